This is an optimization exercise on Yosys and OpenROAD, whose aim is a short achievable clock period and few clock cycles, not a production implementation.
Function was checked by simulation only, so behaviour that the tests miss may differ from the original.
The runs stand in the order in which they began. Some may have run side by side, so a run need not build on the results above it, and the first need not be the original design.
Some runs may be left out. An edit can pass the tests and still lose a function that they never use.
No activity file was given, so power comes from the tool's default toggle rates.

--- config.mk ---
export PLATFORM = sky130hd
export DESIGN_NAME = PipelineCPU_top
export DESIGN_NICKNAME = PipelineCPU_top
export VERILOG_FILES = /design/flow/design.v
export SDC_FILE = /design/flow/constraint.sdc
export NUM_CORES = 4
export LEC_CHECK = 0
export CAP_MARGIN = 20
export CORE_MARGIN = 2
export CORE_UTILIZATION = 40
export SLEW_MARGIN = 20
--- constraint.sdc ---
create_clock -name core_clock -period 9.0 [get_ports {Clk_CPU}]
set_input_delay 1.8000 -clock core_clock [delete_from_list [all_inputs] [get_ports {Clk_CPU}]]
set_output_delay 1.8000 -clock core_clock [all_outputs]
set_load 0.01 [all_outputs]
--- design.v ---
module adder32(
    input [31:0] in0, in1,
    output [31:0] out
);
assign out = in0 + in1;
endmodule
module mux2(
    input sel,
    input [31:0] in0, in1,
    output [31:0] out
);
    function [31:0] select;
        input [31:0] in0,in1;
        input sel;
        case (sel) 
            1'b0: select = in0;
            1'b1: select = in1;
            default: select = in0;
        endcase
    endfunction
    assign out = select(in0, in1, sel);
endmodule
module mux3(
    input [1:0] sel,
    input [31:0] in0, in1, in2, 
    output [31:0] out
);
    function [31:0] select;
        input [31:0] in0,in1,in2;
        input [1:0] sel;
        case (sel) 
            2'b00: select = in0;
            2'b01: select = in1;
            2'b10: select = in2;
            2'b11: select = in1;
            default: select = in0;
        endcase
    endfunction
    assign out = select(in0, in1, in2, sel);
endmodule
module mux4(
    input [2:0] sel,
    input [31:0] in0, in1, in2, in3, 
    output [31:0] out
);
    function [31:0] select;
        input [31:0] in0,in1,in2,in3;
        input [2:0] sel;
        case (sel) 
            3'b000: select = in0;
            3'b001: select = in1;
            3'b010: select = in2;
            3'b100: select = in3;
            default: select = in0;
        endcase
    endfunction
    assign out = select(in0, in1, in2, in3, sel);
endmodule
module AND(
    input [2:0] NPCOp_in,
    input Zero,
    output [2:0] NPCOp_new
);
assign NPCOp_new = {NPCOp_in[2:1], NPCOp_in[0]&Zero};
endmodule
module shift(
    input [31:0] ImmGen_in,
    output [31:0] ImmGen_out
);
assign ImmGen_out = ImmGen_in << 1;
endmodule
module PC_reg_NEW(
    input clk,
    input we,
    input clr,
    input [31:0] NPC,
    output reg [31:0] PC
);
always @(posedge clk)
begin
    if(clr)
        begin
            PC <= 32'b0;
        end
    else
        if(we)
        begin
            PC <= NPC;
        end
end
endmodule
module IF_stage(
    input [31:0] PC, PC_b, PC_jal, PC_jalr,
    input [2:0] NPCOp,
    output [31:0] NPC, PCPLUS4
);
adder32 U_PCPLUS4(
    .in0(PC),
    .in1(32'b0000_0000_0000_0000_0000_0000_0000_0100),
    .out(PCPLUS4)
);
mux4 U_NPC(
    .sel(NPCOp),
    .in0(PCPLUS4),
    .in1(PC_b),
    .in2(PC_jal),
    .in3(PC_jalr),
    .out(NPC)
);
endmodule
module IF_ID_NEW(
    input clk,
    input [31:0] instr_in,
    input [31:0] PCPLUS4_in,
    input [31:0] PC_in,
    input we,
    input clr,
    output reg [31:0] instr_out,
    output reg [31:0] PCPLUS4_out,
    output reg [31:0] PC_out
);
always @(posedge clk)
begin
    if(clr)
        begin
            instr_out <= 32'b0;
            PCPLUS4_out <= 32'b0;
            PC_out <= 32'b0;
        end
    else
        if(we)
        begin
            instr_out <= instr_in;
            PCPLUS4_out <= PCPLUS4_in;
            PC_out <= PC_in;
        end
end
endmodule
module ctrl(
   input [31:0] instr_in,
   output       RegWrite,  
   output [5:0] EXTOp,     
   output [4:0] ALUOp,     
   output [2:0] NPCOp,     
   output ALUSrc,          
	output mem_w,
   output [3:0] wea,
   output [1:0] WDSel      
);
   wire [6:0]  Op;           
   wire [6:0]  Funct7;       
   wire [2:0]  Funct3;       
   assign Op = instr_in[6:0];   
   assign Funct7 = instr_in[31:25];  
   assign Funct3 = instr_in[14:12];  
   wire rtype  = ~Op[6]&Op[5]&Op[4]&~Op[3]&~Op[2]&Op[1]&Op[0];  
   wire i_add  = rtype& ~Funct7[6]&~Funct7[5]&~Funct7[4]&~Funct7[3]&~Funct7[2]&~Funct7[1]&~Funct7[0]&~Funct3[2]&~Funct3[1]&~Funct3[0];  
   wire i_sub  = rtype& ~Funct7[6]& Funct7[5]&~Funct7[4]&~Funct7[3]&~Funct7[2]&~Funct7[1]&~Funct7[0]&~Funct3[2]&~Funct3[1]&~Funct3[0];  
   wire i_or   = rtype& ~Funct7[6]&~Funct7[5]&~Funct7[4]&~Funct7[3]&~Funct7[2]&~Funct7[1]&~Funct7[0]& Funct3[2]& Funct3[1]&~Funct3[0];  
	wire i_xor	= rtype& ~Funct7[6]&~Funct7[5]&~Funct7[4]&~Funct7[3]&~Funct7[2]&~Funct7[1]&~Funct7[0]& Funct3[2]&~Funct3[1]&~Funct3[0];  
   wire i_and  = rtype& ~Funct7[6]&~Funct7[5]&~Funct7[4]&~Funct7[3]&~Funct7[2]&~Funct7[1]&~Funct7[0]& Funct3[2]& Funct3[1]& Funct3[0];  
	wire i_sll	= rtype& ~Funct7[6]&~Funct7[5]&~Funct7[4]&~Funct7[3]&~Funct7[2]&~Funct7[1]&~Funct7[0]&~Funct3[2]&~Funct3[1]& Funct3[0];  
	wire i_sra	= rtype& ~Funct7[6]& Funct7[5]&~Funct7[4]&~Funct7[3]&~Funct7[2]&~Funct7[1]&~Funct7[0]& Funct3[2]&~Funct3[1]& Funct3[0];  
	wire i_srl	= rtype& ~Funct7[6]&~Funct7[5]&~Funct7[4]&~Funct7[3]&~Funct7[2]&~Funct7[1]&~Funct7[0]& Funct3[2]&~Funct3[1]& Funct3[0];  
	wire i_slt	= rtype& ~Funct7[6]&~Funct7[5]&~Funct7[4]&~Funct7[3]&~Funct7[2]&~Funct7[1]&~Funct7[0]&~Funct3[2]& Funct3[1]&~Funct3[0];  
	wire i_sltu	= rtype& ~Funct7[6]&~Funct7[5]&~Funct7[4]&~Funct7[3]&~Funct7[2]&~Funct7[1]&~Funct7[0]&~Funct3[2]& Funct3[1]& Funct3[0];  
   wire itype_l= ~Op[6]&~Op[5]&~Op[4]&~Op[3]&~Op[2]&Op[1]&Op[0];  
	wire i_lw	= itype_l&~Funct3[2]& Funct3[1]&~Funct3[0];  
	wire i_lh	= itype_l&~Funct3[2]&~Funct3[1]& Funct3[0];  
	wire i_lhu	= itype_l& Funct3[2]&~Funct3[1]& Funct3[0];  
	wire i_lb	= itype_l&~Funct3[2]&~Funct3[1]&~Funct3[0];  
	wire i_lbu	= itype_l& Funct3[2]&~Funct3[1]&~Funct3[0];  
	wire itype_r= ~Op[6]&~Op[5]&Op[4]&~Op[3]&~Op[2]&Op[1]&Op[0];  
	wire i_addi	= itype_r&~Funct3[2]&~Funct3[1]&~Funct3[0];  
	wire i_ori	= itype_r& Funct3[2]& Funct3[1]&~Funct3[0];  
	wire i_xori	= itype_r& Funct3[2]&~Funct3[1]&~Funct3[0];  
	wire i_andi	= itype_r& Funct3[2]& Funct3[1]& Funct3[0];  
	wire i_srai	= itype_r& Funct3[2]&~Funct3[1]& Funct3[0]&~Funct7[6]& Funct7[5]&~Funct7[4]&~Funct7[3]&~Funct7[2]&~Funct7[1]&~Funct7[0];  
	wire i_slti	= itype_r&~Funct3[2]& Funct3[1]&~Funct3[0];  
	wire i_sltiu= itype_r&~Funct3[2]& Funct3[1]& Funct3[0];  
	wire i_slli	= itype_r&~Funct3[2]&~Funct3[1]& Funct3[0]&~Funct7[6]&~Funct7[5]&~Funct7[4]&~Funct7[3]&~Funct7[2]&~Funct7[1]&~Funct7[0];  
	wire i_srli	= itype_r& Funct3[2]&~Funct3[1]& Funct3[0]&~Funct7[6]&~Funct7[5]&~Funct7[4]&~Funct7[3]&~Funct7[2]&~Funct7[1]&~Funct7[0];  
	wire i_jalr = Op[6]&Op[5]&~Op[4]&~Op[3]&Op[2]&Op[1]&Op[0]; 
   wire stype  = ~Op[6]&Op[5]&~Op[4]&~Op[3]&~Op[2]&Op[1]&Op[0]; 
   wire i_sw   = stype&~Funct3[2]& Funct3[1]&~Funct3[0];  
	wire i_sh 	= stype&~Funct3[2]&~Funct3[1]& Funct3[0];  
	wire i_sb	= stype&~Funct3[2]&~Funct3[1]&~Funct3[0];  
   wire sbtype = Op[6]&Op[5]&~Op[4]&~Op[3]&~Op[2]&Op[1]&Op[0]; 
   wire i_beq  = sbtype&~Funct3[2]&~Funct3[1]&~Funct3[0];  
	wire i_bne 	= sbtype&~Funct3[2]&~Funct3[1]& Funct3[0];  
	wire i_blt	= sbtype& Funct3[2]&~Funct3[1]&~Funct3[0];  
	wire i_bge	= sbtype& Funct3[2]&~Funct3[1]& Funct3[0];  
	wire i_bltu	= sbtype& Funct3[2]& Funct3[1]&~Funct3[0];  
	wire i_bgeu	= sbtype& Funct3[2]& Funct3[1]& Funct3[0];  
	wire i_lui	= ~Op[6]&Op[5]&Op[4]&~Op[3]&Op[2]&Op[1]&Op[0];  
	wire i_auipc= ~Op[6]&~Op[5]&Op[4]&~Op[3]&Op[2]&Op[1]&Op[0];  
   wire i_jal  = Op[6]&Op[5]&~Op[4]&Op[3]&Op[2]&Op[1]&Op[0]; 
	assign RegWrite   = rtype | itype_r | | itype_l | i_jalr | i_jal | i_lui | i_auipc;  
	assign ALUSrc     = itype_r | itype_l | stype | i_jal | i_jalr | i_lui | i_auipc;    
  assign EXTOp[5] = i_srai | i_slli | i_srli;
  assign EXTOp[4] = i_ori | i_andi | i_jalr | i_addi | i_xori | i_slti | i_sltiu | itype_l;  
  assign EXTOp[3] = stype; 
  assign EXTOp[2] = sbtype; 
  assign EXTOp[1] = i_lui | i_auipc;   
  assign EXTOp[0] = i_jal;         
  assign wea[3] = i_sw;
  assign wea[2] = i_sw;
  assign wea[1] = i_sw | i_sh;
  assign wea[0] = i_sw | i_sh | i_sb;
  assign mem_w = i_sw | i_sh | i_sb;
  assign WDSel[0] = itype_l;
  assign WDSel[1] = i_jal | i_jalr;
  assign NPCOp[0] = sbtype;
  assign NPCOp[1] = i_jal;
  assign NPCOp[2] = i_jalr;
	assign ALUOp[0] = i_add|i_or|i_sll|i_sra|i_sltu|i_addi|i_ori|i_srai|i_sltiu|i_slli|i_jalr|itype_l||stype|i_bne|i_bge|i_bgeu|i_lui|i_jal;
	assign ALUOp[1] = i_add|i_and|i_sll|i_slt|i_sltu|i_addi|i_andi|i_slti|i_sltiu|i_slli|i_jalr|itype_l|stype|i_blt|i_bge|i_auipc|i_jal;
	assign ALUOp[2] = i_sub|i_or|i_xor|i_and|i_sll|i_ori|i_xori|i_andi|i_slli|i_beq|i_bne|i_blt|i_bge;
	assign ALUOp[3] = i_or|i_xor|i_and|i_sll|i_slt|i_sltu|i_ori|i_xori|i_andi|i_slti|i_sltiu|i_slli|i_bltu|i_bgeu;
	assign ALUOp[4] = i_sra|i_srl|i_srai|i_srli;
endmodule
module RF(   
    input clk, 
    input rst,
    input RFWr, 
    input [31:0] instr_in,
    input [4:0] wregnum, 
    input [31:0] WD, 
    output [31:0] RD1, RD2
);
  wire [4:0]  rs1;
  wire [4:0]  rs2;
  assign rs1 = instr_in[19:15];
  assign rs2 = instr_in[24:20];
  reg [31:0] rf[31:0];
  integer i;
  always @(negedge clk)
    if (rst)     
      for (i=1; i<32; i=i+1)
        rf[i] <= 0;
    else 
      if (RFWr)
      begin
        rf[wregnum] <= WD;
      end
  assign RD1 = (rs1 != 0) ? rf[rs1] : 0;
  assign RD2 = (rs2 != 0) ? rf[rs2] : 0; 
endmodule 
module EXT( 
	input [31:0] instr_in,
	input [5:0] EXTOp,
	output reg [31:0] immout
	);
	wire [4:0] iimm_shamt;
	wire [11:0] iimm,simm,bimm;
	wire [19:0] uimm,jimm;
	assign iimm_shamt=instr_in[24:20];
	assign iimm=instr_in[31:20];
	assign simm={instr_in[31:25],instr_in[11:7]};
	assign bimm={instr_in[31],instr_in[7],instr_in[30:25],instr_in[11:8]};
	assign uimm=instr_in[31:12];
	assign jimm={instr_in[31],instr_in[19:12],instr_in[20],instr_in[30:21]};
	always  @(*)
	 case (EXTOp)
		6'b100000:   immout<={27'b0,iimm_shamt[4:0]};
		6'b010000:	immout <= {{20{iimm[11]}}, iimm[11:0]};
		6'b001000:	immout <= {{20{simm[11]}}, simm[11:0]};
		6'b000100:  immout <= {{20{bimm[11]}}, bimm[11:0]};
		6'b000010:	immout <= {uimm[19:0], 12'b0}; 
		6'b000001:	immout <= {{12{jimm[19]}}, jimm[19:0]};
		default:	        immout <= 32'b0;
	 endcase
endmodule
module ID_stage(
    input clk,
    input rst,
    input [31:0] instr_in, 
    input RegWrite_in,
    input [4:0] wregnum,
    input [31:0] WD,
    output RegWrite_out,
    output [4:0] ALUOp_out,
    output [2:0] NPCOp_out,
    output ALUSrc_out,
    output mem_w_out,
    output [3:0] wea_out,
    output [1:0] WDSel_out,
    output [31:0] rs1_out,
    output [31:0] rs2_out,
    output [4:0] wregnum_out,
    output [31:0] ImmGen_out
);
assign wregnum_out = instr_in[11:7];
wire [5:0] EXTOp;
ctrl U_ctrl(
    .instr_in(instr_in),
    .RegWrite(RegWrite_out),
    .EXTOp(EXTOp),
    .ALUOp(ALUOp_out),
    .NPCOp(NPCOp_out),
    .ALUSrc(ALUSrc_out),
    .mem_w(mem_w_out),
    .wea(wea_out),
    .WDSel(WDSel_out)
);
RF U_RF(
    .clk(clk),
    .rst(rst),
    .RFWr(RegWrite_in),
    .instr_in(instr_in),
    .wregnum(wregnum),
    .WD(WD),
    .RD1(rs1_out),
    .RD2(rs2_out)
);
EXT U_EXT(
    .instr_in(instr_in),
    .EXTOp(EXTOp),
    .immout(ImmGen_out)
);
endmodule
module ID_EXE_NEW(
    input clk,
    input we,
    input clr,
    input RegWrite_in,
    input [4:0] ALUOp_in,
    input [2:0] NPCOp_in,
    input ALUSrc_in,
    input mem_w_in,
    input [3:0] wea_in,
    input [1:0] WDSel_in,
    input [31:0] rs1_in,
    input [31:0] rs2_in,
    input [4:0] wregnum_in,
    input [31:0] ImmGen_in,
    input [31:0] PCPLUS4_in,
    input [31:0] PC_in,
    input [1:0] rs1_fwd_sel_in,
    input [1:0] rs2_fwd_sel_in,
    output reg RegWrite_out,
    output reg [4:0] ALUOp_out,
    output reg [2:0] NPCOp_out,
    output reg ALUSrc_out,
    output reg mem_w_out,
    output reg [3:0] wea_out,
    output reg [1:0] WDSel_out,
    output reg [31:0] rs1_out,
    output reg [31:0] rs2_out,
    output reg [4:0] wregnum_out,
    output reg [31:0] ImmGen_out,
    output reg [31:0] PCPLUS4_out,
    output reg [31:0] PC_out,
    output reg [1:0] rs1_fwd_sel_out,
    output reg [1:0] rs2_fwd_sel_out
);
always @(posedge clk)
begin
    if(clr)
        begin
            RegWrite_out <= 1'b0;
            ALUOp_out <= 5'b0;
            NPCOp_out <= 3'b0;
            ALUSrc_out <= 1'b0;
            mem_w_out <= 1'b0;
            wea_out <= 4'b0;
            WDSel_out <= 2'b0;
            rs1_out <= 32'b0;
            rs2_out <= 32'b0;
            wregnum_out <= 5'b0;
            ImmGen_out <= 32'b0;
            PCPLUS4_out <= 32'b0;
            PC_out <= 32'b0;
            rs1_fwd_sel_out <= 2'b0;
            rs2_fwd_sel_out <= 2'b0;
        end
    else
        if(we)
            begin
            RegWrite_out <= RegWrite_in;
            ALUOp_out <= ALUOp_in;
            NPCOp_out <= NPCOp_in;
            ALUSrc_out <= ALUSrc_in;
            mem_w_out <= mem_w_in;
            wea_out <= wea_in;
            WDSel_out <= WDSel_in;
            rs1_out <= rs1_in;
            rs2_out <= rs2_in;
            wregnum_out <= wregnum_in;
            ImmGen_out <= ImmGen_in;
            PCPLUS4_out <= PCPLUS4_in;
            PC_out <= PC_in;
            rs1_fwd_sel_out <= rs1_fwd_sel_in;
            rs2_fwd_sel_out <= rs2_fwd_sel_in;
            end
end
endmodule
module alu(A, B, ALUOp, C, Zero,PC);
   input  signed [31:0] A, B;
   input         [4:0]  ALUOp;
   input  [31:0] PC;
   output signed [31:0] C;
   output Zero;
   reg signed [31:0] C;
   integer    i;
   always @* 
	begin
      case ( ALUOp )
			5'b00000:C=A;
			5'b00001:C=B;
			5'b00010:C=PC+B;
			5'b00011:C=A+B;
			5'b00100:C=A-B;
			5'b00101:C={31'b0,(A==B)};
			5'b00110:C={31'b0,(A>=B)};
			5'b00111:C={31'b0,(A<B)};
			5'b01000:C={31'b0,($unsigned(A)>=$unsigned(B))};
			5'b01001:C={31'b0,($unsigned(A)<$unsigned(B))};
			5'b01010:C={31'b0,(A<B)};
			5'b01011:C={31'b0,($unsigned(A)<$unsigned(B))};
			5'b01100:C=A^B;
			5'b01101:C=A|B;
			5'b01110:C=A&B;
			5'b01111:C=A<<B;
			5'b10000:C=A>>B;
			5'b10001:C=($signed(A))>>>B;
			default:C=32'b0;
      endcase
   end  
   assign Zero = (C == 32'b0);
endmodule
module EXE_stage(
    input [4:0] ALUOp_in,
    input [2:0] NPCOp_in,
    input ALUSrc_in,
    input [31:0] rs1_in,
    input [31:0] rs2_in,
    input [31:0] ImmGen,
    input [31:0] PC,
    input [31:0] WriteBackData_Fwd,
    input [31:0] ALU_result_Fwd,
    input [1:0] rs1_fwd_sel,
    input [1:0] rs2_fwd_sel,
    output [31:0] ALU_B,
    output [2:0] NPCOp_new,
    output [31:0] ALU_result,
    output [31:0] BranchAddr
);
wire [31:0] ALU_A;
mux3 rs1_fwd_mux(
    .sel(rs1_fwd_sel),
    .in0(rs1_in),
    .in1(ALU_result_Fwd),
    .in2(WriteBackData_Fwd),
    .out(ALU_A)
);
mux3 rs2_fwd_mux(
    .sel(rs2_fwd_sel),
    .in0(rs2_in),
    .in1(ALU_result_Fwd),
    .in2(WriteBackData_Fwd),
    .out(ALU_B)
);
wire [31:0] ALUSrc2;
mux2 U_ALUSrc(
    .sel(ALUSrc_in),
    .in0(ALU_B),
    .in1(ImmGen),
    .out(ALUSrc2)
);
wire Zero;
alu U_ALU(
    .A(ALU_A),
    .B(ALUSrc2),
    .ALUOp(ALUOp_in),
    .PC(PC),
    .C(ALU_result),
    .Zero(Zero)
);
AND U_AND(
    .NPCOp_in(NPCOp_in),
    .Zero(Zero),
    .NPCOp_new(NPCOp_new)
);
wire [31:0] ImmGen_out;
shift U_shift(
    .ImmGen_in(ImmGen),
    .ImmGen_out(ImmGen_out)
);
adder32 adder_branch(
    .in0(ImmGen_out),
    .in1(PC),
    .out(BranchAddr)
);
endmodule
module EXE_MEM_NEW(
    input clk,
    input we,
    input clr,
    input RegWrite_in,
    input mem_w_in,
    input [3:0] wea_in,
    input [1:0] WDSel_in,
    input [31:0] ALU_result_in,
    input [31:0] ALU_B_in,
    input [4:0] wregnum_in,
    input [31:0] PCPLUS4_in,
    output reg RegWrite_out,
    output reg mem_w_out,
    output reg [3:0] wea_out,
    output reg [1:0] WDSel_out,
    output reg [31:0] ALU_result_out,
    output reg [31:0] ALU_B_out,
    output reg [4:0] wregnum_out,
    output reg [31:0] PCPLUS4_out
);
always @(posedge clk)
begin
    if(clr)
        begin
            RegWrite_out <= 1'b0;
            mem_w_out <= 1'b0;
            wea_out <= 4'b0;
            WDSel_out <= 2'b0;
            ALU_result_out <= 32'b0;
            ALU_B_out <= 32'b0;
            wregnum_out <= 5'b0;
            PCPLUS4_out <= 32'b0;
        end
    else
        if(we)
        begin
            RegWrite_out <= RegWrite_in;
            mem_w_out <= mem_w_in;
            wea_out <= wea_in;
            WDSel_out <= WDSel_in;
            ALU_result_out <= ALU_result_in;
            ALU_B_out <= ALU_B_in;
            wregnum_out <= wregnum_in;
            PCPLUS4_out <= PCPLUS4_in;
        end
end
endmodule
module MEM_WB_NEW(
   input clk,
    input we,
    input clr,
    input RegWrite_in,
    input [1:0] WDSel_in,
    input [31:0] ALU_result_in,
    input [31:0] dout_in,
    input [4:0] wregnum_in,
    input  [31:0] PCPLUS4_in, 
    output reg RegWrite_out,
    output reg [1:0] WDSel_out,
    output reg [31:0] ALU_result_out,
    output reg [31:0] dout_out,
    output reg [4:0] wregnum_out,
    output reg [31:0] PCPLUS4_out
);
always @(posedge clk)
begin
    if(clr)
        begin
            RegWrite_out <= 1'b0;
            WDSel_out <= 2'b0;
            ALU_result_out <= 32'b0;
            dout_out <= 32'b0;
            wregnum_out <= 5'b0;
            PCPLUS4_out <= 32'b0;
        end
    else
        if(we)
        begin
            RegWrite_out <= RegWrite_in;
            WDSel_out <= WDSel_in;
            ALU_result_out <= ALU_result_in;
            dout_out <= dout_in;
            wregnum_out <= wregnum_in;
            PCPLUS4_out <= PCPLUS4_in;
        end
end
endmodule
module WB_stage(
    input [31:0] ALU_result,
    input [31:0] DM_data,
    input [1:0] WDSel,
    input [31:0] PCPLUS4,
    output [31:0] WriteBackData
);
mux3 U_WB(
    .sel(WDSel),
    .in0(ALU_result),
    .in1(DM_data),
    .in2(PCPLUS4),
    .out(WriteBackData)
);
endmodule
module HazardCtrl(
    input [31:0] instr,
    input RegWrite_EXE,
    input [4:0] wregnum_EXE,  
    input [2:0]  NPCOp_new_EXE,  
    input [1:0] WDSel_EXE,  
    input RegWrite_MEM,  
    input [4:0] wregnum_MEM,  
    output reg stall,
    output [1:0] rs1_fwd_sel,
    output [1:0] rs2_fwd_sel,
    output Flush_IF_ID,
    output Flush_ID_EXE
);
wire [6:0] Op;
wire [4:0] rs1;
wire [4:0] rs2;
assign Op = instr[6:0];
assign rs1 = instr[19:15];
assign rs2 = instr[24:20];
wire jtype = Op[6]&Op[5]&~Op[4]&~Op[3]&Op[2]&Op[1]&Op[0];  
wire btype = Op[6]&Op[5]&~Op[4]&~Op[3]&~Op[2]&Op[1]&Op[0];  
wire itype_load = ~Op[6]&~Op[5]&~Op[4]&~Op[3]&~Op[2]&Op[1]&Op[0];  
wire stype = ~Op[6]&Op[5]&~Op[4]&~Op[3]&~Op[2]&Op[1]&Op[0];  
wire itype_register = ~Op[6]&~Op[5]&Op[4]&~Op[3]&~Op[2]&Op[1]&Op[0];  
wire rtype = ~Op[6]&Op[5]&Op[4]&~Op[3]&~Op[2]&Op[1]&Op[0];  
wire rs1_used = jtype | btype | itype_load | stype | itype_register | rtype;
wire rs2_used = btype | stype | rtype;
assign rs1_fwd_sel[0] = RegWrite_EXE & (rs1 == wregnum_EXE) & (wregnum_EXE != 5'b00000);
assign rs1_fwd_sel[1] = RegWrite_MEM & (rs1 == wregnum_MEM) & (wregnum_MEM != 5'b00000);
assign rs2_fwd_sel[0] = RegWrite_EXE & (rs2 == wregnum_EXE) & (wregnum_EXE != 5'b00000); 
assign rs2_fwd_sel[1] = RegWrite_MEM & (rs2 == wregnum_MEM) & (wregnum_MEM != 5'b00000);
wire load_use;
assign load_use = (rs1_used & (rs1 != 5'b00000) & WDSel_EXE[0] & (rs1 == wregnum_EXE)) | 
                (rs2_used & (rs2 != 5'b00000) & WDSel_EXE[0] & (rs2 == wregnum_EXE)); 
assign Flush_IF_ID = NPCOp_new_EXE[0] + NPCOp_new_EXE[1] + NPCOp_new_EXE[2]; 
assign Flush_ID_EXE = NPCOp_new_EXE[0] + NPCOp_new_EXE[1] + NPCOp_new_EXE[2] + load_use;
always @*
begin 
    if(load_use == 1)
        stall = load_use;
    else
        stall = 0;
end
endmodule
module PipelineCPU_top(
    input Clk_CPU,
    input rst,
    input [31:0] inst_in,
    input [31:0] Data_in,
    output mem_w,
    output [31:0] PC_out,
    output [31:0] Addr_out,
    output [31:0] Data_out,
    output [3:0] wea
);
wire we, clr;
assign we = 1'b1;
assign clr = rst;
wire [31:0] NPC_out;
wire [31:0] PC_IF;
wire [31:0] BranchAddr;
wire [31:0] ALU_result_EXE;
wire [2:0] NPCOp_new;
wire [31:0] PCPLUS4_IF;
wire [31:0] PCPLUS4_ID;
wire [31:0] instr_IF;
wire [31:0] instr_ID;
wire [31:0] PC_ID;
wire stall;
PC_reg_NEW PC(
    .clk(Clk_CPU),
    .we(~stall),
    .clr(clr),
    .NPC(NPC_out),
    .PC(PC_IF)
);
assign PC_out = PC_IF;
IF_stage IF(
    .PC(PC_IF),
    .PC_b(BranchAddr),
    .PC_jal(BranchAddr),
    .PC_jalr(ALU_result_EXE),
    .NPCOp(NPCOp_new),
    .NPC(NPC_out),
    .PCPLUS4(PCPLUS4_IF)
);
assign instr_IF = inst_in;
wire Flush_IF_ID;
IF_ID_NEW IF_ID(
    .clk(Clk_CPU),
    .instr_in(instr_IF),
    .PCPLUS4_in(PCPLUS4_IF),
    .PC_in(PC_IF),
    .we(~stall),
    .clr(Flush_IF_ID | rst),
    .instr_out(instr_ID),
    .PCPLUS4_out(PCPLUS4_ID),
    .PC_out(PC_ID)
);
wire RegWrite_from_WB;
wire RegWrite_from_ID;
wire [31:0] WriteBackData;
wire [4:0] ALUOp_ID;  
wire [2:0] NPCOp_ID;
wire ALUSrc_ID;
wire mem_w_ID;
wire [3:0] wea_ID;
wire [1:0] WDSel_ID;
wire [31:0] rs1_ID;
wire [31:0] rs2_ID;
wire [4:0] wregnum_ID;
wire [4:0] wregnum_from_WB;
wire [31:0] ImmGen_ID;
ID_stage ID(
    .clk(Clk_CPU),
    .rst(rst),
    .instr_in(instr_ID),
    .RegWrite_in(RegWrite_from_WB),
    .wregnum(wregnum_from_WB),
    .WD(WriteBackData),
    .RegWrite_out(RegWrite_from_ID),
    .ALUOp_out(ALUOp_ID),
    .NPCOp_out(NPCOp_ID),
    .ALUSrc_out(ALUSrc_ID),
    .mem_w_out(mem_w_ID),
    .wea_out(wea_ID),
    .WDSel_out(WDSel_ID),
    .rs1_out(rs1_ID),
    .rs2_out(rs2_ID),
    .wregnum_out(wregnum_ID),
    .ImmGen_out(ImmGen_ID)
);
wire RegWrite_EXE;
wire [4:0] ALUOp_EXE;
wire [2:0] NPCOp_EXE;
wire ALUSrc_EXE;
wire mem_w_EXE;
wire [3:0] wea_EXE;
wire [1:0] WDSel_EXE;
wire [31:0] rs1_EXE;
wire [31:0] rs2_EXE;
wire [4:0] wregnum_EXE;
wire [31:0] ImmGen_EXE;
wire [31:0] PCPLUS4_EXE;
wire [31:0] PC_EXE;
wire [1:0] rs1_fwd_sel_ID;
wire [1:0] rs2_fwd_sel_ID;
wire [1:0] rs1_fwd_sel_EXE;
wire [1:0] rs2_fwd_sel_EXE;
wire Flush_ID_EXE;
ID_EXE_NEW ID_EXE(
    .clk(Clk_CPU),
    .we(we),
    .clr(Flush_ID_EXE | rst),
    .RegWrite_in(RegWrite_from_ID),
    .ALUOp_in(ALUOp_ID),
    .NPCOp_in(NPCOp_ID),
    .ALUSrc_in(ALUSrc_ID),
    .mem_w_in(mem_w_ID),
    .wea_in(wea_ID),
    .WDSel_in(WDSel_ID),
    .rs1_in(rs1_ID),
    .rs2_in(rs2_ID),
    .wregnum_in(wregnum_ID),
    .ImmGen_in(ImmGen_ID),
    .PCPLUS4_in(PCPLUS4_ID),
    .PC_in(PC_ID),
    .rs1_fwd_sel_in(rs1_fwd_sel_ID),
    .rs2_fwd_sel_in(rs2_fwd_sel_ID),
    .RegWrite_out(RegWrite_EXE),
    .ALUOp_out(ALUOp_EXE),
    .NPCOp_out(NPCOp_EXE),
    .ALUSrc_out(ALUSrc_EXE),
    .mem_w_out(mem_w_EXE),
    .wea_out(wea_EXE),
    .WDSel_out(WDSel_EXE),
    .rs1_out(rs1_EXE),
    .rs2_out(rs2_EXE),
    .wregnum_out(wregnum_EXE),
    .ImmGen_out(ImmGen_EXE),
    .PCPLUS4_out(PCPLUS4_EXE),
    .PC_out(PC_EXE),
    .rs1_fwd_sel_out(rs1_fwd_sel_EXE),
    .rs2_fwd_sel_out(rs2_fwd_sel_EXE)
);
wire [31:0] ALU_result_MEM;
wire [31:0] ALU_B_EXE;
EXE_stage EXE(
    .ALUOp_in(ALUOp_EXE),
    .NPCOp_in(NPCOp_EXE),
    .ALUSrc_in(ALUSrc_EXE),
    .rs1_in(rs1_EXE),
    .rs2_in(rs2_EXE),
    .ImmGen(ImmGen_EXE),
    .PC(PC_EXE),
    .WriteBackData_Fwd(WriteBackData),
    .ALU_result_Fwd(ALU_result_MEM),
    .rs1_fwd_sel(rs1_fwd_sel_EXE),
    .rs2_fwd_sel(rs2_fwd_sel_EXE),
    .ALU_B(ALU_B_EXE),
    .NPCOp_new(NPCOp_new),
    .ALU_result(ALU_result_EXE),
    .BranchAddr(BranchAddr)
);
wire RegWrite_MEM;
wire [1:0] WDSel_MEM;
wire mem_w_MEM;
wire [3:0] wea_MEM;
wire [31:0] rs2_MEM;
wire [4:0] wregnum_MEM;
wire [31:0] PCPLUS4_MEM;
EXE_MEM_NEW EXE_MEM(
    .clk(Clk_CPU),
    .we(we),
    .clr(clr),
    .RegWrite_in(RegWrite_EXE),
    .mem_w_in(mem_w_EXE),
    .wea_in(wea_EXE),
    .WDSel_in(WDSel_EXE),
    .ALU_result_in(ALU_result_EXE),
    .ALU_B_in(ALU_B_EXE),
    .wregnum_in(wregnum_EXE),
    .PCPLUS4_in(PCPLUS4_EXE),
    .RegWrite_out(RegWrite_MEM),
    .mem_w_out(mem_w_MEM),
    .wea_out(wea_MEM),
    .WDSel_out(WDSel_MEM),
    .ALU_result_out(ALU_result_MEM),
    .ALU_B_out(rs2_MEM),
    .wregnum_out(wregnum_MEM),
    .PCPLUS4_out(PCPLUS4_MEM)
);
wire [31:0] ReadData_MEM;
assign mem_w = mem_w_MEM;
assign wea = wea_MEM;
assign Addr_out = ALU_result_MEM;
assign Data_out = rs2_MEM;
assign ReadData_MEM = Data_in;
wire [1:0] WDSel_WB;
wire [31:0] ALU_result_WB;
wire [31:0] dout_WB;
wire [31:0] PCPLUS4_WB;
MEM_WB_NEW MEM_WB(
    .clk(Clk_CPU),
    .we(we),
    .clr(clr),
    .RegWrite_in(RegWrite_MEM),
    .WDSel_in(WDSel_MEM),
    .ALU_result_in(ALU_result_MEM),
    .dout_in(ReadData_MEM),
    .wregnum_in(wregnum_MEM),
    .PCPLUS4_in(PCPLUS4_MEM),
    .RegWrite_out(RegWrite_from_WB),
    .WDSel_out(WDSel_WB),
    .ALU_result_out(ALU_result_WB),
    .dout_out(dout_WB),
    .wregnum_out(wregnum_from_WB),
    .PCPLUS4_out(PCPLUS4_WB)
);
WB_stage WB(
    .ALU_result(ALU_result_WB),
    .DM_data(dout_WB),
    .WDSel(WDSel_WB),
    .PCPLUS4(PCPLUS4_WB),
    .WriteBackData(WriteBackData)
);
HazardCtrl U_HazardCtrl(
    .instr(instr_ID),
    .RegWrite_EXE(RegWrite_EXE),
    .wregnum_EXE(wregnum_EXE),
    .NPCOp_new_EXE(NPCOp_new),
    .WDSel_EXE(WDSel_EXE),
    .RegWrite_MEM(RegWrite_MEM),
    .wregnum_MEM(wregnum_MEM),
    .stall(stall),
    .rs1_fwd_sel(rs1_fwd_sel_ID),
    .rs2_fwd_sel(rs2_fwd_sel_ID),
    .Flush_IF_ID(Flush_IF_ID),
    .Flush_ID_EXE(Flush_ID_EXE)
);
endmodule
--- run.sh ---
#!/bin/bash
# synth_recipe.tcl (not shown) runs the flow's synth.tcl, then flattens the netlist and writes it again
# the make line also repeats each setting of config.mk as NAME=value (left out here)
make -C /OpenROAD-flow-scripts/flow DESIGN_CONFIG=/design/flow/config.mk WORK_HOME=/design/flow/orfs CLKGATE_MAP_FILE= SYNTH_SCRIPT=/design/flow/synth_recipe.tcl finish
==> summary.txt, run 1 <==
GRT
  – Largest net degree at the start of global routing: 151
  – Vias in the first global route: 71400
  – Gr usage total: 0.315
  – Initial antenna violation count: 21
  – Global route overflow: 0
  – First-pass GRT wire length: 498 mm

Critical path
  – Setup Crit Path Kind: register to register
  – R2r worst-path depth: 26
  – Worst Setup Start Kind: register
  – R2R Setup Slk: ~0.63 ns
  – Reg-to-Reg End: PC.PC[10]
  – Worst Setup EP: PC.PC[10]
  – Crit. End Element: register
  – Worst-path maximum fanout: 61
  – Worst r2r src: ID_EXE.rs2_fwd_sel_out[0]
  – WP data required: 9.69 ns
  – Critical path launch point: ID_EXE.rs2_fwd_sel_out[0]
  – Arrival time worst endpoint: 9.06 ns

Run
  – Max cap viols: 0

Timing
  – Max frequency: between 0.1 and 0.15 GHz
  – Setup tns final: 0 ns
  – Period utilization: 0.930
  – Slew Limit Fails: 0
  – Final Hold Viols: 0
  – Worst-Margin Slew: 1.35 ns
  – Fin crit period: roughly 8.4 ns
  – Max transition margin: 0.0921
  – Worst Skew: between 0.08 and 0.09 ns
  – RSZ-0062 raised after global routing: false
  – Final setup viols: 0

Drt
  – Initial drt markers: 10600
  – Routed WL: 349 mm
  – Routed len/inst: 30.1 um
  – Drt drc: 0
  – Vias per inst: ~6
  – Antenna Nets Post-Route: 0
  – TritonRoute pass-1 iters: 9
  – Vias: 71500

Clock tree
  – Worst-Skew Late Latency: 0.85 ns
  – Postcts setup bufs: 0
  – CTS Buffer Depth: 3
  – Root buffer cell: clkbuf_16
  – Reg clk slew, reported paths: 0.06 ns
  – Num CTS Buffers: 170
  – CTS tree: yes
  – H-tree depth: 4
  – Cts hold-fix bufs: 0
  – Cts repair resizes: 0
  – CTS sink cnt: 1543

Yosys
  – Cells after synthesis: 7544
  – Syn avg cell area: 11.3 sq um
  – Top-count cell post-synth: nor2_1
  – Ranking of synthesized cells by area: edfxtp_1, mux4_2, dfxtp_1
  – Synthesized area: 85400 sq um
  – Sequential cell area fraction in the yosys report: 0.482
  – Syn_nets: 7774
  – Post-synth EDFFs: 1024
  – Synth cell types: 108
  – Commonest cells in the netlist: nor2_1, edfxtp_1, mux4_2
  – Asr flop ratio synth: 0
  – Synth Flop Type: edfxtp_1
  – Synth warnings: 12
  – Area leader, netlist: edfxtp_1
  – Synth top area share: 0.360
  – Post-synthesis register bit count: 1543

Finish
  – Max FFs per register: 1024
  – Synth-to-layout area growth: 19.1%
  – Number of nets in the layout: 8867
  – Fraction of layout instances using a drive strength above 1: 0.177
  – Final core occ: 0.479
  – # fillers: between 15000 and 20000
  – Biggest register: ID.U_RF.rf

Pwr
  – Maximum vdd drop: ~220 uV
  – Leakage power: roughly 40 nW
  – Pwr per Cell Area: between 150 and 200 nW/um^2

Floorplanning
  – Die Span Y: 466 um
  – Number of placement rows: ~170
  – Ports: 167
  – Die area: 217000 sq um
  – Die W: 466 um
  – Core footprint: about 210000 sq um
  – Initial core utilization: 0.402

Placement
  – Port Buffers: 166
  – Placer Congestion: 1.06
  – HPWL Detailed: about 250 mm

Worst hold path
  – Hold Crit Class: register to register

Outcome
  – Outcome: timing/DRC/antenna clean
where the power goes:
| part | internal (mW) | total, mW | switching, mW |
|---|---|---|---|
| sequential | 7.80 | 8.02 | 0.219 |
| clock | 4.88 | 9.20 | 4.32 |
| combinational | 1.06 | 2.93 | 1.87 |
stage by stage:
| step | area (sq um) | hold slack [ns] | worst slack (ns) | instances | power (mW) |
|---|---|---|---|---|---|
| floorplan | 85400 | 0.414 | 0.440 | 7544 | 10.3 |
| global placement | 91900 | 0.421 | 0.526 | 10300 | 11.6 |
| detailed placement | 91900 | 0.424 | 0.499 | 10300 | 11.6 |
| CTS | 102000 | 0.438 | 0.838 | 11600 | 20.2 |
| global route | 102000 | 0.454 | 0.429 | 11600 | 21.0 |
| finish | 102000 | 0.435 | 0.628 | 11600 | 20.2 |
worst min-delay path by stage:
stage / from / slack (ns) / cells after the start / end
floorplan: ID_EXE.PCPLUS4_out[10] / 0.41 / 1 / EXE_MEM.PCPLUS4_out[10]
global placement: EXE_MEM.PCPLUS4_out[23] / 0.42 / 1 / MEM_WB.PCPLUS4_out[23]
detailed placement: EXE_MEM.PCPLUS4_out[1] / 0.42 / 1 / MEM_WB.PCPLUS4_out[1]
CTS: ID_EXE.PCPLUS4_out[14] / 0.44 / 1 / EXE_MEM.PCPLUS4_out[14]
global route: EXE_MEM.PCPLUS4_out[14] / 0.45 / 1 / MEM_WB.PCPLUS4_out[14]
finish: EXE_MEM.WDSel_out[1] / 0.43 / 1 / MEM_WB.WDSel_out[1]
worst max-delay path, stage by stage (launching register included):
cell       delay, ns
dfxtp_2         0.34
buf_4           0.57
o31a_1          0.57
nand2_1         0.09
o21ai_0         0.38
inv_1           0.39
ha_1            0.46
a211o_1         0.33
a21o_1          0.21
nand2b_1        0.18
xor2_1          0.21
a221o_1         0.35
a221o_1         0.38
a41oi_1         0.27
o2111a_1        0.51
and4_1          0.26
nand4bb_1       0.10
or4_1           0.58
or4_1           0.55
buf_4           0.20
buf_4           0.16
o31ai_2         0.22
buf_4           0.16
nand2_1         0.06
buf_4           0.15
a2111oi_0       0.43
nor4_1          0.10
layout by cell type (no fill, tap or decap), drive strengths merged, types with 22 or more instances in the layout:
cell	instances
mux4	641
mux2	42
o21ai	209
nand2	505
mux2i	215
and3	112
and2	27
nand4	24
clkinv	27
nand2b	68
ha	160
nor2	1457
a21oi	337
clkbuf	189
xor2	39
o21bai	27
dfxtp	519
a221oi	33
buf	391
o31a	22
o22ai	55
a22oi	36
a21o	42
a211oi	82
bufinv	23
nor4	33
nand3	83
o221ai	63
nor3	99
o21a	33
a31oi	56
and3b	26
clkdlybuf4s50	165
inv	1251
o31ai	40
clkinvlp	22
o211ai	39
nor2b	177
edfxtp	1024
xnor2	84
cell type report:
cell class              count  area [sq um]  share of cell area
inverters                 180           681             0.00669
diodes                      8          20.0            0.000197
clock inverters          1143          5250              0.0515
clock buffers             187          4500              0.0443
repair buffers            558          5160              0.0507
well taps                2821          3530              0.0347
multi-input cells        5160         41400               0.407
flip-flops and latches   1543         41200               0.405
cells by family (layout without fill, tap and decap cells):
group / count (synthesis) / after routing / share of synthesized area
flip-flops: 1543 / 1543 / 0.482
adder cells (fa/ha/maj): 164 / 164 / 0.0244
buffers and inverters: 841 / 2068 / 0.0394
other: 0 / 8 / 0
multiplexers: 898 / 898 / 0.200
AND/OR/NAND/NOR: 2710 / 2710 / 0.141
AO/OA/AOI/OAI: 1263 / 1263 / 0.101
XOR/XNOR: 125 / 125 / 0.0132
layer usage:
metal | up-vias | GRT usage | part of all wire
li1 | 30300 | - | -
met1 | 35600 | 0.398 | 0.37
met2 | 4708 | 0.482 | 0.45
met3 | 895 | 0.0866 | 0.11
met4 | 10 | 0.192 | 0.065
met5 | - | 0 | 0.00020
Testbench counts, summed over its fixed seeds: cycles 85,726.
==> run 2: changes to the inputs <==
==> design.v (replaced) <==
module PipelineCPU_top(
    input Clk_CPU,
    input rst,
    input [31:0] inst_in,
    input [31:0] Data_in,
    output mem_w,
    output [31:0] PC_out,
    output [31:0] Addr_out,
    output [31:0] Data_out,
    output [3:0] wea
);
localparam BTB_IDX = 3;              
localparam BTB_TAG = 5;              
localparam BTB_N = 1 << BTB_IDX;
localparam TLO = BTB_IDX + 2;
localparam THI = BTB_IDX + 1 + BTB_TAG;
reg [31:0] pc;
reg        d_valid;
reg [31:0] d_inst;
reg [31:0] d_pc;
reg [31:0] d_imm;       
reg [31:0] d_imm_pc;    
reg [8:0]  d_cls;       
reg [31:1] d_s1, d_s2;  
reg        d_btb;       
reg        d_exact;     
reg        e_wen;       
reg        e_load;
reg        e_store;
reg        e_t1, e_t0, e_n1, e_n0;
reg        e_jalr;      
reg        e_ceq, e_clt, e_cltu;    
reg [4:0]  e_rd;
reg [31:0] e_a, e_b, e_s;
reg        e_sl;        
reg [31:0] e_bx;        
reg        e_sq;        
reg        e_sub, e_arith;
reg        e_sel_add, e_sel_sll, e_sel_slt, e_sel_sltu, e_sel_xor, e_sel_sr;
reg        e_sel_or, e_sel_and, e_sel_b, e_sel_p;
reg [3:0]  e_wea;
reg [31:0] e_pc4;
reg [31:2] e_pcb;       
reg        m_wen;
reg [31:1] m_we;        
reg        m_load;
reg        m_store;
reg [4:0]  m_rd;
reg [31:0] m_res;
reg [31:0] m_addr;      
reg [31:0] m_dout;      
reg [3:0]  m_wea;
reg [31:0] rf [1:31];
assign PC_out   = pc;
assign mem_w    = m_store;
assign Addr_out = m_addr;
assign Data_out = m_dout;
assign wea      = m_wea;
wire [6:0] op  = d_inst[6:0];
wire [2:0] f3  = d_inst[14:12];
wire       f7b = d_inst[30];
wire [4:0] rd  = d_inst[11:7];
wire [4:0] rs1 = d_inst[19:15];
wire [4:0] rs2 = d_inst[24:20];
wire is_lui   = d_cls[0];
wire is_auipc = d_cls[1];
wire is_jal   = d_cls[2];
wire is_jalr  = d_cls[3];
wire is_br    = d_cls[4];
wire is_load  = d_cls[5];
wire is_store = d_cls[6];
wire is_opimm = d_cls[7];
wire is_op    = d_cls[8];
wire use_rs1 = is_jalr | is_br | is_load | is_store | is_opimm | is_op;
wire use_rs2 = is_br | is_store | is_op;
wire wr_rd   = (is_lui | is_auipc | is_jal | is_jalr | is_load | is_opimm | is_op) & (rd != 5'd0);
wire [31:0] d_tgt  = d_pc + d_imm_pc;
wire [31:0] d_pc4  = d_pc + 32'd4;
wire fuse = is_jalr & e_wen & !e_sq & e_sel_b & (e_rd == rs1);
wire [31:0] fuse_tgt = e_b + d_imm;
wire d_hit  = d_btb & d_exact & (is_jal | is_br);
wire d_pt   = is_jal | (is_br & (d_inst[31] | d_hit));    
wire d_take = !d_hit & (is_jal | (is_br & d_inst[31]));
wire d_fix  = d_btb & !d_hit & !d_take;
wire d_redirect = d_valid & (d_take | fuse | d_fix);
wire [31:0] d_redirect_tgt = fuse ? fuse_tgt : d_take ? d_tgt : d_pc4;
wire [31:0] m_val = m_load ? Data_in : m_res;
reg [31:0] rf1, rf2;
integer r;
always @* begin
    rf1 = 32'd0;
    rf2 = 32'd0;
    for (r = 1; r < 32; r = r + 1) begin
        rf1 = rf1 | ({32{d_s1[r]}} & rf[r]);
        rf2 = rf2 | ({32{d_s2[r]}} & rf[r]);
    end
end
wire m_hit1 = m_wen & (m_rd == rs1);
wire m_hit2 = m_wen & (m_rd == rs2);
wire [31:0] r1 = m_hit1 ? m_val : rf1;
wire [31:0] r2 = m_hit2 ? m_val : rf2;
wire e_hit1 = e_wen & !e_sq & (e_rd == rs1);
wire e_hit2 = e_wen & !e_sq & (e_rd == rs2);
wire stall = d_valid & e_load & !e_sq & ((use_rs1 & e_hit1) | ((is_br | is_op) & e_hit2));
wire [31:0] a = e_a;
wire [31:0] b = e_b;
wire [31:0] s = e_s;
wire [32:0] sum33 = {a, 1'b1} + {e_bx, e_sub};
wire [31:0] sum = sum33[32:1];
wire        lt  = $signed(a) < $signed(b);
wire        ltu = a < b;
wire        eq  = a == b;
wire        big = |b[31:5];
wire [31:0] shl = big ? 32'd0 : (a << b[4:0]);
wire signed [32:0] sra_in = {e_arith & a[31], a};
wire signed [32:0] sra_out = sra_in >>> b[4:0];
wire [31:0] shr = big ? {32{e_arith & a[31]}} : sra_out[31:0];
wire [31:0] res_o = ({32{e_sel_sll}}  & shl)
                | ({32{e_sel_slt}}  & {31'b0, lt})
                | ({32{e_sel_sltu}} & {31'b0, ltu})
                | ({32{e_sel_xor}}  & (a ^ b))
                | ({32{e_sel_sr}}   & shr)
                | ({32{e_sel_or}}   & (a | b))
                | ({32{e_sel_and}}  & (a & b))
                | ({32{e_sel_b}}    & b)
                | ({32{e_sel_p}}    & e_pc4);
wire [31:0] res = e_sel_add ? sum : res_o;
wire cond = (e_ceq & eq) | (e_clt & lt) | (e_cltu & ltu);
wire e_rt = !e_sq & (cond ? e_t1 : e_t0);    
wire e_rn = !e_sq & (cond ? e_n1 : e_n0);    
wire e_rj = !e_sq & e_jalr;                  
wire e_redirect = e_rt | e_rn | e_rj;
wire [6:0] f_op = inst_in[6:0];
wire f_lui   = f_op == 7'b0110111;
wire f_auipc = f_op == 7'b0010111;
wire f_jal   = f_op == 7'b1101111;
wire f_jalr  = f_op == 7'b1100111;
wire f_br    = f_op == 7'b1100011;
wire f_load  = f_op == 7'b0000011;
wire f_store = f_op == 7'b0100011;
wire f_opimm = f_op == 7'b0010011;
wire f_opr   = f_op == 7'b0110011;
wire f_shimm = f_opimm & (inst_in[13:12] == 2'b01);
wire [31:0] f_imm_i = {{20{inst_in[31]}}, inst_in[31:20]};
wire [31:0] f_imm_s = {{20{inst_in[31]}}, inst_in[31:25], inst_in[11:7]};
wire [31:0] f_imm_b = {{20{inst_in[31]}}, inst_in[7], inst_in[30:25], inst_in[11:8], 1'b0};
wire [31:0] f_imm_u = {inst_in[31:12], 12'b0};
wire [31:0] f_imm_j = {{12{inst_in[31]}}, inst_in[19:12], inst_in[20], inst_in[30:21], 1'b0};
wire [31:0] f_imm    = f_store ? f_imm_s : (f_lui | f_auipc) ? f_imm_u :
                       f_shimm ? {27'b0, inst_in[24:20]} : f_imm_i;
wire [31:0] f_imm_pc = f_br ? f_imm_b : f_jal ? f_imm_j : f_imm_u;
reg               btb_v   [0:BTB_N-1];
reg [31:TLO]      btb_tag [0:BTB_N-1];
reg [31:0]        btb_tgt [0:BTB_N-1];
reg [BTB_N-1:0]   f_hitv;
reg [31:0]        f_btgt;
integer k;
always @* begin
    f_btgt = 32'd0;
    for (k = 0; k < BTB_N; k = k + 1) begin
        f_hitv[k] = btb_v[k] & (pc[TLO-1:2] == k) & (btb_tag[k][THI:TLO] == pc[THI:TLO]);
        f_btgt = f_btgt | ({32{f_hitv[k]}} & btb_tgt[k]);
    end
end
wire btb_hit = |f_hitv;
reg f_exact;
integer k2;
always @* begin
    f_exact = 1'b0;
    for (k2 = 0; k2 < BTB_N; k2 = k2 + 1)
        f_exact = f_exact | ((pc[TLO-1:2] == k2) & (btb_tag[k2] == pc[31:TLO]));
end
wire [31:0] pc_rest = stall      ? pc :
                      d_redirect ? d_redirect_tgt :
                      btb_hit    ? f_btgt : pc + 32'd4;
wire e_rt1 = !e_sq & e_t1, e_rt0 = !e_sq & e_t0;
wire e_rn1 = !e_sq & e_n1, e_rn0 = !e_sq & e_n0;
wire [31:0] pc_c1 = e_rt1 ? e_s : e_rn1 ? e_pc4 : e_rj ? sum : pc_rest;
wire [31:0] pc_c0 = e_rt0 ? e_s : e_rn0 ? e_pc4 : e_rj ? sum : pc_rest;
wire [31:0] pc_next = cond ? pc_c1 : pc_c0;
always @(posedge Clk_CPU) begin
    if (rst) begin
        pc <= 32'd0;
        d_valid <= 1'b0;
    end else begin
        pc <= pc_next;
        if (e_redirect)
            d_valid <= 1'b0;
        else if (!stall)
            d_valid <= !d_redirect;
    end
    if (!stall) begin
        d_inst <= inst_in;
        for (r = 1; r < 32; r = r + 1) begin
            d_s1[r] <= inst_in[19:15] == r;
            d_s2[r] <= inst_in[24:20] == r;
        end
        d_cls <= {f_opr, f_opimm, f_store, f_load, f_br, f_jalr, f_jal, f_auipc, f_lui};
        d_pc <= pc;
        d_imm <= f_imm;
        d_imm_pc <= f_imm_pc;
        d_btb <= btb_hit;
        d_exact <= f_exact;
    end
end
reg              u_ins, u_del;
reg [31:2]       u_pc;
reg [31:0]       u_tgt;
reg              v_ins, v_del;
reg [31:2]       v_pc;
reg [31:0]       v_tgt;
integer j;
always @(posedge Clk_CPU) begin
    if (rst) begin
        u_ins <= 1'b0;
        u_del <= 1'b0;
    end else begin
        u_ins <= e_rt;
        u_del <= e_rn;
        v_ins <= d_valid & d_take;
        v_del <= d_valid & d_fix;
    end
    u_pc <= e_pcb;
    u_tgt <= e_s;
    v_pc <= d_pc[31:2];
    v_tgt <= d_tgt;
    for (j = 0; j < BTB_N; j = j + 1) begin
        if (rst)
            btb_v[j] <= 1'b0;
        else if ((u_ins | u_del) && u_pc[TLO-1:2] == j) begin
            btb_v[j] <= u_ins;
            btb_tag[j] <= u_pc[31:TLO];
            btb_tgt[j] <= u_tgt;
        end else if ((v_ins | v_del) && v_pc[TLO-1:2] == j) begin
            btb_v[j] <= v_ins;
            btb_tag[j] <= v_pc[31:TLO];
            btb_tgt[j] <= v_tgt;
        end
    end
end
wire d_go = d_valid & !stall;
wire d_sub = is_op & f7b & (f3 == 3'b000);
always @(posedge Clk_CPU) begin
    e_sq <= e_redirect;
    if (rst || !d_go) begin
        e_wen <= 1'b0;
        e_load <= 1'b0;
        e_store <= 1'b0;
        e_t1 <= 1'b0;
        e_t0 <= 1'b0;
        e_n1 <= 1'b0;
        e_n0 <= 1'b0;
        e_jalr <= 1'b0;
    end else begin
        e_wen <= wr_rd;
        e_load <= is_load;
        e_store <= is_store;
        e_t1 <= is_br & !f3[0] & !d_pt;
        e_t0 <= is_br &  f3[0] & !d_pt;
        e_n1 <= is_br &  f3[0] & d_pt;
        e_n0 <= is_br & !f3[0] & d_pt;
        e_jalr <= is_jalr & !fuse;
    end
    e_ceq  <= !f3[2];
    e_clt  <= f3[2] & !f3[1];
    e_cltu <= f3[2] & f3[1];
    e_pc4 <= d_pc4;
    e_pcb <= d_pc[31:2];
    e_rd <= rd;
    e_a  <= (e_hit1 & e_sel_add) ? sum : e_hit1 ? res_o : r1;
    e_b  <= ((is_op | is_br) & e_hit2 & e_sel_add) ? sum :
            (is_op | is_br) ? (e_hit2 ? res_o : r2) :
            is_auipc ? d_tgt : d_imm;
    e_bx <= (is_op & e_hit2 & e_sel_add) ? (sum ^ {32{d_sub}}) :
            is_op ? ((e_hit2 ? res_o : r2) ^ {32{d_sub}}) : d_imm;
    e_sl <= is_store & e_hit2 & e_load;
    e_s  <= (is_store & e_hit2 & e_sel_add) ? sum :
            is_store ? (e_hit2 ? res_o : r2) : d_tgt;
    e_sub <= d_sub;
    e_arith <= f7b;
    e_sel_add  <= is_load | is_store | ((is_op | is_opimm) & (f3 == 3'b000));
    e_sel_sll  <= (is_op | is_opimm) & (f3 == 3'b001);
    e_sel_slt  <= (is_op | is_opimm) & (f3 == 3'b010);
    e_sel_sltu <= (is_op | is_opimm) & (f3 == 3'b011);
    e_sel_xor  <= (is_op | is_opimm) & (f3 == 3'b100);
    e_sel_sr   <= (is_op | is_opimm) & (f3 == 3'b101);
    e_sel_or   <= (is_op | is_opimm) & (f3 == 3'b110);
    e_sel_and  <= (is_op | is_opimm) & (f3 == 3'b111);
    e_sel_b    <= is_lui | is_auipc;
    e_sel_p    <= is_jal | is_jalr;
    e_wea <= (f3[1:0] == 2'b10) ? 4'b1111 : (f3[1:0] == 2'b01) ? 4'b0011 : 4'b0001;
end
integer i;
always @(posedge Clk_CPU) begin
    if (rst) begin
        m_wen <= 1'b0;
        m_we <= 31'd0;
        m_load <= 1'b0;
        m_store <= 1'b0;
    end else begin
        m_wen <= e_wen & !e_sq;
        for (i = 1; i < 32; i = i + 1)
            m_we[i] <= e_wen & !e_sq & (e_rd == i);
        m_load <= e_load & !e_sq;
        m_store <= e_store & !e_sq;
    end
    m_rd <= e_rd;
    m_res <= res;
    if (e_load | e_store)
        m_addr <= sum;
    if (e_store)
        m_dout <= e_sl ? Data_in : s;
    m_wea <= e_wea;
end
always @(posedge Clk_CPU) begin
    for (i = 1; i < 32; i = i + 1)
        if (rst)
            rf[i] <= 32'd0;
        else if (m_we[i])
            rf[i] <= m_val;
end
endmodule
==> flow/run.sh (new file) <==
#!/bin/bash
set -eo pipefail
MARGIN=${MARGIN:-5.6}
bash standard.sh synth > synth.log 2>&1
bash standard.sh SETUP_SLACK_MARGIN=$MARGIN floorplan > floorplan.log 2>&1
bash standard.sh SETUP_SLACK_MARGIN=$MARGIN place > place.log 2>&1
bash standard.sh SETUP_SLACK_MARGIN=$MARGIN cts > cts.log 2>&1
bash standard.sh SETUP_SLACK_MARGIN=$MARGIN route > route.log 2>&1
bash standard.sh SETUP_SLACK_MARGIN=$MARGIN finish > finish.log 2>&1
==> standard.sh (new file) <==
#!/bin/bash
# synth_recipe.tcl (not shown) runs the flow's synth.tcl, then flattens the netlist and writes it again
# the make line also repeats each setting of config.mk as NAME=value (left out here)
make -C /OpenROAD-flow-scripts/flow DESIGN_CONFIG=/design/flow/config.mk WORK_HOME=/design/flow/orfs CLKGATE_MAP_FILE= SYNTH_SCRIPT=/design/flow/synth_recipe.tcl "${@:-finish}"
--- a/config.mk
+++ b/config.mk
@@ -5,7 +5,9 @@
 export SDC_FILE = /design/flow/constraint.sdc
 export NUM_CORES = 4
 export LEC_CHECK = 0
+export ABC_CLOCK_PERIOD_IN_PS = 2500
 export CAP_MARGIN = 20
 export CORE_MARGIN = 2
-export CORE_UTILIZATION = 40
+export CORE_UTILIZATION = 45
+export SETUP_SLACK_MARGIN = 5
 export SLEW_MARGIN = 20
removed: run.sh
==> run 2 against run 1 <==
Compared with the run above: non-clock buffer count is 277 higher; clock skew down 0.020 ns; worst hold slack got worse by 0.10 ns; final area grew 24%; largest power group is now sequential cells.
==> summary.txt, run 2 <==
Outcome
  – Outcome: timing/DRC/antenna clean

Critical path
  – Crit. End Element: register
  – WP data required: around 9.8 ns
  – Worst Setup Start Kind: register
  – Worst-path maximum fanout: 2
  – Setup Crit Path Kind: register to register
  – Arrival time worst endpoint: 4.43 ns

Yosys
  – Syn avg cell area: 9.97 sq um
  – Synth warnings: 5
  – Post-synthesis register bit count: approximately 2100
  – Synth top area share: 0.271
  – Asr flop ratio synth: 0
  – Post-synthesis mux area share: 0.0804
  – Syn_nets: 10800
  – Cells after synthesis: 10600
  – Top-count cell post-synth: dfxtp_1
  – Synth Area in Adders: 0.0239
  – Synth cell types: 92
  – Area leader, netlist: dfxtp_1
  – Commonest cells in the netlist: dfxtp_1, nor2_1, a211oi_1
  – Synth Flop Type: dfxtp_1
  – Post-synth EDFFs: 725
  – Synth Area in XOR/XNOR: 0.0297
  – Ranking of synthesized cells by area: dfxtp_1, edfxtp_1, a211oi_1
  – Compound-Gate Fraction of Synth Area: 0.229
  – Synthesized area: roughly 110000 sq um
  – Combinational family with the most area after synthesis: compound AO/OA/AOI/OAI gates
  – Sequential cell area fraction in the yosys report: 0.478
  – Post-synthesis simple-gate area fraction: 0.117

Timing
  – Worst-Margin Slew: approximately 1.3 ns
  – Max transition margin: 0.141
  – Final setup viols: 0
  – Final Hold Viols: 0
  – Worst Skew: ~0.061 ns
  – Max frequency: 0.276 GHz
  – Slew Limit Fails: 0
  – RSZ-0062 raised after global routing: true
  – Period utilization: 0.403
  – Setup tns final: 0 ns
  – Fin crit period: 3.63 ns

Drt
  – Routed len/inst: between 40 and 50 um
  – Vias per inst: about 7.3
  – Routed WL: 563 mm
  – Initial drt markers: approximately 20000
  – TritonRoute pass-1 iters: 11
  – Vias: around 100k
  – Antenna Nets Post-Route: 0
  – Drt drc: 0

Pwr
  – Comb pwr share: 0.085
  – Pwr per Cell Area: around 180 nW/um^2
  – Sw Share: 0.262
  – Maximum vdd drop: 183 uV
  – Tot Pwr: 22.8 mW
  – Int Power: between 15 and 20 mW
  – Switching pwr: between 5 and 6 mW
  – Flop pwr share: 0.466
  – Leakage power: ~44 nW
  – Clock share of power: 0.449

Placement
  – HPWL Detailed: ~340 mm
  – Placer Congestion: 1.03
  – Port Buffers: 165

Floorplanning
  – Die W: 487 um
  – Core footprint: between 200000 and 250000 sq um
  – Initial core utilization: 0.452
  – Ports: approximately 170
  – Die area: around 240000 sq um
  – Number of placement rows: between 150 and 200
  – Die Span Y: 487 um

Finish
  – Most frequent cells in the layout: nor2_1, dfxtp_1, a211oi_1, edfxtp_1, buf_4
  – Max FFs per register: 992
  – Top flop regs: rf (992), btb_tgt (256), btb_tag (216)
  – Biggest register: rf
  – Number of nets in the layout: between 10000 and 15000
  – # fillers: roughly 20000
  – Final core occ: 0.543
  – Synth-to-layout area growth: 20.1%
  – Commonest non-fill, non-tap cell in the layout: nor2_1
  – Fraction of layout instances using a drive strength above 1: 0.215

Clock tree
  – Worst-Skew Late Latency: 0.96 ns
  – H-tree depth: 4
  – Root buffer cell: clkbuf_16
  – Reg clk slew, reported paths: 0.07 ns
  – CTS Buffer Depth: 3
  – CTS tree: yes
  – Cts hold-fix bufs: 0
  – Num CTS Buffers: 225
  – CTS sink cnt: 2148

GRT
  – Initial antenna violation count: 57
  – Largest net degree at the start of global routing: 225
  – Gr usage total: 0.453
  – Vias in the first global route: a little over 90000
  – Global route overflow: 0
  – First-pass GRT wire length: 756 mm

Worst hold path
  – Hold Crit Class: register to register

Run
  – Max cap viols: 0
-- run 2: changes by cell type in the layout (fill, tap and decap cells not counted), sizes merged, moves of 261 or more --
| cell | previous run | this run |
|---|---|---|
| inv | 1251 | 191 |
| a211oi | 82 | 1064 |
| dfxtp | 519 | 1423 |
| mux4 | 641 | 62 |
| mux2 | 42 | 490 |
| a22oi | 36 | 482 |
| edfxtp | 1024 | 725 |
| buf | 391 | 681 |
| a22o | 6 | 283 |
| a221oi | 33 | 294 |
-- run 2: routing by layer --
metal | routed length, um | vias up | part of all wire | global-route usage
li1 | - | 40600 | - | -
met1 | 202000 | 49200 | 0.36 | 0.564
met2 | 225000 | 9298 | 0.40 | 0.624
met3 | 82100 | 2661 | 0.15 | 0.172
met4 | 53800 | 35 | 0.095 | 0.355
met5 | 631 | - | 0.0011 | 0.0149
-- run 2: layout make-up --
cell class	count	area (sq um)	share of cell area
Clock inverter	118	1680	0.0133
Clock buffer	308	6360	0.0504
Tap cell	3043	3810	0.0302
Timing Repair inverter	2	22.5	0.000178
Multi-Input combinational cell	7256	54600	0.432
Timing Repair Buffer	835	8270	0.0655
Sequential cell	2148	50600	0.401
Inverter	189	778	0.00617
Antenna cell	56	140	0.00111
-- run 2: worst paths after layout --
kind	from	to	slack, ns	cells after the start
setup / recovery	d_pc[1]	pc[2]	5.37	13
hold / removal	e_wea[1]	m_wea[1]	0.33	0
setup reg to reg	d_pc[1]	pc[2]	5.37	13
hold reg to reg	e_wea[1]	m_wea[1]	0.33	0
-- run 2: power by group through the flow --
stage / clock network (mW) / logic, mW / registers [mW]
after floorplan: 0 / 0.866 / 10.6
after CTS: 10.2 / 1.74 / 10.6
after detailed placement: 0 / 1.51 / 10.8
after global placement: 0 / 1.50 / 10.8
after global routing: 10.6 / 1.95 / 10.6
final: 10.2 / 1.93 / 10.6
-- run 2: timing repair --
item,in CTS,in global routing
pin swaps,114,153
cloned,24,11
gates resized for setup,928,329
setup buffers,187,124
setup endpoints to repair,1229,730
-- run 2: cells by family (layout without fill, tap and decap cells) --
kind of cell / Yosys count / after routing
AO/OA/AOI/OAI: 3207 / 3208
XOR/XNOR: 356 / 356
adder cells (fa/ha/maj): 199 / 199
buffers and inverters: 1161 / 1452
flip-flops: 2148 / 2148
multiplexers: 706 / 715
other: 1 / 57
AND/OR/NAND/NOR: 2773 / 2777
-- run 2: critical path, cell delays in order (launching register included) --
cell,delay (ns)
edfxtp_1,0.43
ha_2,0.22
inv_2,0.04
fa_2,0.54
buf_12,0.13
clkinvlp_4,0.24
o211ai_1,0.87
o311ai_2,0.24
buf_6,0.22
o311ai_4,0.07
a22o_1,0.19
o211ai_1,0.10
o21ai_1,0.11
o22ai_1,0.10
-- run 2: stage by stage --
step / hold WS [ns] / std cells / setup WS, ns / instance area, sq um
floorplan: 0.310 / 10600 / 5.21 / 105000
global route: 0.346 / 13900 / 5.38 / 126000
CTS: 0.335 / 13800 / 5.34 / 123000
finish: 0.333 / 14000 / 5.37 / 126000
detailed placement: 0.321 / 13100 / 3.52 / 110000
global placement: 0.317 / 13100 / 3.57 / 110000
Testbench counts for the RTL of run 2, summed over its fixed seeds: cycles 76,388.
==> run 3: changes to the inputs <==
==> run.sh (new file) <==
#!/bin/bash
# synth_recipe.tcl (not shown) runs the flow's synth.tcl, then flattens the netlist and writes it again
# the make line also repeats each setting of config.mk as NAME=value (left out here)
make -C /OpenROAD-flow-scripts/flow DESIGN_CONFIG=/design/flow/config.mk WORK_HOME=/design/flow/orfs CLKGATE_MAP_FILE= SYNTH_SCRIPT=/design/flow/synth_recipe.tcl finish
removed: flow/run.sh
removed: standard.sh
==> run 3 against run 2 <==
Compared with the run above: combinational power down 16%; critical endpoint is now pc[9]; worst hold slack worse by 0.0070 ns; wire length down 5.5%; core utilization down 2.8 points; critical path depth up 2; fmax down 12%; global-route usage down 2.2 points; highest routed layer unchanged; first-iteration DRC count down 4.8%.
==> summary.txt, run 3 <==
Outcome
  – Outcome: timing/DRC/antenna clean

Clock tree
  – Num CTS Buffers: 224
  – CTS tree: yes
  – Root buffer cell: clkbuf_16
  – CTS sink cnt: about 2100
  – H-tree depth: 4
  – Worst-Skew Late Latency: 0.94 ns
  – Reg clk slew, reported paths: 0.07 ns
  – CTS Buffer Depth: 3

GRT
  – Peak-usage layer in the global routing report: met2
  – Vias in the first global route: 89900
  – Initial antenna violation count: 50
  – Global route overflow: 0
  – Met1 usage: 0.540
  – GR Layer Usage met3: 0.158
  – Gr usage total: 0.431
  – Largest net degree at the start of global routing: 253
  – First-pass GRT wire length: just over 700 mm
  – Met2 usage: 0.600

Finish
  – Area used by multi-input combinational logic: 52000 sq um
  – Number of nets in the layout: 10600
  – Final core occ: 0.514
  – Biggest register: rf
  – Commonest non-fill, non-tap cell in the layout: nor2_1
  – # fillers: 20800
  – Max FFs per register: 992
  – Most frequent cells in the layout: nor2_1, dfxtp_1, a211oi_1, edfxtp_1, nand2_1
  – Top flop regs: rf (992), btb_tgt (256), btb_tag (216)
  – Register Area: 50500 sq um
  – Synth-to-layout area growth: 13.8%
  – Fraction of layout instances using a drive strength above 1: 0.147

Drt
  – TritonRoute pass-1 iters: 13
  – Drt drc: 0
  – Initial drt markers: 18800
  – Routed WL: 532 mm
  – Routed len/inst: 39.2 um
  – Vias per inst: 7.26
  – Antenna Nets Post-Route: 0
  – Vias: 98700

Yosys
  – Post-synthesis register bit count: 2148
  – Ranking of synthesized cells by area: dfxtp_1, edfxtp_1, a211oi_1
  – Syn avg cell area: between 9 and 10 sq um
  – Area leader, netlist: dfxtp_1
  – Syn_nets: 10800
  – Synth warnings: 5
  – Cells after synthesis: 10600
  – Commonest cells in the netlist: dfxtp_1, nor2_1, a211oi_1
  – Synth top area share: 0.271
  – Top-count cell post-synth: dfxtp_1
  – Synthesized area: 105000 sq um
  – Sequential cell area fraction in the yosys report: 0.478
  – Synth cell types: just over 90
  – Synth Flop Type: dfxtp_1
  – Asr flop ratio synth: 0
  – Post-synth EDFFs: just over 700

Timing
  – Final setup viols: 0
  – WHS: around 0.33 ns
  – Max transition margin: 0.0802
  – Max frequency: 0.243 GHz
  – RSZ-0062 raised after global routing: true
  – Period utilization: 0.457
  – Final Hold Viols: 0
  – Slew Limit Fails: 0
  – Worst Skew: 0.0847 ns
  – Fin crit period: 4.11 ns
  – Setup tns final: 0 ns
  – Worst-Margin Slew: 1.37 ns

Worst hold path
  – Hold Crit Class: register to register
  – Hold Crit Start: e_wea[1]
  – Hold-critical path endpoint: m_wea[1]
  – Hold Path Depth: 0

Critical path
  – Arrival time worst endpoint: 4.87 ns
  – Worst r2r src: e_b[4]
  – Setup Crit Path Kind: register to register
  – R2R Setup Slk: 4.89 ns
  – R2r worst-path depth: 15
  – Worst-path maximum fanout: 25
  – WP data required: 9.76 ns
  – Crit. End Element: register
  – Reg-to-Reg End: pc[9]
  – Worst Setup Start Kind: register

Pwr
  – Maximum vdd drop: about 180 uV
  – Leakage power: 41.4 nW
  – Pwr per Cell Area: 185 nW/um^2

Placement
  – HPWL Detailed: 333 mm
  – Placer Congestion: 1.06
  – Port Buffers: 165

Floorplanning
  – Die Span Y: 487 um
  – Initial core utilization: 0.452
  – Die W: 487 um
  – Number of placement rows: approximately 180
  – Ports: 167
  – Die area: 238000 sq um
  – Core footprint: 233000 sq um

Run
  – Max cap viols: 0
==> run 3: cell count changes in the layout (fill, tap and decap cells not counted), moves of 25 or more <==
cell and change:
dfxtp_2 -30, dfxtp_1 +52, a21oi_1 +33, ha_1 +50
ha_4 -33, a21oi_2 -25, clkdlybuf4s15_1 -44, buf_12 -58
nor3_1 +25, o21ai_0 +37, buf_4 -241, buf_2 -25
clkdlybuf4s50_1 +101, buf_6 -32
==> run 3: how the worst max path moves through the flow <==
stage	from	to	slack, ns	cells past startpoint
after floorplan	rst	btb_tag[1][10]	4.44	5
after CTS	e_a[15]	pc[30]	4.97	11
after detailed placement	e_b[1]	pc[30]	3.67	13
final	e_b[4]	pc[9]	4.89	15
after global routing	e_b[4]	pc[9]	4.81	15
after global placement	e_b[1]	pc[19]	3.51	13
==> run 3: power by group <==
part	total, mW	leakage (nW)	internal, mW	switching [mW]
clock network	9.83	3.79	5.56	4.27
logic	1.62	18.9	0.516	1.11
registers	10.6	18.7	10.2	0.389
total	22.1	41.4	16.3	5.77
==> run 3: cell type report <==
type,count,share of cell area
antenna,49,0.00103
clock buffer,323,0.0546
clock inverter,98,0.0103
timing repair buffer,498,0.0397
multi-input combinational,7242,0.434
sequential,2148,0.422
tap,3043,0.0318
inverter,189,0.00614
==> run 3: critical path, cell delays in order (launching register included) <==
cell	delay, ns
dfxtp_2	0.43
buf_12	0.23
inv_1	0.07
buf_4	0.23
ha_1	0.22
nor3_1	0.17
o21ai_0	0.15
a221oi_2	0.40
nor4_4	0.13
a211oi_4	0.31
a21oi_1	0.23
nor3_4	0.22
buf_8	0.25
mux2i_1	0.30
nor3b_1	0.11
or3b_2	0.46
==> run 3: routing by layer <==
layer	wire length, um	up-vias	part of all wire
met5	340	-	0.00064
met4	49100	26	0.092
met3	76200	2423	0.14
met2	216000	8755	0.40
met1	191000	47700	0.36
li1	-	39800	-
==> run 3: repair_timing <==
| action | 4_1_cts | 5_1_grt |
|---|---|---|
| hold buffers | 0 | 0 |
| buffers inserted | 7 | 7 |
| pin swaps | 5 | 5 |
| gates cloned | 1 | 1 |
| endpoints found under the setup margin | 152 | 148 |
| gates resized for setup | 154 | 96 |
==> run 3: through the flow <==
| stage | setup slack, ns | cells | total power [mW] | cell area (sq um) |
|---|---|---|---|---|
| after global routing | 4.81 | 13500 | 22.4 | 120000 |
| final | 4.89 | 13600 | 22.1 | 120000 |
| after CTS | 4.97 | 13500 | 21.9 | 119000 |
| after floorplan | 4.44 | 10600 | 11.4 | 105000 |
| after detailed placement | 3.67 | 13100 | 12.3 | 110000 |
| after global placement | 3.51 | 13100 | 12.3 | 110000 |
==> run 3: cell families (layout without fill, tap and decap cells) <==
logic type      after synthesis  after routing  synth area share
xor+xnor                    356            356            0.0297
other cells                   1             50         0.0000357
flops                      2148           2148             0.478
fa+ha+maj                   199            199            0.0239
buf+inv                    1161           1108            0.0423
simple gates               2773           2773             0.117
compound gates             3207           3207             0.229
mux                         706            706            0.0804
==> run 4: changes to the inputs <==
--- a/design.v
+++ b/design.v
@@ -163,13 +163,8 @@
     end
 end
 wire btb_hit = |f_hitv;
-reg f_exact;
-integer k2;
-always @* begin
-    f_exact = 1'b0;
-    for (k2 = 0; k2 < BTB_N; k2 = k2 + 1)
-        f_exact = f_exact | ((pc[TLO-1:2] == k2) & (btb_tag[k2] == pc[31:TLO]));
-end
+wire [31:TLO] f_tag = btb_tag[pc[TLO-1:2]];
+wire f_exact = f_tag == pc[31:TLO];
 wire [31:0] pc_rest = stall      ? pc :
                       d_redirect ? d_redirect_tgt :
                       btb_hit    ? f_btgt : pc + 32'd4;
==> flow/run.sh (new file) <==
#!/bin/bash
set -eo pipefail
MARGIN=${MARGIN:-5.5}
bash standard.sh synth > synth.log 2>&1
bash standard.sh SETUP_SLACK_MARGIN=$MARGIN floorplan > floorplan.log 2>&1
bash standard.sh SETUP_SLACK_MARGIN=$MARGIN place > place.log 2>&1
bash standard.sh SETUP_SLACK_MARGIN=$MARGIN cts > cts.log 2>&1
bash standard.sh SETUP_SLACK_MARGIN=$MARGIN route > route.log 2>&1
bash standard.sh SETUP_SLACK_MARGIN=$MARGIN finish > finish.log 2>&1
==> standard.sh (new file) <==
#!/bin/bash
# synth_recipe.tcl (not shown) runs the flow's synth.tcl, then flattens the netlist and writes it again
# the make line also repeats each setting of config.mk as NAME=value (left out here)
make -C /OpenROAD-flow-scripts/flow DESIGN_CONFIG=/design/flow/config.mk WORK_HOME=/design/flow/orfs CLKGATE_MAP_FILE= SYNTH_SCRIPT=/design/flow/synth_recipe.tcl "${@:-finish}"
--- a/config.mk
+++ b/config.mk
@@ -8,6 +8,6 @@
 export ABC_CLOCK_PERIOD_IN_PS = 2500
 export CAP_MARGIN = 20
 export CORE_MARGIN = 2
-export CORE_UTILIZATION = 45
+export CORE_UTILIZATION = 52
 export SETUP_SLACK_MARGIN = 5
 export SLEW_MARGIN = 20
removed: run.sh
==> run 4 against run 3 <==
Compared with the run above: first-iteration DRC count increased by 5.7%; synthesized cell count decreased by 1.7%; final cell count decreased by 2.0%; power increased by 2.5%; clock skew decreased by 0.00089 ns; worst setup slack improved by 0.33 ns; sequential power about the same; via count increased by 1.8%; largest cell class unchanged; largest power group unchanged.
==> summary.txt, run 4 <==
Finish
  – Synth-to-layout area growth: 18.5%
  – Fraction of layout instances using a drive strength above 1: 0.206
  – Most frequent cells in the layout: nor2_1, dfxtp_1, a211oi_1, edfxtp_1, mux2_2
  – Biggest register: rf
  – Top flop regs: rf (992), btb_tgt (256), btb_tag (216)
  – Max FFs per register: ~990
  – Number of nets in the layout: 10700
  – Commonest non-fill, non-tap cell in the layout: nor2_1

GRT
  – Largest net degree at the start of global routing: roughly 210
  – Gr usage total: 0.509
  – Met1 usage: 0.613
  – Vias in the first global route: 90500
  – First-pass GRT wire length: 732 mm
  – Peak-usage layer in the global routing report: met2
  – Initial antenna violation count: 66
  – GR Layer Usage met3: 0.211
  – Global route overflow: 0
  – Met2 usage: 0.707

Clock tree
  – CTS Buffer Depth: 3
  – Reg clk slew, reported paths: 0.06 ns
  – Root buffer cell: clkbuf_16
  – H-tree depth: 4
  – CTS tree: yes
  – Num CTS Buffers: 228
  – CTS sink cnt: between 2000 and 2500
  – Worst-Skew Late Latency: 0.94 ns

Worst hold path
  – Hold Crit Class: register to register

Critical path
  – WP data required: 9.72 ns
  – Worst Setup Start Kind: register
  – Worst-path maximum fanout: 54
  – Arrival time worst endpoint: 4.50 ns
  – Setup Crit Path Kind: register to register
  – R2R Setup Slk: 5.22 ns
  – Crit. End Element: register

Yosys
  – Commonest cells in the netlist: nor2_1, dfxtp_1, a211oi_1
  – Cells after synthesis: 10400
  – Sequential cell area fraction in the yosys report: 0.484
  – Area leader, netlist: dfxtp_1
  – Asr flop ratio synth: 0
  – Synth top area share: 0.274
  – Post-synthesis register bit count: between 2000 and 2500
  – Synth cell types: 97
  – Syn_nets: 10600
  – Synthesized area: between 100000 and 150000 sq um
  – Post-synth EDFFs: 725
  – Synth Area in Adders: 0.0242
  – Compound-Gate Fraction of Synth Area: 0.234
  – Syn avg cell area: 10.0 sq um
  – Synth Area in XOR/XNOR: 0.0197
  – Synth Flop Type: dfxtp_1
  – Combinational family with the most area after synthesis: compound AO/OA/AOI/OAI gates
  – Post-synthesis simple-gate area fraction: 0.113
  – Synth warnings: 5
  – Top-count cell post-synth: nor2_1
  – Post-synthesis mux area share: 0.0834
  – Ranking of synthesized cells by area: dfxtp_1, edfxtp_1, a211oi_1

Placement
  – Post-Place Worst Slack: around 3.8 ns
  – HPWL Detailed: ~320 mm
  – Port Buffers: approximately 170
  – Placer Congestion: about 1.1

Drt
  – Vias: 100000
  – Routed WL: 543 mm
  – Initial drt markers: 19900
  – Drt drc: 0
  – Vias per inst: ~7.5
  – Antenna Nets Post-Route: 0
  – Routed len/inst: 40.7 um
  – TritonRoute pass-1 iters: 12

Timing
  – Worst Skew: 0.0838 ns
  – Final Hold Viols: 0
  – Period utilization: 0.420
  – Setup WS post-layout: approximately 5.2 ns
  – Fin crit period: between 3 and 4 ns
  – Max transition margin: 0.143
  – RSZ-0062 raised after global routing: true
  – Final setup viols: 0
  – Max frequency: 0.265 GHz
  – Setup tns final: 0 ns
  – Worst-Margin Slew: 1.29 ns
  – Slew Limit Fails: 0

Floorplanning
  – Die area: 203000 sq um
  – Initial core utilization: 0.522
  – Die W: 451 um
  – Number of placement rows: 164
  – Ports: between 150 and 200
  – Core footprint: 199000 sq um
  – Die Span Y: around 450 um

Pwr
  – Tot Pwr: 22.6 mW
  – Leakage power: 42.8 nW
  – Maximum vdd drop: approximately 180 uV
  – Pwr per Cell Area: 184 nW/um^2

Outcome
  – Outcome: timing/DRC/antenna clean

Run
  – Max cap viols: 0
[run 4: kinds of logic after synthesis]
kind of cell / Yosys count
AO/OA/AOI/OAI: 3244
AND/OR/NAND/NOR: 2699
flip-flops: 2148
buffers and inverters: 1128
multiplexers: 716
XOR/XNOR: 233
adder cells (fa/ha/maj): 199
other: 1
[run 4: timing repair]
action,in CTS,in global routing
gates cloned,23,9
hold buffers,0,0
gates resized for setup,627,317
setup buffers,168,108
pin swaps,71,108
endpoints found under the setup margin,650,413
[run 4: stage by stage]
step                      utilization  cell area, sq um  hold slack [ns]  instances
after floorplan                     -            104000            0.310      10400
after global placement          0.544            108000            0.312      12500
after detailed placement        0.544            108000            0.314      12500
after CTS                       0.604            120000            0.333      13100
after global routing            0.618            123000            0.349      13300
final                           0.618            123000            0.331      13300
[run 4: per-layer routing]
layer / routed length, um / vias to the layer above
met5: 432 / -
met4: 57500 / 48
met3: 84200 / 2987
met2: 216000 / 9653
met1: 184000 / 47900
li1: - / 39900
[run 4: final timing paths]
kind / from / end / cells after the start
max: d_inst[22] / e_bx[29] / 9
max reg2reg: d_inst[22] / e_bx[29] / 9
min reg2reg: e_wea[2] / m_wea[2] / 0
min: e_wea[2] / m_wea[2] / 0
[run 4: final cells by class]
class | instances | area, sq um
antenna | 51 | 128
clock buffer | 310 | 6560
clock inverter | 115 | 1510
fill | 16500 | 76000
inverter | 170 | 687
multi-input combinational | 7105 | 52800
sequential | 2148 | 50600
tap | 2656 | 3320
timing repair buffer | 764 | 7420
timing repair inverter | 1 | 8.76
[run 4: worst max-delay path, cell delays in order (launching register included)]
cell	delay, ns
edfxtp_1	0.42
xor2_1	0.16
nor4_1	0.33
and3_4	0.57
buf_12	0.43
nor3_2	0.24
a211oi_2	0.82
a21oi_2	0.11
mux2i_1	0.22
o21ai_1	0.10
[run 4: report_power, final]
| group | switching, mW | total [mW] | internal [mW] | leakage (nW) |
|---|---|---|---|---|
| Combinational | 1.24 | 1.89 | 0.654 | 20.1 |
| Clock | 4.31 | 10.2 | 5.92 | 3.97 |
| Sequential | 0.329 | 10.5 | 10.2 | 18.7 |
| Total | 5.87 | 22.6 | 16.8 | 42.8 |
Testbench counts for the RTL of run 4, summed over its fixed seeds: cycles 76,388.

## port drivers added, routing unchanged
The flow's constraints put no driver on any port. The routed layouts listed below were extracted and timed again, unchanged, in two steps.
Step 1 (the two cells are an assumption about what drives the block):
set clk [get_ports {Clk_CPU}]
set_driving_cell -lib_cell sky130_fd_sc_hd__clkbuf_16 $clk
set_driving_cell -lib_cell sky130_fd_sc_hd__buf_2 [delete_from_list [all_inputs] $clk]
Step 2 also shifts input and output timing later by t, the mid clock arrival at the registers, as if the neighbouring blocks saw the same clock.
Slacks: no drivers / after step 1 / after step 2; pairs: no drivers / after step 1.
run | t, ns | setup WS [ns] | worst hold slack (ns)
run 2 | 1.015 | 5.373 / 5.373 / 4.685 | 0.333 / 0.333 / 0.333
run 3 | 1.002 | 4.890 / 4.890 / 4.365 | 0.326 / 0.326 / 0.326
run 4 | 0.996 | 5.220 / 5.220 / 4.421 | 0.331 / 0.331 / 0.331
After both steps setup and hold are still met in every run listed. For run 4, which loses most, drivers alone change the setup slack by 0.000 ns; drivers and shift together by -0.799 ns.
